Source: an optimization exercise on an open RTL-to-GDS flow (aim: small area and a short achievable clock period). Production flows keep margins and buffers that such runs may drop. RTL that was checked went through simulation tests only; none was proved equivalent to the original. The runs stand in the order in which they began. Some may have run side by side, so a run need not build on the results above it, and the first need not be the original design. Not every run is shown, and edits may drop behaviour that the tests do not exercise. No functional check of the RTL was part of runs 2 to 5 and 13. Power and IR drop assume default switching activity.

--- flow/run.sh ---
#!/bin/bash
# synth_recipe.tcl (not shown) runs the flow's synth.tcl, then flattens the netlist and writes it again
# the make line also repeats each setting of config.mk as NAME=value (left out here)
make -C /OpenROAD-flow-scripts/flow DESIGN_CONFIG=/design/flow/config.mk WORK_HOME=/design/flow/orfs CLKGATE_MAP_FILE= SYNTH_SCRIPT=/design/flow/synth_recipe.tcl finish
--- flow/config.mk ---
export PLATFORM = sky130hd
export DESIGN_NAME = RegisterFile
export DESIGN_NICKNAME = RegisterFile
export VERILOG_FILES = /design/flow/design.v
export SDC_FILE = /design/flow/constraint.sdc
export NUM_CORES = 4
export LEC_CHECK = 0
export CAP_MARGIN = 20
export CORE_MARGIN = 2
export CORE_UTILIZATION = 40
export SLEW_MARGIN = 20
--- flow/constraint.sdc ---
create_clock -name core_clock -period 3.5 [get_ports {clk}]
set_input_delay 0.7000 -clock core_clock [delete_from_list [all_inputs] [get_ports {clk}]]
set_output_delay 0.7000 -clock core_clock [all_outputs]
set_load 0.01 [all_outputs]
--- flow/design.v ---
module RegisterFile(input wire clk,
                    input wire [7:0] A1,
                    input wire [7:0] A2,
                    input wire [7:0] A3,
                    input wire [7:0] WriteData,  
					input wire regWriteEnable,  
                    output wire [7:0] RD1,	 
                    output wire [7:0] RD2);	 
  reg[255:0] registers;  
  assign RD1 = registers[A1[4:0]*8 +: 8];
  assign RD2 = registers[A2[4:0]*8 +: 8];
  genvar i;
  generate
    for (i = 0; i < 32; i = i + 1) begin : reg_write
      always @(posedge clk) begin
        if(regWriteEnable && A3[4:0] == i) begin
          registers[i*8 +: 8] <= WriteData;
        end
      end
    end
  endgenerate
endmodule
==> results of run 1 <==
[stage by stage]
stage	hold WS, ns	power, mW	setup WS [ns]	TNS (ns)
5_1_grt	0.720	6.96	0.0108	0
2_1_floorplan	0.799	3.86	0.378	0
3_3_place_gp	1.76	4.14	-0.226	-2.93
3_5_place_dp	1.77	4.16	-0.222	-2.99
6_report	0.701	6.77	0.0392	0
4_1_cts	1.23	6.81	0.00173	0
[layer usage]
metal	GRT usage	routed length, um
met1	0.262	11500
met2	0.350	16000
met3	0.0332	2180
met4	0.0847	1270
met5	0	0
[power by group through the flow]
stage	clock (mW)	combinational, mW	sequential (mW)
after floorplan	0	0.375	3.49
after global placement	0	0.654	3.49
after detailed placement	0	0.669	3.49
after CTS	2.68	0.699	3.43
after global routing	2.80	0.732	3.43
final	2.64	0.698	3.43
[cell families (layout without fill, tap and decap cells)]
family / after synthesis / count (layout) / share of synthesized area
buffers and inverters: 41 / 169 / 0.0182
flip-flops: 256 / 256 / 0.647
multiplexers: 176 / 176 / 0.318
AND/OR/NAND/NOR: 48 / 48 / 0.0170
[synthesized netlist by cell type]
cell type	number	area, um2
edfxtp_1	256	7690
mux4_2	160	3600
nor2_1	33	124
mux2_2	16	180
buf_1	13	48.8
buf_4	12	90.1
clkbuf_1	12	45.0
nand2_1	4	15.0
nand3_1	4	20.0
nor2b_1	3	18.8
buf_2	2	10.0
buf_6	2	22.5
nand2b_1	2	12.5
nand4_1	1	6.26
or2_2	1	6.26
[worst paths after layout]
path | from | to | slack (ns) | depth (start not counted)
worst max-delay path | A2[0] | RD2[0] | 0.04 | 7
worst min-delay path | WriteData[3] | registers[3] | 0.70 | 1
[layout by cell type (no fill, tap or decap), drive strengths merged]
cell,n
nand2,4
clkdlybuf4s50,14
nor2b,3
dlygate4sd2,14
nand3,4
clkinvlp,2
clkdlybuf4s15,2
or2,1
clkbuf,32
buf,95
nor2,33
nand4,1
mux4,160
clkinv,8
edfxtp,256
nand2b,2
mux2,16
bufinv,2
[final cells by class]
| class | instances | area [um2] | area share |
|---|---|---|---|
| well taps | 390 | 488 | 0.0340 |
| multi-input cells | 224 | 3990 | 0.278 |
| clock inverters | 12 | 110 | 0.00766 |
| clock buffers | 32 | 694 | 0.0483 |
| flip-flops and latches | 256 | 7690 | 0.535 |
| repair buffers | 125 | 1400 | 0.0972 |
[worst max-delay path, cell delays in order]
cell and delay [ns]:
buf_12 0.13, buf_12 0.15, buf_12 0.12, mux4_2 0.50, mux4_2 0.55, mux2_4 0.30, dlygate4sd2_1 0.30
[timing repair]
action,in CTS,in global routing
gates cloned,5,0
setup buffers,8,10
endpoints found under the hold margin,0,0
pin swaps,0,0
resized for setup,36,1
endpoints found under the setup margin,16,4
hold buffers,0,0
==> flow_summary_export.csv, run 1 <==
group,metric,value,unit
pwr,power.net_switching,1.44,mW
clock_tree,cts_tree,"built",
placement,routabilityCongestion,0.812,
logic_synthesis,yosysUniqueCellTypes,15,
routing,vias_per_cell,6.08,
sta,rsz0062_at_grt,"false",
global_route,track_usage,0.205,
die,die_area,31100,um2
flow_run,drv_cap,0,
placement,port_buffers,40,
pwr,p_leak,4.61,nW
final_layout,antenna_cells,0,
clock_tree,cts-root-buf,"clkbuf_16",
pwr,pwr-share-seq,0.507,
die,core_area,29500,um2
min_path,hold_class,"input pin to flop",
global_route,grt_pass1_vias,6577,
setup_path,required,2.80,ns
logic_synthesis,yosys_warnings,1,
routing,post_drt_wl_per_cell,29.8,um
global_route,grt_first_pass_wirelength,45.0,mm
clock_tree,clkTransAtPathRegs,0.06,ns
pwr,power_frac_comb,0.103,
logic_synthesis,synth_area,11900,um2
outcome,status,"finished clean",
setup_path,crit_type,"input pin to output pin",
routing,antenna_left,0,
routing,drt-initial-drc-count,659,
final_layout,fill_cells,2377,
sta,tightest_slew,1.02,ns
die,fp-row-count,63,
placement,placed_cell_area,13300,um2
die,initial_core_util,0.403,
setup_path,cp.arrival,2.76,ns
clock_tree,ctsHtreeMaxLevel,1,
sta,max-slew-margin-rel,0.321,
global_route,grt_overflow,0,
pwr,power.internal,5.33,mW
clock_tree,cts_made_buffers,26,
sta,finalMaxSlewViolations,0,
global_route,grt_max_degree,33,
routing,drc,0,
setup_path,start_kind,"input pin",
pwr,power_density,471,nW/um2
sta,period_needed,3.46,ns
sta,max_freq,0.289,GHz
die,io_pins,50,
final_layout,syn_to_final_growth,20.9,%
routing,wl,31.0,mm
logic_synthesis,ys_seq_area_frac,0.647,
logic_synthesis,syn_inst,521,
final_layout,fin_area,14400,um2
final_layout,finish.utilization,0.487,
setup_path,cp-end-kind,"output pin",
sta,setup_viol,0,
final_layout,largest_reg_flops,256,
die,fp.dieW,176,um
logic_synthesis,syn-num-nets,555,
clock_tree,cts_buffer_depth,3,
global_route,antenna_found_initial,0,
final_layout,layout.cells.non_filler,1039,
pwr,ir_worst_vdd,0.226,mV
die,die_y,176,um
logic_synthesis,ys_ff_latch,256,
final_layout,layout.nets,667,
pwr,swShare,0.213,
routing,vias,6319,
setup_path,critPathMaxFanout,7,
clock_tree,cts_num_sinks,256,
final_layout,drive_gt1_frac,0.476,
placement,hpwl,19.6,mm
routing,first_pass_iters,5,
sta,fin_crit_sh,0.989,
pwr,clkPwrFrac,0.390,
final_layout,top_regs,"registers x256",
final_layout,largest_register,"registers",
logic_synthesis,synth_area_per_cell,22.8,um2
sta,hold_viol_final,0,
placement,place_inst,972,
==> inputs of run 2 (changes only) <==
==> flow/design.v (replaced) <==
module RegisterFile(input wire clk,
                    input wire [7:0] A1,
                    input wire [7:0] A2,
                    input wire [7:0] A3,
                    input wire [7:0] WriteData,
                    input wire regWriteEnable,
                    output wire [7:0] RD1,
                    output wire [7:0] RD2);
  reg  [255:0] registers;  
  wire [255:0] next;
  wire [31:0] wen, nwen, sel1, sel2;
  rf_wdec  u_wdec (.a(A3[4:0]), .we(regWriteEnable), .en(wen), .nen(nwen));
  rf_rdec  u_rdec1(.a(A1[4:0]), .sel(sel1));
  rf_rdec  u_rdec2(.a(A2[4:0]), .sel(sel2));
  genvar i, b;
  generate
    for (i = 0; i < 32; i = i + 1) begin : row
      for (b = 0; b < 8; b = b + 1) begin : bt
        rf_hold u_hold(.q(registers[i*8 + b]), .en(wen[i]), .nen(nwen[i]),
                       .wd(WriteData[b]), .d(next[i*8 + b]));
      end
    end
  endgenerate
  always @(posedge clk)
    registers <= next;
  generate
    for (b = 0; b < 8; b = b + 1) begin : rd
      wire [31:0] col;
      for (i = 0; i < 32; i = i + 1) begin : c
        assign col[i] = registers[i*8 + b];
      end
      rf_rmux u_rmux1(.d(col), .sel(sel1), .y(RD1[b]));
      rf_rmux u_rmux2(.d(col), .sel(sel2), .y(RD2[b]));
    end
  endgenerate
endmodule
module rf_hold(input wire q, input wire en, input wire nen, input wire wd, output wire d);
  assign d = (q & nen) | (wd & en);
endmodule
module rf_wdec(input wire [4:0] a, input wire we, output wire [31:0] en, output wire [31:0] nen);
  genvar i;
  generate
    for (i = 0; i < 32; i = i + 1) begin : d
      assign en[i]  = we & (a == i);
      assign nen[i] = ~(we & (a == i));
    end
  endgenerate
endmodule
module rf_rdec(input wire [4:0] a, output wire [31:0] sel);
  genvar i;
  generate
    for (i = 0; i < 32; i = i + 1) begin : d
      assign sel[i] = (a == i);
    end
  endgenerate
endmodule
module rf_aoi222(input wire a0, input wire s0, input wire a1, input wire s1,
                 input wire a2, input wire s2, output wire y);
  assign y = ~((a0 & s0) | (a1 & s1) | (a2 & s2));
endmodule
module rf_aoi22(input wire a0, input wire s0, input wire a1, input wire s1, output wire y);
  assign y = ~((a0 & s0) | (a1 & s1));
endmodule
module rf_nand4(input wire a, input wire b, input wire c, input wire d, output wire y);
  assign y = ~(a & b & c & d);
endmodule
module rf_nand3(input wire a, input wire b, input wire c, output wire y);
  assign y = ~(a & b & c);
endmodule
module rf_or3(input wire a, input wire b, input wire c, output wire y);
  assign y = a | b | c;
endmodule
module rf_rmux(input wire [31:0] d, input wire [31:0] sel, output wire y);
  wire [10:0] p;
  wire [2:0]  q;
  genvar k;
  generate
    for (k = 0; k < 10; k = k + 1) begin : g
      rf_aoi222 u(.a0(d[3*k]), .s0(sel[3*k]), .a1(d[3*k+1]), .s1(sel[3*k+1]),
                  .a2(d[3*k+2]), .s2(sel[3*k+2]), .y(p[k]));
    end
  endgenerate
  rf_aoi22 u_last(.a0(d[30]), .s0(sel[30]), .a1(d[31]), .s1(sel[31]), .y(p[10]));
  rf_nand4 u_n0(.a(p[0]), .b(p[1]), .c(p[2]), .d(p[3]), .y(q[0]));
  rf_nand4 u_n1(.a(p[4]), .b(p[5]), .c(p[6]), .d(p[7]), .y(q[1]));
  rf_nand3 u_n2(.a(p[8]), .b(p[9]), .c(p[10]), .y(q[2]));
  rf_or3   u_o (.a(q[0]), .b(q[1]), .c(q[2]), .y(y));
endmodule
--- a/flow/config.mk
+++ b/flow/config.mk
@@ -10,2 +10,3 @@
 export CORE_UTILIZATION = 40
 export SLEW_MARGIN = 20
+export SYNTH_HIERARCHICAL = 1
==> run 2 against run 1 <==
Against the previous run: now fails the layout checks on setup timing; sequential cell count is the same; core utilization grew 2.6 points; first-iteration DRC count grew to 4.0 times the previous value; combinational power grew 65%; non-clock buffer count grew 20; synthesized cell count grew 81%; critical endpoint is now RD1[4].
==> flow_summary_export.csv, run 2 <==
group,metric,value,unit
outcome,status,"finished with violations",
outcome,so.violations,"setup timing",
logic_synthesis,ys_ff_latch,256,
final_layout,top_regs,"registers x256",
die,io_pins,50,
final_layout,layout.nets,1137,
final_layout,drive_gt1_frac,0.228,
die,die_area,27500,um2
logic_synthesis,synth_edf_count,0,
global_route,grt_first_pass_wirelength,61.3,mm
clock_tree,cts_num_sinks,256,
sta,fin_crit_sh,1.01,
setup_path,crit_type,"input pin to output pin",
clock_tree,clkTransAtPathRegs,0.06,ns
sta,period_needed,3.53,ns
die,initial_core_util,0.405,
clock_tree,ctsHoldBuffers,0,
die,die_y,166,um
clock_tree,ctsHtreeMaxLevel,1,
global_route,track_usage,0.283,
logic_synthesis,synthXorXnorAreaFrac,0,
die,fp.dieW,166,um
final_layout,largest_register,"registers",
routing,wl,41.0,mm
final_layout,final_cell_mix,"256 x a22o_1, 256 x dfxtp_1, 160 x a222oi_1",
placement,hpwl,28.6,mm
sta,finalWorstSetupSlack,-0.0337,ns
logic_synthesis,yosys_warnings,7,
global_route,grt_pass1_vias,9527,
logic_synthesis,synthArstFlopShare,0,
sta,hold_viol_final,0,
logic_synthesis,muxShareOfSynthArea,0,
logic_synthesis,synth_area_leaders,"dfxtp_1 49%, a22o_1 21%, a222oi_1 15%, nor2_1 3.5%, nand4_1 2.0%",
routing,post_drt_wl_per_cell,28.1,um
routing,drt-initial-drc-count,2667,
sta,finalMaxSlewViolations,0,
placement,routabilityCongestion,0.922,
sta,max-slew-margin-rel,0.497,
pwr,p_leak,5.00,nW
clock_tree,clk_latency,0.54,ns
sta,setup_viol,3,
logic_synthesis,synth_compound_area_frac,0.386,
clock_tree,cts-root-buf,"clkbuf_16",
logic_synthesis,yosysUniqueCellTypes,24,
sta,holdWs,0.514,ns
min_path,hold_class,"flop to flop",
global_route,grt_max_degree,33,
final_layout,syn_to_final_growth,26.8,%
logic_synthesis,synth_ff_type,"dfxtp_1",
sta,skew,0,ns
setup_path,cp-end-kind,"output pin",
pwr,power_density,644,nW/um2
routing,antenna_left,0,
routing,vias_per_cell,7.22,
logic_synthesis,synthTopCellsByCount,"256 x a22o_1, 256 x dfxtp_1, 160 x a222oi_1",
logic_synthesis,synth_top_area_frac,0.489,
die,fp-row-count,59,
logic_synthesis,synth_adder_area_share,0,
routing,drc,0,
clock_tree,cts_made_buffers,28,
global_route,antenna_found_initial,0,
final_layout,fill_cells,2335,
die,core_area,25900,um2
pwr,p_total,8.57,mW
pwr,ir_worst_vdd,0.530,mV
logic_synthesis,yosys.area_share.simple,0.120,
logic_synthesis,synth_area,10500,um2
logic_synthesis,synth_area_per_cell,11.1,um2
logic_synthesis,yosys.area.top_type,"dfxtp_1",
setup_path,required,2.80,ns
logic_synthesis,syn-num-nets,978,
clock_tree,cts_tree,"built",
final_layout,layout.cells.non_filler,1460,
routing,vias,10537,
flow_run,drv_cap,0,
sta,tightest_slew,0.752,ns
routing,first_pass_iters,11,
final_layout,largest_reg_flops,256,
sta,max_freq,0.283,GHz
setup_path,critPathMaxFanout,8,
logic_synthesis,synth_top_family_by_area,"compound AO/OA/AOI/OAI gates",
placement,port_buffers,40,
setup_path,start_kind,"input pin",
logic_synthesis,ys_seq_area_frac,0.489,
setup_path,cp.arrival,2.83,ns
global_route,grt_overflow,0,
placement,place_inst,1396,
clock_tree,cts_buffer_depth,3,
logic_synthesis,syn_inst,944,
sta,setup_tns,-0.0452,ns
final_layout,antenna_cells,0,
run 2: cell count changes in the layout (fill, tap and decap cells not counted), moves of 31 or more:
cell	previous run	this run
edfxtp_1	256	0
nand4_1	1	33
dfxtp_1	0	256
buf_4	56	98
nor2_2	0	38
mux4_2	160	0
a22o_1	0	256
nand2_1	4	35
a222oi_1	0	160
run 2: Yosys stat by module, one instance, submodules excluded, excerpt:
module | cells inside | flops+latches | times used
rf_aoi22 | 1 | 0 | 16
rf_wdec | 98 | 0 | 1
rf_aoi222 | 1 | 0 | 160
rf_hold | 1 | 0 | 256
rf_or3 | 1 | 0 | 16
rf_nand4 | 1 | 0 | 32
RegisterFile | 256 | 256 | 1
rf_nand3 | 1 | 0 | 16
rf_rdec | 47 | 0 | 2
run 2: metal layers:
metal | vias up | share of wire | global-route usage
li1 | 4528 | - | -
met1 | 5128 | 0.43 | 0.415
met2 | 775 | 0.42 | 0.413
met3 | 106 | 0.10 | 0.0448
met4 | 0 | 0.044 | 0.115
met5 | - | 0 | 0
run 2: path summary, 6_finish.rpt:
kind                       start        endpoint  slack [ns]  cells after the start
setup / recovery           A1[0]          RD1[4]       -0.03                      8
hold / removal    registers[121]  registers[121]        0.51                      1
setup reg to reg  registers[244]  registers[244]        2.78                      1
hold reg to reg   registers[121]  registers[121]        0.51                      1
run 2: power breakdown:
group	switching [mW]	internal (mW)	total (mW)
sequential	0.526	3.50	4.03
clock	1.22	2.17	3.39
combinational	0.474	0.674	1.15
run 2: area by class of cell:
| cell class | instances | area [um2] | share of cell area |
|---|---|---|---|
| Multi-Input combinational cell | 672 | 5480 | 0.412 |
| Sequential cell | 256 | 5120 | 0.386 |
| Timing Repair Buffer | 145 | 1190 | 0.0892 |
| Clock buffer | 39 | 833 | 0.0627 |
| Tap cell | 335 | 419 | 0.0315 |
| Clock inverter | 13 | 248 | 0.0186 |
run 2: worst max-delay path, cell delays in order:
cell	delay [ns]
buf_4	0.14
or3b_4	0.27
buf_4	0.14
nor2_2	0.09
a222oi_1	0.49
nand4_1	0.26
or3_1	0.45
dlygate4sd2_1	0.30
run 2: repair_timing:
action | CTS | global route
gates resized for setup | 121 | 26
pin swaps | 60 | 33
setup buffers | 7 | 5
endpoints found under the setup margin | 16 | 14
run 2: cell families after synthesis:
| family | count (synthesis) |
|---|---|
| and+or+nand+nor | 240 |
| DFF | 256 |
| buffers and inverters | 16 |
| AOI/OAI and AO/OA | 432 |
run 2: through the flow:
| step | area [um2] | worst slack (ns) | util |
|---|---|---|---|
| after floorplan | 10500 | 0.809 | - |
| after global placement | 12000 | -0.703 | 0.463 |
| after detailed placement | 12000 | -0.789 | 0.463 |
| after CTS | 13300 | 0.0262 | 0.513 |
| after global routing | 13300 | -0.00594 | 0.513 |
| final | 13300 | -0.0337 | 0.513 |
==> inputs of run 3 (changes only) <==
--- a/flow/design.v
+++ b/flow/design.v
@@ -39,19 +39,52 @@
 endmodule
 module rf_wdec(input wire [4:0] a, input wire we, output wire [31:0] en, output wire [31:0] nen);
+  wire [4:0] an;
+  wire [3:0] pl;   
+  wire [7:0] ph;   
   genvar i;
   generate
+    for (i = 0; i < 5; i = i + 1) begin : n
+      rf_inv u(.a(a[i]), .y(an[i]));
+    end
+    for (i = 0; i < 4; i = i + 1) begin : l
+      rf_nand3 u(.a(we), .b(i[1] ? a[1] : an[1]), .c(i[0] ? a[0] : an[0]), .y(pl[i]));
+    end
+    for (i = 0; i < 8; i = i + 1) begin : h
+      rf_nand3 u(.a(i[2] ? a[4] : an[4]), .b(i[1] ? a[3] : an[3]), .c(i[0] ? a[2] : an[2]), .y(ph[i]));
+    end
     for (i = 0; i < 32; i = i + 1) begin : d
-      assign en[i]  = we & (a == i);
-      assign nen[i] = ~(we & (a == i));
+      rf_nor2 u(.a(pl[i % 4]), .b(ph[i / 4]), .y(en[i]));
+      rf_inv  v(.a(en[i]), .y(nen[i]));
     end
   endgenerate
 endmodule
 module rf_rdec(input wire [4:0] a, output wire [31:0] sel);
+  wire [4:0] an;
+  wire [3:0] pl;   
+  wire [7:0] ph;   
   genvar i;
   generate
+    for (i = 0; i < 5; i = i + 1) begin : n
+      rf_inv u(.a(a[i]), .y(an[i]));
+    end
+    for (i = 0; i < 4; i = i + 1) begin : l
+      rf_nand2 u(.a(i[1] ? a[1] : an[1]), .b(i[0] ? a[0] : an[0]), .y(pl[i]));
+    end
+    for (i = 0; i < 8; i = i + 1) begin : h
+      rf_nand3 u(.a(i[2] ? a[4] : an[4]), .b(i[1] ? a[3] : an[3]), .c(i[0] ? a[2] : an[2]), .y(ph[i]));
+    end
     for (i = 0; i < 32; i = i + 1) begin : d
-      assign sel[i] = (a == i);
+      rf_nor2 u(.a(pl[i % 4]), .b(ph[i / 4]), .y(sel[i]));
     end
   endgenerate
+endmodule
+module rf_inv(input wire a, output wire y);
+  assign y = ~a;
+endmodule
+module rf_nand2(input wire a, input wire b, output wire y);
+  assign y = ~(a & b);
+endmodule
+module rf_nor2(input wire a, input wire b, output wire y);
+  assign y = ~(a | b);
 endmodule
 module rf_aoi222(input wire a0, input wire s0, input wire a1, input wire s1,
--- a/flow/config.mk
+++ b/flow/config.mk
@@ -9,4 +9,5 @@
 export CORE_MARGIN = 2
 export CORE_UTILIZATION = 40
+export SETUP_SLACK_MARGIN = 1.2
 export SLEW_MARGIN = 20
 export SYNTH_HIERARCHICAL = 1
==> run 3 against run 2 <==
Against the previous run: now clean on timing, DRC and antenna; combinational power up 12%; design area up 3.8%; register-to-register slack barely moved; power decreased by 2.7%; routed wire length decreased by 1.9%; die area fell by 2.1%; core utilization rose by 3.5 points; synthesized area decreased by 2.2%; sequential power about the same; worst hold slack improved by 0.0010 ns; first-iteration DRC count fell by 19%; critical path type unchanged.
==> flow_summary_export.csv, run 3 <==
group,metric,value,unit
outcome,status,"finished clean",
setup_path,reg2reg_from,"registers[253]",
die,io_pins,50,
clock_tree,ctsHtreeMaxLevel,1,
global_route,grt_overflow,0,
placement,hpwl,27.3,mm
final_layout,largest_register,"registers",
min_path,min_from,"registers[39]",
routing,vias,10257,
flow_run,drv_cap,0,
logic_synthesis,syn-num-nets,965,
clock_tree,cts-root-buf,"clkbuf_16",
pwr,p_total,8.34,mW
logic_synthesis,synth_edf_count,0,
global_route,antenna_found_initial,0,
global_route,track_usage,0.292,
final_layout,fill_cells,2171,
logic_synthesis,synth_area,10300,um2
clock_tree,cts_tree,"built",
die,die_area,26900,um2
logic_synthesis,syn_inst,931,
routing,antenna_left,0,
sta,max-slew-margin-rel,0.348,
die,die_y,164,um
clock_tree,cts_buffer_depth,3,
setup_path,worst_path_max_delay_cell,"a222oi_1",
setup_path,reg2reg_to,"registers[253]",
routing,wl,40.2,mm
logic_synthesis,synthArstFlopShare,0,
sta,skew,0,ns
sta,max_freq,0.303,GHz
setup_path,critPathMaxFanout,8,
min_path,hold_path_depth,1,
pwr,ir_worst_vdd,0.408,mV
setup_path,required,2.80,ns
setup_path,path_buf_inv,4,
sta,finalMaxSlewViolations,0,
global_route,grt_first_pass_wirelength,59.6,mm
final_layout,final_cell_mix,"256 x a22o_1, 256 x dfxtp_1, 160 x a222oi_1",
setup_path,critPathMaxStageDelay,0.47,ns
sta,rsz0062_at_grt,"true",
logic_synthesis,synth_top_area_frac,0.500,
routing,first_pass_iters,15,
setup_path,cp_top_family,"simple AND/OR/NAND/NOR gates",
final_layout,fin_area,13800,um2
sta,holdWs,0.515,ns
placement,placed_cell_area,12200,um2
min_path,hold_end,"registers[39]",
min_path,hold_class,"flop to flop",
pwr,p_leak,5.11,nW
routing,drc,0,
logic_synthesis,synth_area_per_cell,11.0,um2
die,core_area,25200,um2
logic_synthesis,yosys.area.top_type,"dfxtp_1",
final_layout,layout.nets,1161,
clock_tree,cts_num_sinks,256,
sta,tightest_slew,0.978,ns
sta,setup_viol,0,
logic_synthesis,yosys_warnings,7,
setup_path,start_kind,"input pin",
setup_path,ff2ff_path_depth,1,
setup_path,crit_type,"input pin to output pin",
logic_synthesis,yosysUniqueCellTypes,10,
die,initial_core_util,0.407,
sta,period_needed,3.30,ns
pwr,power_density,604,nW/um2
routing,vias_per_cell,6.94,
sta,setup_tns,0,ns
logic_synthesis,synthTopCellsByCount,"256 x a22o_1, 256 x dfxtp_1, 160 x a222oi_1",
setup_path,path_cells,"buf_8, buf_4, inv_6, nand3_4, nor2_4, a222oi_1, nand4_1, or3_4, buf_6",
placement,routabilityCongestion,0.958,
clock_tree,cts_made_buffers,28,
placement,port_buffers,40,
setup_path,r2r_slack,2.78,ns
sta,fin_crit_sh,0.942,
sta,hold_viol_final,0,
global_route,grt_max_degree,33,
final_layout,syn_to_final_growth,34.5,%
setup_path,cp.arrival,2.60,ns
global_route,grt_pass1_vias,9458,
final_layout,antenna_cells,0,
routing,post_drt_wl_per_cell,27.2,um
clock_tree,clkTransAtPathRegs,0.06,ns
die,fp.dieW,164,um
clock_tree,ctsHoldBuffers,0,
final_layout,top_regs,"registers x256",
logic_synthesis,ys_seq_area_frac,0.500,
logic_synthesis,synth_area_leaders,"dfxtp_1 50%, a22o_1 22%, a222oi_1 16%, nor2_1 3.5%, nand3_1 2.1%",
logic_synthesis,ys_ff_latch,256,
final_layout,drive_gt1_frac,0.283,
routing,drt-initial-drc-count,2147,
final_layout,largest_reg_flops,256,
setup_path,cp-end-kind,"output pin",
clock_tree,clk_latency,0.54,ns
die,fp-row-count,58,
logic_synthesis,synth_ff_type,"dfxtp_1",
run 3: cell count changes after synthesis, sizes merged, moves of 6 or more:
cell,change
clkbuf,-14
nand3b,-6
inv,+47
nand2,-27
or3b,-6
nand2b,-6
nand3,+26
run 3: kinds of logic after synthesis:
family,Yosys count,synth area share
AO/OA/AOI/OAI,432,0.394
AND/OR/NAND/NOR,196,0.0888
buffers and inverters,47,0.0172
flip-flops,256,0.500
run 3: worst max path at each step:
stage                     slack, ns  startpoint  endpoint  cells past startpoint
after detailed placement      -0.59       A2[0]    RD2[6]                     10
after floorplan                1.01       A1[1]    RD1[0]                      6
final                          0.20       A2[2]    RD2[0]                      9
after global routing           0.21       A2[2]    RD2[0]                      9
after global placement        -0.61       A1[1]    RD1[5]                      9
after CTS                      0.28       A1[0]    RD1[7]                     10
run 3: area by class of cell:
type                            count  area [um2]  area share
Clock buffer                       34         764      0.0554
Clock inverter                     16         175      0.0127
Inverter                           47         196      0.0142
Multi-Input combinational cell    628        5620       0.407
Sequential cell                   256        5120       0.371
Tap cell                          330         413      0.0299
Timing Repair Buffer              166        1510       0.109
run 3: report_power, final:
part / switching [mW] / internal, mW
registers: 0.550 / 3.50
clock network: 1.27 / 1.72
logic: 0.527 / 0.765
run 3: repair_timing:
item                                    in CTS  in global routing
hold endpoints to repair                     0                  0
buffers inserted                             5                  7
endpoints found under the setup margin      16                 24
resized for setup                          254                 24
pin swaps                                   95                 34
run 3: metrics by stage:
| step | setup WS, ns | instances | utilization |
|---|---|---|---|
| finish | 0.203 | 1477 | 0.548 |
| global route | 0.209 | 1477 | 0.548 |
| CTS | 0.282 | 1470 | 0.542 |
| detailed placement | -0.586 | 1415 | 0.483 |
| global placement | -0.610 | 1415 | 0.483 |
| floorplan | 1.01 | 931 | - |
run 3: modules after synthesis, one instance, submodules excluded, a selection:
module	flops+latches	cell area [um2]	cells	times used
rf_nand2	0	3.75	1	8
RegisterFile	256	5120	256	1
rf_aoi22	0	12.5	1	16
rf_hold	0	8.76	1	256
rf_or3	0	6.26	1	16
rf_nand3	0	5.00	1	44
run 3: routing by layer:
metal	routed length (um)	track usage	up-vias
li1	-	-	4511
met1	17300	0.420	4997
met2	17200	0.441	642
met3	3890	0.0376	107
met4	1750	0.116	0
met5	0	0	-
==> inputs of run 4 (changes only) <==
--- a/flow/design.v
+++ b/flow/design.v
@@ -88,34 +88,23 @@
   assign y = ~(a | b);
 endmodule
-module rf_aoi222(input wire a0, input wire s0, input wire a1, input wire s1,
-                 input wire a2, input wire s2, output wire y);
-  assign y = ~((a0 & s0) | (a1 & s1) | (a2 & s2));
-endmodule
-module rf_aoi22(input wire a0, input wire s0, input wire a1, input wire s1, output wire y);
-  assign y = ~((a0 & s0) | (a1 & s1));
-endmodule
-module rf_nand4(input wire a, input wire b, input wire c, input wire d, output wire y);
-  assign y = ~(a & b & c & d);
+module rf_rmux(input wire [31:0] d, input wire [31:0] sel, output wire y);
+  wire [15:0] p;   
+  wire [3:0]  q;   
+  wire [1:0]  r;   
+  genvar k;
+  generate
+    for (k = 0; k < 16; k = k + 1) begin : g
+      assign p[k] = ~((d[2*k] & sel[2*k]) | (d[2*k+1] & sel[2*k+1]));
+    end
+    for (k = 0; k < 4; k = k + 1) begin : h
+      assign q[k] = ~(&p[4*k +: 4]);
+    end
+    for (k = 0; k < 2; k = k + 1) begin : m
+      assign r[k] = ~(q[2*k] | q[2*k+1]);
+    end
+  endgenerate
+  assign y = ~(r[0] & r[1]);
 endmodule
 module rf_nand3(input wire a, input wire b, input wire c, output wire y);
   assign y = ~(a & b & c);
 endmodule
-module rf_or3(input wire a, input wire b, input wire c, output wire y);
-  assign y = a | b | c;
-endmodule
-module rf_rmux(input wire [31:0] d, input wire [31:0] sel, output wire y);
-  wire [10:0] p;
-  wire [2:0]  q;
-  genvar k;
-  generate
-    for (k = 0; k < 10; k = k + 1) begin : g
-      rf_aoi222 u(.a0(d[3*k]), .s0(sel[3*k]), .a1(d[3*k+1]), .s1(sel[3*k+1]),
-                  .a2(d[3*k+2]), .s2(sel[3*k+2]), .y(p[k]));
-    end
-  endgenerate
-  rf_aoi22 u_last(.a0(d[30]), .s0(sel[30]), .a1(d[31]), .s1(sel[31]), .y(p[10]));
-  rf_nand4 u_n0(.a(p[0]), .b(p[1]), .c(p[2]), .d(p[3]), .y(q[0]));
-  rf_nand4 u_n1(.a(p[4]), .b(p[5]), .c(p[6]), .d(p[7]), .y(q[1]));
-  rf_nand3 u_n2(.a(p[8]), .b(p[9]), .c(p[10]), .y(q[2]));
-  rf_or3   u_o (.a(q[0]), .b(q[1]), .c(q[2]), .y(y));
-endmodule
--- a/flow/config.mk
+++ b/flow/config.mk
@@ -9,4 +9,5 @@
 export CORE_MARGIN = 2
 export CORE_UTILIZATION = 40
+export CTS_BUF_LIST = sky130_fd_sc_hd__clkbuf_4 sky130_fd_sc_hd__clkbuf_8
 export SETUP_SLACK_MARGIN = 1.2
 export SLEW_MARGIN = 20
==> run 4 against run 3 <==
Against the previous run: largest cell class unchanged; sequential cell count is the same; design area grew 8.9%; routed wire length grew 9.2%; synthesized cell count grew 10%; via count grew 4.7%; worst hold slack lost 0.0015 ns; sequential share of layout area shrank 3.0 points; highest routed layer unchanged; clock-buffer cell count grew 34.
==> flow_summary_export.csv, run 4 <==
group,metric,value,unit
outcome,status,"finished clean",
global_route,grt_pass1_vias,10262,
pwr,power_frac_comb,0.160,
final_layout,fill_cells,2211,
global_route,grt_overflow,0,
die,fp.dieW,167,um
pwr,p_total,8.23,mW
global_route,grt_first_pass_wirelength,64.9,mm
logic_synthesis,syn_inst,1027,
sta,tightest_slew,0.612,ns
routing,antenna_left,0,
final_layout,layout.nets,1294,
logic_synthesis,ys_ff_latch,256,
logic_synthesis,yosysUniqueCellTypes,10,
global_route,track_usage,0.304,
logic_synthesis,yosys.area.top_type,"dfxtp_1",
die,die_area,27800,um2
final_layout,drive_gt1_frac,0.371,
setup_path,cp-end-kind,"output pin",
routing,drc,0,
logic_synthesis,synth_area,10600,um2
clock_tree,cts_buffer_depth,3,
clock_tree,cts_tree,"built",
sta,skew,0,ns
logic_synthesis,synth_ff_type,"dfxtp_1",
min_path,hold_class,"flop to flop",
sta,setup_viol,0,
setup_path,cp_top_family,"simple AND/OR/NAND/NOR gates",
setup_path,path_buf_inv,3,
die,io_pins,50,
routing,drt-initial-drc-count,1137,
logic_synthesis,synthArstFlopShare,0,
pwr,p_leak,5.42,nW
clock_tree,cts_num_sinks,256,
placement,port_buffers,40,
sta,finalMaxSlewViolations,0,
placement,routabilityCongestion,0.967,
logic_synthesis,synthTopCellsByCount,"256 x a22o_1, 256 x dfxtp_1, 240 x a22oi_1",
logic_synthesis,syn-num-nets,1061,
pwr,pwr-share-seq,0.503,
flow_run,drv_cap,0,
final_layout,largest_reg_flops,256,
routing,first_pass_iters,6,
logic_synthesis,synth_area_leaders,"dfxtp_1 48%, a22o_1 21%, a22oi_1 17%, nand4_1 3.8%, nor2_1 3.4%",
sta,hold_viol_final,0,
logic_synthesis,synth_compound_area_frac,0.401,
routing,wl,43.9,mm
setup_path,worst_path_max_delay_cell,"or4_4",
routing,post_drt_wl_per_cell,27.0,um
final_layout,finish.utilization,0.577,
sta,rsz0062_at_grt,"true",
logic_synthesis,synth_top_area_frac,0.484,
logic_synthesis,synth_top_family_by_area,"compound AO/OA/AOI/OAI gates",
setup_path,crit_top_cell,"buf_6",
logic_synthesis,synth_adder_area_share,0,
sta,period_needed,3.17,ns
logic_synthesis,yosys_warnings,7,
clock_tree,ctsHoldBuffers,0,
pwr,ir_worst_vdd,0.561,mV
routing,vias_per_cell,6.61,
global_route,grt_max_degree,33,
clock_tree,clkTransAtPathRegs,0.06,ns
setup_path,path_cells,"buf_8, buf_6, nand3_4, nor2_2, a22oi_1, nand4_1, or4_4, buf_6",
pwr,power_density,548,nW/um2
sta,setup_tns,0,ns
die,core_area,26100,um2
pwr,swShare,0.290,
placement,hpwl,30.5,mm
final_layout,syn_to_final_growth,41.8,%
final_layout,final_cell_mix,"256 x a22o_1, 256 x dfxtp_1, 138 x a22oi_1",
logic_synthesis,synth_edf_count,0,
setup_path,critPathMaxStageDelay,0.57,ns
sta,max-slew-margin-rel,0.592,
logic_synthesis,ys_seq_area_frac,0.484,
logic_synthesis,synthXorXnorAreaFrac,0,
die,initial_core_util,0.407,
logic_synthesis,yosys.area_share.simple,0.0992,
logic_synthesis,synth_area_per_cell,10.3,um2
setup_path,cp.arrival,2.47,ns
clock_tree,clk_latency,0.56,ns
clock_tree,cts-root-buf,"clkbuf_8",
setup_path,critPathMaxFanout,8,
setup_path,crit_type,"input pin to output pin",
pwr,clkPwrFrac,0.337,
final_layout,largest_register,"registers",
global_route,antenna_found_initial,2,
clock_tree,ctsHtreeMaxLevel,2,
logic_synthesis,muxShareOfSynthArea,0,
pwr,power.net_switching,2.39,mW
clock_tree,cts_made_buffers,43,
setup_path,required,2.80,ns
die,fp-row-count,59,
pwr,power.internal,5.84,mW
sta,fin_crit_sh,0.906,
final_layout,top_regs,"registers x256",
sta,max_freq,0.315,GHz
routing,vias,10742,
die,die_y,167,um
setup_path,start_kind,"input pin",
[run 4: repair_timing]
| action | in CTS | in global routing |
|---|---|---|
| pin swaps | 116 | 49 |
| setup buffers | 9 | 6 |
| resized for setup | 374 | 43 |
| setup endpoints to repair | 16 | 24 |
| gates cloned | 0 | 0 |
[run 4: final timing paths]
kind / startpoint / endpoint / slack (ns) / depth (start not counted)
worst min register to register: registers[138] / registers[138] / 0.51 / 1
worst min-delay path: registers[138] / registers[138] / 0.51 / 1
worst max-delay path: A1[2] / RD1[3] / 0.33 / 8
worst max register to register: registers[100] / registers[100] / 2.77 / 1
[run 4: stage by stage]
stage / instance area, um2 / hold WS (ns) / setup WS [ns] / cells
final: 15000 / 0.514 / 0.327 / 1624
after floorplan: 10800 / 0.479 / 1.01 / 1027
after detailed placement: 12700 / 0.497 / -0.568 / 1535
after global placement: 12700 / 0.490 / -0.555 / 1535
after CTS: 14800 / 0.514 / 0.391 / 1617
after global routing: 15000 / 0.532 / 0.295 / 1624
[run 4: final cells by class]
class,count,area (um2),area share
inverter,47,201,0.0134
antenna,1,2.50,0.000167
sequential,256,5120,0.341
clock buffer,68,867,0.0577
tap,335,419,0.0279
multi-input combinational,724,6530,0.435
clock inverter,5,33.8,0.00225
timing repair buffer,188,1840,0.123
[run 4: per-module statistics from Yosys (local to each module, per instance), a selection]
| module | flip-flops and latches | cell area [um2] |
|---|---|---|
| rf_nand3 | 0 | 5.00 |
| rf_nand2 | 0 | 3.75 |
| rf_nor2 | 0 | 3.75 |
| rf_rmux | 0 | 158 |
| RegisterFile | 256 | 5120 |
| rf_hold | 0 | 8.76 |
| rf_inv | 0 | 3.75 |
[run 4: power by group through the flow]
stage / combinational, mW / clock (mW) / sequential (mW)
global route: 1.40 / 2.94 / 4.19
floorplan: 0.760 / 0 / 3.90
detailed placement: 1.18 / 0 / 4.09
global placement: 1.15 / 0 / 4.08
CTS: 1.28 / 2.80 / 4.10
finish: 1.32 / 2.77 / 4.14
[run 4: cell families after synthesis]
kind of cell	after synthesis
buffers and inverters	47
DFF	256
and+or+nand+nor	212
AOI/OAI and AO/OA	512
[run 4: per-layer routing]
layer | share of wire | GRT usage | vias up
met1 | 0.41 | 0.394 | 5217
met5 | 0 | 0 | -
met3 | 0.092 | 0.0770 | 165
met4 | 0.054 | 0.165 | 0
li1 | - | - | 4776
met2 | 0.44 | 0.466 | 584
==> inputs of run 5 (changes only) <==
--- a/flow/config.mk
+++ b/flow/config.mk
@@ -9,5 +9,4 @@
 export CORE_MARGIN = 2
 export CORE_UTILIZATION = 40
-export CTS_BUF_LIST = sky130_fd_sc_hd__clkbuf_4 sky130_fd_sc_hd__clkbuf_8
 export SETUP_SLACK_MARGIN = 1.2
 export SLEW_MARGIN = 20
==> run 5 against run 4 <==
Against the previous run: still clean; clock skew stayed put; design area decreased by 0.20%; clock-buffer cell count down 28; critical path depth grew 2; critical path type unchanged; critical endpoint is now RD1[1]; largest cell class unchanged; highest routed layer unchanged.
==> flow_summary_export.csv, run 5 <==
group,metric,value,unit
sta,period_needed,3.17,ns
global_route,grt_pass1_vias,10159,
sta,hold_viol_final,0,
logic_synthesis,yosys_warnings,7,
sta,tightest_slew,0.595,ns
routing,post_drt_wl_per_cell,27.4,um
placement,hpwl,30.5,mm
final_layout,antenna_cells,0,
setup_path,reg2reg_from,"registers[100]",
logic_synthesis,yosys.area.top_type,"dfxtp_1",
die,io_pins,50,
pwr,p_leak,5.36,nW
sta,setup_viol,0,
clock_tree,cts_tree,"built",
final_layout,syn_to_final_growth,41.5,%
setup_path,path_cells,"buf_8, buf_6, nand3_4, nor2_4, buf_6, buf_4, a22oi_2, nand4_1, or4_4, buf_6",
logic_synthesis,synthTopCellsByCount,"256 x a22o_1, 256 x dfxtp_1, 240 x a22oi_1",
final_layout,top_regs,"registers x256",
die,fp.dieW,167,um
final_layout,final_cell_mix,"256 x a22o_1, 256 x dfxtp_1, 134 x a22oi_1",
setup_path,path_buf_inv,5,
logic_synthesis,syn_inst,1027,
clock_tree,cts_num_sinks,256,
sta,max_freq,0.315,GHz
setup_path,worst_path_max_delay_cell,"or4_4",
sta,rsz0062_at_grt,"true",
global_route,grt_overflow,0,
logic_synthesis,synthArstFlopShare,0,
setup_path,r2r_slack,2.77,ns
routing,drc,0,
flow_run,drv_cap,0,
sta,finalWorstSetupSlack,0.330,ns
logic_synthesis,synth_area_per_cell,10.3,um2
final_layout,largest_register,"registers",
setup_path,crit_top_cell,"buf_6",
placement,dpl_worst_slack,-0.568,ns
setup_path,critPathMaxFanout,6,
final_layout,drive_gt1_frac,0.358,
global_route,grt_first_pass_wirelength,64.9,mm
routing,antenna_left,0,
logic_synthesis,yosysUniqueCellTypes,10,
setup_path,cp_top_family,"simple AND/OR/NAND/NOR gates",
sta,setup_tns,0,ns
routing,first_pass_iters,6,
clock_tree,cts_buffer_depth,3,
setup_path,crit_type,"input pin to output pin",
pwr,ir_worst_vdd,0.425,mV
pwr,power_density,555,nW/um2
setup_path,crit_end,"RD1[1]",
logic_synthesis,syn-num-nets,1061,
clock_tree,cts-root-buf,"clkbuf_16",
min_path,hold_class,"flop to flop",
logic_synthesis,synth_edf_count,0,
clock_tree,clkTransAtPathRegs,0.06,ns
sta,fin_crit_sh,0.906,
final_layout,layout.nets,1280,
routing,vias,10740,
final_layout,fill_cells,2234,
global_route,track_usage,0.302,
logic_synthesis,ys_ff_latch,256,
clock_tree,ctsHtreeMaxLevel,1,
final_layout,largest_reg_flops,256,
global_route,grt_max_degree,33,
setup_path,start_kind,"input pin",
setup_path,required,2.80,ns
die,die_area,27800,um2
sta,finalMaxSlewViolations,0,
setup_path,startpoint,"A1[2]",
die,fp-row-count,59,
logic_synthesis,ys_seq_area_frac,0.484,
placement,port_buffers,40,
logic_synthesis,synth_area,10600,um2
pwr,p_total,8.32,mW
setup_path,cp-end-kind,"output pin",
logic_synthesis,synth_ff_type,"dfxtp_1",
clock_tree,ctsHoldBuffers,0,
final_layout,layout.cells.non_filler,1601,
global_route,antenna_found_initial,0,
die,die_y,167,um
logic_synthesis,synth_area_leaders,"dfxtp_1 48%, a22o_1 21%, a22oi_1 17%, nand4_1 3.8%, nor2_1 3.4%",
setup_path,critPathMaxStageDelay,0.55,ns
die,initial_core_util,0.407,
clock_tree,clk_latency,0.54,ns
sta,skew,0,ns
routing,vias_per_cell,6.71,
routing,drt-initial-drc-count,1134,
clock_tree,cts_made_buffers,26,
die,core_area,26100,um2
setup_path,ff2ff_path_depth,1,
routing,wl,43.8,mm
sta,max-slew-margin-rel,0.603,
logic_synthesis,synth_top_area_frac,0.484,
final_layout,finish.utilization,0.575,
setup_path,cp.arrival,2.47,ns
outcome,status,"finished clean",
setup_path,worst-path-stages,10,
placement,place_inst,1535,
placement,routabilityCongestion,0.967,
setup_path,reg2reg_to,"registers[100]",
[run 5: stage by stage]
stage               hold WS, ns  cell area (um2)
global placement          0.490            12700
CTS                       0.515            14800
floorplan                 0.479            10800
detailed placement        0.497            12700
global route              0.534            15000
finish                    0.516            15000
[run 5: routing by layer]
layer / up-vias / GRT usage / wire length, um
li1: 4752 / - / -
met1: 5258 / 0.403 / 18200
met2: 578 / 0.474 / 19500
met3: 152 / 0.0587 / 3720
met4: 0 / 0.143 / 2370
met5: - / 0 / 0
[run 5: what timing repair did]
item / 4_1_cts / 5_1_grt
pin swaps: 118 / 51
buffers inserted: 12 / 6
resized for setup: 373 / 39
endpoints found under the setup margin: 16 / 24
[run 5: how the worst min path moves through the flow]
| stage | slack (ns) | from | endpoint | depth (start not counted) |
|---|---|---|---|---|
| floorplan | 0.48 | registers[104] | registers[104] | 1 |
| global route | 0.53 | registers[68] | registers[68] | 1 |
| CTS | 0.52 | registers[192] | registers[192] | 1 |
| global placement | 0.49 | registers[159] | registers[159] | 1 |
| finish | 0.52 | registers[159] | registers[159] | 1 |
| detailed placement | 0.50 | registers[172] | registers[172] | 1 |
[run 5: final cells by class]
class | instances | area [um2] | share of cell area
multi-input combinational | 724 | 6550 | 0.437
sequential | 256 | 5120 | 0.342
timing repair buffer | 191 | 1830 | 0.122
clock buffer | 40 | 774 | 0.0517
tap | 335 | 419 | 0.0280
inverter | 47 | 194 | 0.0129
clock inverter | 8 | 104 | 0.00693
[run 5: logic make-up (layout without fill, tap and decap cells)]
| family | count (synthesis) | after routing | synth area share |
|---|---|---|---|
| AO/OA/AOI/OAI | 512 | 512 | 0.401 |
| AND/OR/NAND/NOR | 212 | 212 | 0.0992 |
| flip-flops | 256 | 256 | 0.484 |
| buffers and inverters | 47 | 286 | 0.0166 |
[run 5: modules after synthesis (local to each module, per instance), a selection]
module / area [um2] / copies in the design / cells
rf_nor2: 3.75 / 96 / 1
rf_nand2: 3.75 / 8 / 1
rf_nand3: 5.00 / 28 / 1
RegisterFile: 5120 / 1 / 256
rf_hold: 8.76 / 256 / 1
rf_inv: 3.75 / 47 / 1
rf_rmux: 158 / 16 / 21
[run 5: power breakdown]
| part | internal, mW | switching [mW] | total, mW | leakage (nW) |
|---|---|---|---|---|
| sequential | 3.50 | 0.642 | 4.14 | 2.13 |
| combinational | 0.776 | 0.544 | 1.32 | 2.82 |
| clock | 1.67 | 1.19 | 2.86 | 0.415 |
==> inputs of run 6 (changes only) <==
--- a/flow/design.v
+++ b/flow/design.v
@@ -88,21 +88,27 @@
   assign y = ~(a | b);
 endmodule
-module rf_rmux(input wire [31:0] d, input wire [31:0] sel, output wire y);
-  wire [15:0] p;   
-  wire [3:0]  q;   
-  wire [1:0]  r;   
+module rf_grp8(input wire [7:0] d, input wire [7:0] sel, output wire y);
+  wire [3:0] p;   
   genvar k;
   generate
-    for (k = 0; k < 16; k = k + 1) begin : g
+    for (k = 0; k < 4; k = k + 1) begin : g
       assign p[k] = ~((d[2*k] & sel[2*k]) | (d[2*k+1] & sel[2*k+1]));
     end
+  endgenerate
+  assign y = ~(&p);
+endmodule
+module rf_rmux(input wire [31:0] d, input wire [31:0] sel, output wire y);
+  wire [3:0] q;   
+  wire [1:0] r;   
+  genvar k;
+  generate
     for (k = 0; k < 4; k = k + 1) begin : h
-      assign q[k] = ~(&p[4*k +: 4]);
+      rf_grp8 u(.d(d[8*k +: 8]), .sel(sel[8*k +: 8]), .y(q[k]));
     end
     for (k = 0; k < 2; k = k + 1) begin : m
-      assign r[k] = ~(q[2*k] | q[2*k+1]);
+      rf_nor2 u(.a(q[2*k]), .b(q[2*k+1]), .y(r[k]));
     end
   endgenerate
-  assign y = ~(r[0] & r[1]);
+  rf_nand2 u_o(.a(r[0]), .b(r[1]), .y(y));
 endmodule
 module rf_nand3(input wire a, input wire b, input wire c, output wire y);
--- a/flow/config.mk
+++ b/flow/config.mk
@@ -9,5 +9,5 @@
 export CORE_MARGIN = 2
 export CORE_UTILIZATION = 40
-export SETUP_SLACK_MARGIN = 1.2
+export GPL_TIMING_DRIVEN = 0
 export SLEW_MARGIN = 20
 export SYNTH_HIERARCHICAL = 1
==> run 6 against run 5 <==
Against the previous run: the layout now fails its checks (setup timing); highest routed layer unchanged; clock-buffer cell count down 8; core utilization down 5.9 points; sequential share of layout area up 4.0 points; synthesized area down 0.19%; die area down 0.19%; sequential cell count unchanged; sequential power down 2%; combinational power down 8%; critical path depth down 2; global-route usage down 1.7 points; largest power group unchanged; fmax down 9.7%; critical endpoint is now RD1[5].
==> flow_summary_export.csv, run 6 <==
group,metric,value,unit
final_layout,final_cell_mix,"256 x a22o_1, 256 x dfxtp_1, 246 x a22oi_1",
setup_path,start_kind,"input pin",
global_route,antenna_found_initial,0,
final_layout,seq_area,5120,um2
logic_synthesis,ys_ff_latch,256,
sta,max-slew-margin-rel,0.461,
setup_path,cp-end-kind,"output pin",
routing,wl,41.1,mm
routing,post_drt_wl_per_cell,27.5,um
setup_path,path_buf_inv,2,
die,core_area,26000,um2
routing,top_layer_used,"met4",
final_layout,largest_register,"registers",
clock_tree,cts-root-buf,"clkbuf_16",
logic_synthesis,synth_area_per_cell,9.99,um2
clock_tree,ctsHtreeMaxLevel,1,
routing,routedLengthMet1,17.7,mm
flow_run,drv_cap,0,
sta,tightest_slew,0.806,ns
global_route,grt_overflow,0,
clock_tree,cts_buffer_depth,3,
logic_synthesis,yosysUniqueCellTypes,8,
logic_synthesis,synthArstFlopShare,0,
min_path,hold_class,"flop to flop",
global_route,grt_pass1_vias,9699,
clock_tree,clk_latency,0.55,ns
die,initial_core_util,0.407,
setup_path,required,2.80,ns
sta,fin_crit_sh,1.00,
die,fp-row-count,59,
die,die_y,167,um
logic_synthesis,synth_area,10600,um2
routing,vias,10358,
logic_synthesis,yosys_warnings,7,
final_layout,top_regs,"registers x256",
die,io_pins,50,
setup_path,crit_type,"input pin to output pin",
logic_synthesis,synth_edf_count,0,
routing,first_pass_iters,6,
setup_path,cp.arrival,2.81,ns
pwr,p_leak,4.67,nW
sta,rsz0062_at_grt,"true",
routing,drc,0,
logic_synthesis,syn_inst,1059,
final_layout,largest_reg_flops,256,
routing,wl_met2,17.7,mm
setup_path,path_cells,"clkdlybuf4s15_2, nand2_4, nor2_4, a22oi_1, nand4_1, nor2_2, nand2_1, clkdlybuf4s50_1",
final_layout,layout.nets,1174,
logic_synthesis,synth_top_area_frac,0.485,
final_layout,fill_cells,2382,
final_layout,drive_gt1_frac,0.173,
global_route,grt_first_pass_wirelength,61.2,mm
placement,routabilityCongestion,0.956,
routing,met3_length,4.19,mm
final_layout,multi_input_area,6130,um2
sta,hold_viol_final,0,
outcome,status,"finished with violations",
logic_synthesis,synth_ff_type,"dfxtp_1",
pwr,power_density,625,nW/um2
logic_synthesis,ys_seq_area_frac,0.485,
routing,drt-initial-drc-count,1356,
final_layout,finish.utilization,0.516,
final_layout,syn_to_final_growth,26.9,%
sta,finalMaxSlewViolations,0,
logic_synthesis,yosys.area.top_type,"dfxtp_1",
logic_synthesis,synthTopCellsByCount,"256 x a22o_1, 256 x a22oi_1, 256 x dfxtp_1",
clock_tree,ctsHoldBuffers,0,
final_layout,antenna_cells,0,
placement,port_buffers,40,
setup_path,cp_top_family,"simple AND/OR/NAND/NOR gates",
setup_path,critPathMaxFanout,8,
global_route,track_usage,0.285,
routing,antenna_left,0,
setup_path,critPathMaxStageDelay,0.49,ns
clock_tree,cts_num_sinks,256,
pwr,ir_worst_vdd,0.548,mV
logic_synthesis,synth_area_leaders,"dfxtp_1 48%, a22o_1 21%, a22oi_1 18%, nor2_1 4.5%, nand4_1 3.8%",
pwr,p_total,8.39,mW
placement,hpwl,28.8,mm
die,fp.dieW,167,um
sta,max_freq,0.285,GHz
outcome,so.violations,"setup timing",
clock_tree,clkTransAtPathRegs,0.06,ns
die,die_area,27800,um2
sta,period_needed,3.51,ns
clock_tree,cts_tree,"built",
sta,setup_viol,2,
clock_tree,cts_made_buffers,26,
sta,skew,0,ns
setup_path,worst_path_max_delay_cell,"clkdlybuf4s50_1",
routing,vias_per_cell,6.93,
sta,finalWorstSetupSlack,-0.0119,ns
logic_synthesis,syn-num-nets,1093,
global_route,grt_max_degree,26,
run 6: final cells by class:
| cell class | count | share of cell area |
|---|---|---|
| inverters | 47 | 0.0143 |
| clock inverters | 15 | 0.0173 |
| repair buffers | 53 | 0.0437 |
| well taps | 335 | 0.0312 |
| flip-flops and latches | 256 | 0.382 |
| clock buffers | 32 | 0.0547 |
| multi-input cells | 756 | 0.457 |
run 6: cell families after synthesis:
group | synth area share
flip-flops | 0.485
AO/OA/AOI/OAI | 0.394
AND/OR/NAND/NOR | 0.105
buffers and inverters | 0.0167
run 6: routing by layer:
metal  vias to the layer above  GRT usage
li1                       4526          -
met1                      5073      0.408
met2                       651      0.432
met3                       108     0.0537
met4                         0     0.0952
met5                         -          0
run 6: report_power, final:
part           switching, mW  internal, mW
clock                   1.19          1.93
sequential             0.549          3.50
combinational          0.555         0.664
run 6: timing repair:
| item | 4_1_cts | 5_1_grt |
|---|---|---|
| setup endpoints to repair | 16 | 16 |
| buffers inserted | 0 | 5 |
| resized for setup | 210 | 56 |
| pin swaps | 3 | 17 |
run 6: final timing paths:
check | cells after the start | endpoint | startpoint | slack (ns)
worst max-delay path | 8 | RD1[5] | A1[0] | -0.01
worst min-delay path | 1 | registers[236] | registers[236] | 0.52
worst max register to register | 1 | registers[27] | registers[27] | 2.80
worst min register to register | 1 | registers[236] | registers[236] | 0.52
run 6: Yosys stat by module (local to each module, per instance), a selection:
module	times used	cells
RegisterFile	1	256
rf_grp8	64	5
rf_inv	47	1
rf_nand2	24	1
rf_nand3	28	1
rf_nor2	128	1
run 6: stage by stage:
step           TNS, ns  worst slack (ns)  hold WS (ns)  cell area [um2]  std cells
3_5_place_dp     -7.74            -0.587         0.498            11500       1442
6_report       -0.0195           -0.0119         0.515            13400       1494
2_1_floorplan        0              1.18         0.479            10600       1059
3_3_place_gp     -7.42            -0.505         0.492            11400       1434
4_1_cts              0           0.00307         0.514            13200       1489
5_1_grt        -0.0486           -0.0347         0.528            13400       1494
==> inputs of run 7 (changes only) <==
--- a/flow/config.mk
+++ b/flow/config.mk
@@ -10,4 +10,5 @@
 export CORE_UTILIZATION = 40
 export GPL_TIMING_DRIVEN = 0
+export SETUP_SLACK_MARGIN = 0.8
 export SLEW_MARGIN = 20
 export SYNTH_HIERARCHICAL = 1
==> run 7 against run 6 <==
Against the previous run: clock skew unchanged; setup slack gained 0.54 ns; synthesized cell count stayed put; sequential share of layout area shrank 1.7 points; die area is the same; routed wire length increased by 1.1%; now clean on timing, DRC and antenna; combinational power about the same; sequential cell count did not move; critical path type unchanged; global-route usage up 0.40 points; synthesized area unchanged; fmax grew 18%; cell count grew 1.0%.
==> flow_summary_export.csv, run 7 <==
group,metric,value,unit
outcome,status,"finished clean",
pwr,pwr-share-seq,0.484,
logic_synthesis,synth_area,10600,um2
min_path,hold_class,"flop to flop",
logic_synthesis,synth_top_area_frac,0.485,
final_layout,largest_register,"registers",
pwr,p_total,8.46,mW
final_layout,top_regs,"registers x256",
logic_synthesis,synth_area_per_cell,9.99,um2
logic_synthesis,synth_area_leaders,"dfxtp_1 48%, a22o_1 21%, a22oi_1 18%, nor2_1 4.5%, nand4_1 3.8%",
setup_path,critPathMaxFanout,8,
die,die_y,167,um
min_path,min_from,"registers[137]",
sta,period_needed,2.97,ns
die,die_area,27800,um2
routing,first_pass_iters,6,
sta,setup_viol,0,
pwr,p_leak,4.81,nW
pwr,clkPwrFrac,0.368,
die,core_area,26000,um2
logic_synthesis,synth_compound_area_frac,0.394,
final_layout,drive_gt1_frac,0.273,
clock_tree,ctsHtreeMaxLevel,1,
logic_synthesis,synth_ff_type,"dfxtp_1",
routing,drc,0,
setup_path,reg2reg_to,"registers[130]",
setup_path,start_kind,"input pin",
sta,tightest_slew,0.963,ns
logic_synthesis,muxShareOfSynthArea,0,
logic_synthesis,synthArstFlopShare,0,
pwr,power.internal,6.09,mW
die,fp-row-count,59,
setup_path,cp-end-kind,"output pin",
clock_tree,cts_num_sinks,256,
clock_tree,clk_latency,0.55,ns
clock_tree,cts_tree,"built",
flow_run,drv_cap,0,
clock_tree,cts-root-buf,"clkbuf_16",
logic_synthesis,yosysUniqueCellTypes,8,
clock_tree,cts_made_buffers,26,
clock_tree,cts_buffer_depth,3,
routing,vias,10322,
global_route,track_usage,0.289,
sta,rsz0062_at_grt,"true",
logic_synthesis,ys_seq_area_frac,0.485,
logic_synthesis,synth_edf_count,0,
setup_path,startpoint,"A1[1]",
placement,routabilityCongestion,0.956,
final_layout,layout.nets,1189,
logic_synthesis,yosys_warnings,7,
die,initial_core_util,0.407,
die,io_pins,50,
logic_synthesis,syn_inst,1059,
sta,max-slew-margin-rel,0.356,
global_route,grt_max_degree,26,
sta,skew,0,ns
clock_tree,ctsHoldBuffers,0,
sta,max_freq,0.336,GHz
setup_path,crit_type,"input pin to output pin",
pwr,power_frac_comb,0.147,
logic_synthesis,synthXorXnorAreaFrac,0,
clock_tree,clkTransAtPathRegs,0.06,ns
final_layout,antenna_cells,0,
global_route,antenna_found_initial,0,
logic_synthesis,synth_adder_area_share,0,
logic_synthesis,yosys.area_share.simple,0.105,
sta,hold_viol_final,0,
final_layout,multi_input_area,6580,um2
global_route,grt_first_pass_wirelength,62.4,mm
placement,port_buffers,40,
pwr,power_density,603,nW/um2
die,fp.dieW,167,um
logic_synthesis,synthTopCellsByCount,"256 x a22o_1, 256 x a22oi_1, 256 x dfxtp_1",
setup_path,crit_end,"RD1[2]",
sta,fin_crit_sh,0.849,
routing,antenna_left,0,
min_path,hold_path_depth,1,
routing,vias_per_cell,6.84,
pwr,swShare,0.280,
final_layout,seq_area,5120,um2
final_layout,final_cell_mix,"256 x a22o_1, 256 x dfxtp_1, 177 x a22oi_1",
placement,hpwl,28.8,mm
sta,finalMaxSlewViolations,0,
setup_path,r2r_slack,2.79,ns
final_layout,largest_reg_flops,256,
logic_synthesis,ys_ff_latch,256,
final_layout,fill_cells,2313,
final_layout,syn_to_final_growth,32.6,%
setup_path,ff2ff_path_depth,1,
setup_path,required,2.80,ns
placement,placed_cell_area,11500,um2
global_route,grt_pass1_vias,9876,
logic_synthesis,yosys.area.top_type,"dfxtp_1",
routing,wl,41.6,mm
logic_synthesis,syn-num-nets,1093,
logic_synthesis,synth_top_family_by_area,"compound AO/OA/AOI/OAI gates",
pwr,ir_worst_vdd,0.549,mV
routing,post_drt_wl_per_cell,27.5,um
global_route,grt_overflow,0,
setup_path,cp.arrival,2.27,ns
setup_path,reg2reg_from,"registers[130]",
pwr,power.net_switching,2.37,mW
final_layout,fin_area,14000,um2
routing,drt-initial-drc-count,1294,
-- run 7: power groups by stage --
stage,sequential [mW],combinational [mW],clock (mW)
after floorplan,3.88,0.713,0
after global placement,4.06,1.05,0
after detailed placement,4.07,1.10,0
after CTS,4.05,1.18,3.15
after global routing,4.16,1.32,3.26
final,4.10,1.24,3.12
-- run 7: cells by family after synthesis --
group | Yosys count
AO/OA/AOI/OAI | 512
flip-flops | 256
AND/OR/NAND/NOR | 244
buffers and inverters | 47
-- run 7: Yosys stat by module (local to each module, per instance), a selection --
module | copies in the design | flip-flops and latches | cells | area [um2]
rf_hold | 256 | 0 | 1 | 8.76
rf_inv | 47 | 0 | 1 | 3.75
rf_nor2 | 128 | 0 | 1 | 3.75
rf_nand3 | 28 | 0 | 1 | 5.00
rf_nand2 | 24 | 0 | 1 | 3.75
rf_grp8 | 64 | 0 | 5 | 36.3
RegisterFile | 1 | 256 | 256 | 5120
-- run 7: layer usage --
| layer | global-route usage | up-vias | routed length [um] |
|---|---|---|---|
| li1 | - | 4573 | - |
| met1 | 0.412 | 4997 | 18000 |
| met2 | 0.436 | 616 | 17800 |
| met3 | 0.0558 | 136 | 3990 |
| met4 | 0.103 | 0 | 1750 |
| met5 | 0 | - | 0 |
-- run 7: critical path: stages --
cell,delay (ns)
buf_12,0.09
clkinvlp_4,0.17
nand2_8,0.24
nor2_4,0.10
a22oi_2,0.20
nand4_1,0.28
nor2_4,0.25
nand2_2,0.08
buf_2,0.15
-- run 7: metrics by stage --
step / setup slack (ns) / cells / hold WS [ns] / utilization / TNS (ns)
CTS: 0.622 / 1507 / 0.514 / 0.528 / 0
detailed placement: -0.587 / 1442 / 0.498 / 0.444 / -7.74
global route: 0.509 / 1509 / 0.531 / 0.540 / 0
floorplan: 1.18 / 1059 / 0.479 / - / 0
global placement: -0.505 / 1434 / 0.492 / 0.439 / -7.42
finish: 0.528 / 1509 / 0.519 / 0.540 / 0
-- run 7: timing repair --
action | CTS | global route
setup buffers | 18 | 2
gates resized for setup | 396 | 66
setup endpoints to repair | 16 | 102
hold endpoints to repair | 0 | 0
pin swaps | 78 | 55
-- run 7: how the worst min path moves through the flow --
stage	end	slack (ns)
final	registers[137]	0.52
after global routing	registers[137]	0.53
after CTS	registers[39]	0.51
after detailed placement	registers[197]	0.50
after global placement	registers[55]	0.49
after floorplan	registers[100]	0.48
-- run 7: final cells by class --
type | instances | share of cell area
repair buffers | 68 | 0.0516
multi-input cells | 756 | 0.469
inverters | 47 | 0.0147
flip-flops and latches | 256 | 0.365
clock inverters | 15 | 0.0166
clock buffers | 32 | 0.0524
well taps | 335 | 0.0299
==> inputs of run 8 (changes only) <==
==> flow/flow/run.sh (new file) <==
#!/bin/bash
# Standard layout, with plain buffers (not delay cells) on the ports.
set -euo pipefail
export BUFFER_PORTS_ARGS="-buffer_cell sky130_fd_sc_hd__buf_2"
bash standard.sh > flow_standard.log 2>&1
==> flow/standard.sh (new file) <==
#!/bin/bash
# synth_recipe.tcl (not shown) runs the flow's synth.tcl, then flattens the netlist and writes it again
# the make line also repeats each setting of config.mk as NAME=value (left out here)
make -C /OpenROAD-flow-scripts/flow DESIGN_CONFIG=/design/flow/config.mk WORK_HOME=/design/flow/orfs CLKGATE_MAP_FILE= SYNTH_SCRIPT=/design/flow/synth_recipe.tcl "${@:-finish}"
removed: flow/run.sh
==> run 8 against run 7 <==
Against the previous run: still clean; routed wire length down 1.3%; sequential power about the same; setup slack better by 0.0050 ns; cell count decreased by 0.66%; sequential cell count is the same; first-iteration DRC count is 6.2% lower; register-to-register slack worse by 0.02 ns; clock skew unchanged; synthesized cell count stayed put; power is 4.9% lower; clock power down 12%; critical path depth unchanged; critical path type unchanged.
==> flow_summary_export.csv, run 8 <==
group,metric,value,unit
setup_path,required,2.80,ns
routing,drc,0,
sta,max_freq,0.337,GHz
pwr,power_density,595,nW/um2
setup_path,crit_type,"input pin to output pin",
clock_tree,clkTransAtPathRegs,0.06,ns
pwr,p_total,8.05,mW
pwr,ir_worst_vdd,0.474,mV
clock_tree,cts_made_buffers,26,
min_path,hold_class,"flop to flop",
pwr,swShare,0.285,
final_layout,fill_cells,2381,
setup_path,ff2ff_path_depth,1,
clock_tree,cts_num_sinks,256,
setup_path,cp.arrival,2.27,ns
logic_synthesis,synth_top_area_frac,0.485,
sta,rsz0062_at_grt,"true",
final_layout,largest_reg_flops,256,
global_route,track_usage,0.282,
clock_tree,clk_latency,0.54,ns
final_layout,antenna_cells,0,
pwr,power.internal,5.76,mW
die,initial_core_util,0.407,
setup_path,cp_top_family,"simple AND/OR/NAND/NOR gates",
setup_path,reg2reg_to,"registers[134]",
setup_path,path_buf_inv,3,
final_layout,seq_area,5120,um2
placement,dpl_worst_slack,0.304,ns
placement,place_inst,1434,
die,die_area,27800,um2
final_layout,final_cell_mix,"256 x a22o_1, 256 x dfxtp_1, 187 x a22oi_1",
die,io_pins,50,
sta,period_needed,2.97,ns
setup_path,critPathMaxFanout,8,
sta,setup_tns,0,ns
logic_synthesis,syn_inst,1059,
setup_path,critPathMaxStageDelay,0.28,ns
final_layout,top_regs,"registers x256",
setup_path,r2r_slack,2.77,ns
routing,first_pass_iters,7,
routing,antenna_left,0,
clock_tree,cts_tree,"built",
setup_path,worst_path_max_delay_cell,"nor2_2",
die,fp-row-count,59,
setup_path,path_cells,"buf_12, clkinvlp_4, nand3_4, nor2_4, a22oi_2, nand4_1, nor2_2, nand2_1, buf_2",
placement,placed_cell_area,11200,um2
final_layout,multi_input_area,6440,um2
final_layout,fin_area,13500,um2
logic_synthesis,yosys_warnings,7,
die,fp.dieW,167,um
final_layout,layout.cells.non_filler,1499,
logic_synthesis,ys_ff_latch,256,
routing,vias,10297,
logic_synthesis,yosysUniqueCellTypes,8,
logic_synthesis,synth_edf_count,0,
global_route,grt_first_pass_wirelength,60.4,mm
sta,setup_viol,0,
pwr,power.net_switching,2.29,mW
pwr,clkPwrFrac,0.341,
global_route,grt_pass1_vias,9657,
global_route,grt_overflow,0,
global_route,grt_max_degree,33,
logic_synthesis,synthTopCellsByCount,"256 x a22o_1, 256 x a22oi_1, 256 x dfxtp_1",
pwr,p_leak,4.65,nW
setup_path,reg2reg_from,"registers[134]",
logic_synthesis,synth_area_leaders,"dfxtp_1 48%, a22o_1 21%, a22oi_1 18%, nor2_1 4.5%, nand4_1 3.8%",
placement,hpwl,27.1,mm
final_layout,layout.nets,1182,
sta,finalWorstSetupSlack,0.533,ns
placement,routabilityCongestion,0.968,
sta,holdWs,0.509,ns
die,core_area,26000,um2
logic_synthesis,yosys.area.top_type,"dfxtp_1",
sta,max-slew-margin-rel,0.313,
global_route,antenna_found_initial,0,
clock_tree,cts_buffer_depth,3,
clock_tree,ctsHtreeMaxLevel,1,
setup_path,start_kind,"input pin",
clock_tree,cts-root-buf,"clkbuf_16",
final_layout,largest_register,"registers",
flow_run,drv_cap,0,
routing,post_drt_wl_per_cell,27.4,um
placement,port_buffers,40,
logic_synthesis,synthArstFlopShare,0,
routing,drt-initial-drc-count,1214,
min_path,hold_end,"registers[138]",
clock_tree,ctsHoldBuffers,0,
die,die_y,167,um
routing,vias_per_cell,6.87,
logic_synthesis,synth_area_per_cell,9.99,um2
sta,fin_crit_sh,0.848,
setup_path,cp-end-kind,"output pin",
final_layout,drive_gt1_frac,0.246,
sta,hold_viol_final,0,
final_layout,syn_to_final_growth,27.9,%
logic_synthesis,ys_seq_area_frac,0.485,
min_path,hold_path_depth,1,
sta,tightest_slew,1.03,ns
logic_synthesis,synth_ff_type,"dfxtp_1",
final_layout,finish.utilization,0.521,
sta,finalMaxSlewViolations,0,
logic_synthesis,syn-num-nets,1093,
pwr,power_frac_comb,0.149,
min_path,min_from,"registers[138]",
logic_synthesis,synth_area,10600,um2
outcome,status,"finished clean",
routing,wl,41.0,mm
sta,skew,0,ns
pwr,pwr-share-seq,0.510,
## run 8: changes by cell type in the layout (fill, tap and decap cells not counted), moves of 6 or more
cell             before  now
a22oi_1             177  187
clkdlybuf4s50_1       6    0
nor2_2               24   18
buf_2                20   26
clkbuf_1              1    7
nor2_4               68   62
nor2_1               36   48
a22oi_2              79   69
## run 8: layout make-up
type	instances	share of cell area
multi-input cells	756	0.476
flip-flops and latches	256	0.379
clock buffers	41	0.0590
repair buffers	61	0.0372
well taps	335	0.0310
inverters	47	0.0150
clock inverters	3	0.00296
## run 8: timing repair
action	CTS	global route
resized for setup	253	60
hold endpoints to repair	0	0
setup endpoints to repair	16	16
pin swaps	47	68
setup buffers	15	6
## run 8: modules after synthesis (local to each module, per instance), a selection
| module | flip-flops and latches | times used |
|---|---|---|
| RegisterFile | 256 | 1 |
| rf_grp8 | 0 | 64 |
| rf_hold | 0 | 256 |
| rf_inv | 0 | 47 |
| rf_nand2 | 0 | 24 |
| rf_nand3 | 0 | 28 |
| rf_nor2 | 0 | 128 |
## run 8: layer usage
layer  wire, um  vias up  GRT usage
met3       3880      128     0.0613
met2      17800      601      0.428
met5          0        -          0
li1           -     4541          -
met4       1620        0     0.0967
met1      17700     5027      0.398
## run 8: power by group through the flow
stage	sequential [mW]	combinational, mW	clock, mW
after floorplan	3.88	0.713	0
after global placement	4.08	0.989	0
after detailed placement	4.08	1.02	0
after CTS	4.06	1.12	2.77
after global routing	4.16	1.28	2.89
final	4.11	1.20	2.74
## run 8: worst max-delay path by stage
| stage | from | to | slack [ns] | depth (start not counted) |
|---|---|---|---|---|
| after floorplan | A1[2] | RD1[0] | 1.18 | 7 |
| after global placement | A1[1] | RD1[6] | 0.31 | 9 |
| after detailed placement | A1[1] | RD1[7] | 0.30 | 9 |
| after CTS | A1[3] | RD1[7] | 0.61 | 9 |
| after global routing | A2[4] | RD2[3] | 0.53 | 9 |
| final | A2[4] | RD2[3] | 0.53 | 9 |
## run 8: cell families after synthesis
logic type	count (synthesis)	synth area share
AOI/OAI and AO/OA	512	0.394
DFF	256	0.485
and+or+nand+nor	244	0.105
buffers and inverters	47	0.0167
==> inputs of run 9 (changes only) <==
--- a/flow/config.mk
+++ b/flow/config.mk
@@ -10,5 +10,5 @@
 export CORE_UTILIZATION = 40
 export GPL_TIMING_DRIVEN = 0
-export SETUP_SLACK_MARGIN = 0.8
+export SETUP_SLACK_MARGIN = 1.1
 export SLEW_MARGIN = 20
 export SYNTH_HIERARCHICAL = 1
==> run 9 against run 8 <==
Against the previous run: still clean on timing, DRC and antenna; critical path depth stayed put; combinational power hardly changed; core utilization hardly changed; power is 0.12% higher; sequential cell count stayed put; sequential share of layout area hardly changed; setup slack better by 0.0070 ns; die area stayed put; synthesized area stayed put; global-route usage stayed put; via count stayed put; critical path type unchanged; largest cell class unchanged; highest routed layer unchanged.
==> flow_summary_export.csv, run 9 <==
group,metric,value,unit
outcome,status,"finished clean",
final_layout,syn_to_final_growth,28.0,%
setup_path,cp.arrival,2.26,ns
global_route,grt_overflow,0,
logic_synthesis,yosys.area.top_type,"dfxtp_1",
logic_synthesis,ys_seq_area_frac,0.485,
logic_synthesis,synth_ff_type,"dfxtp_1",
sta,hold_viol_final,0,
logic_synthesis,syn-num-nets,1093,
sta,setup_viol,0,
logic_synthesis,synthArstFlopShare,0,
setup_path,path_buf_inv,3,
global_route,antenna_found_initial,0,
placement,port_buffers,40,
clock_tree,ctsHtreeMaxLevel,1,
pwr,power_density,595,nW/um2
sta,max-slew-margin-rel,0.321,
logic_synthesis,synth_top_area_frac,0.485,
final_layout,largest_reg_flops,256,
sta,setup_tns,0,ns
routing,first_pass_iters,6,
final_layout,finish.utilization,0.521,
logic_synthesis,syn_inst,1059,
setup_path,crit_type,"input pin to output pin",
min_path,hold_path_depth,1,
clock_tree,ctsHoldBuffers,0,
final_layout,top_regs,"registers x256",
final_layout,largest_register,"registers",
sta,rsz0062_at_grt,"true",
sta,period_needed,2.96,ns
die,die_y,167,um
logic_synthesis,yosysUniqueCellTypes,8,
min_path,hold_class,"flop to flop",
logic_synthesis,synth_area_per_cell,9.99,um2
logic_synthesis,yosys_warnings,7,
clock_tree,clk_latency,0.54,ns
logic_synthesis,synth_adder_area_share,0,
clock_tree,cts_tree,"built",
die,core_area,26000,um2
logic_synthesis,synthTopCellsByCount,"256 x a22o_1, 256 x a22oi_1, 256 x dfxtp_1",
die,fp-row-count,59,
global_route,grt_max_degree,33,
placement,hpwl,27.1,mm
final_layout,layout.nets,1182,
logic_synthesis,synthXorXnorAreaFrac,0,
global_route,track_usage,0.282,
final_layout,fin_area,13500,um2
setup_path,worst-path-stages,9,
routing,post_drt_wl_per_cell,27.4,um
die,die_area,27800,um2
setup_path,path_cells,"buf_12, clkinvlp_4, nand3_4, nor2_4, a22oi_2, nand4_1, nor2_2, nand2_1, buf_2",
setup_path,cp-end-kind,"output pin",
logic_synthesis,yosys.area_share.simple,0.105,
flow_run,drv_cap,0,
sta,max_freq,0.338,GHz
placement,placed_cell_area,11200,um2
clock_tree,clkTransAtPathRegs,0.06,ns
final_layout,antenna_cells,0,
global_route,grt_first_pass_wirelength,60.4,mm
sta,fin_crit_sh,0.846,
logic_synthesis,synth_top_family_by_area,"compound AO/OA/AOI/OAI gates",
setup_path,required,2.80,ns
sta,holdWs,0.508,ns
sta,finalMaxSlewViolations,0,
clock_tree,cts_made_buffers,26,
routing,antenna_left,0,
setup_path,worst_path_max_delay_cell,"nor2_2",
clock_tree,cts_num_sinks,256,
setup_path,cp_top_family,"simple AND/OR/NAND/NOR gates",
die,io_pins,50,
pwr,p_leak,4.65,nW
final_layout,drive_gt1_frac,0.248,
routing,vias_per_cell,6.87,
logic_synthesis,synth_compound_area_frac,0.394,
setup_path,critPathMaxFanout,8,
logic_synthesis,synth_edf_count,0,
final_layout,final_cell_mix,"256 x a22o_1, 256 x dfxtp_1, 187 x a22oi_1",
global_route,grt_pass1_vias,9657,
die,fp.dieW,167,um
routing,drt-initial-drc-count,1200,
setup_path,start_kind,"input pin",
routing,wl,41.0,mm
sta,skew,0,ns
logic_synthesis,synth_area_leaders,"dfxtp_1 48%, a22o_1 21%, a22oi_1 18%, nor2_1 4.5%, nand4_1 3.8%",
setup_path,ff2ff_path_depth,1,
placement,routabilityCongestion,0.968,
logic_synthesis,synth_area,10600,um2
clock_tree,cts_buffer_depth,3,
logic_synthesis,muxShareOfSynthArea,0,
sta,tightest_slew,1.02,ns
routing,vias,10297,
clock_tree,cts-root-buf,"clkbuf_16",
logic_synthesis,ys_ff_latch,256,
setup_path,critPathMaxStageDelay,0.28,ns
routing,drc,0,
pwr,ir_worst_vdd,0.473,mV
die,initial_core_util,0.407,
-- run 9: cell counts after synthesis --
No cell type changed its count.
-- run 9: final cells by class --
| cell class | count | area [um2] |
|---|---|---|
| timing repair buffer | 61 | 503 |
| inverter | 47 | 203 |
| sequential | 256 | 5120 |
| clock inverter | 3 | 40.0 |
| clock buffer | 41 | 798 |
| tap | 335 | 419 |
| multi-input combinational | 756 | 6450 |
| fill | 2380 | 12500 |
-- run 9: routing by layer --
| layer | GRT usage | wire [um] | up-vias |
|---|---|---|---|
| li1 | - | - | 4537 |
| met1 | 0.398 | 18000 | 5051 |
| met2 | 0.428 | 17700 | 572 |
| met3 | 0.0613 | 3690 | 137 |
| met4 | 0.0967 | 1660 | 0 |
| met5 | 0 | 0 | - |
-- run 9: timing repair --
action / 4_1_cts / 5_1_grt
pin swaps: 47 / 68
setup endpoints to repair: 16 / 26
buffers inserted: 15 / 6
gates resized for setup: 253 / 63
-- run 9: cell families (layout without fill, tap and decap cells) --
kind of cell    count (synthesis)  after routing
buf+inv                        47            152
flops                         256            256
simple gates                  244            244
compound gates                512            512
-- run 9: final timing paths --
kind,slack (ns),startpoint,end
max reg2reg,2.77,registers[134],registers[134]
min reg2reg,0.51,registers[138],registers[138]
max,0.54,A2[4],RD2[3]
min,0.51,registers[138],registers[138]
-- run 9: Yosys stat by module, one instance, submodules excluded, a selection --
module        times used  cells
rf_nand2              24      1
rf_grp8               64      5
rf_hold              256      1
RegisterFile           1    256
rf_nand3              28      1
rf_inv                47      1
rf_nor2              128      1
-- run 9: metrics by stage --
stage | setup slack (ns) | std cells | power (mW)
after floorplan | 1.18 | 1059 | 4.60
after detailed placement | 0.304 | 1434 | 5.10
final | 0.540 | 1499 | 8.06
after CTS | 0.613 | 1493 | 7.96
after global routing | 0.532 | 1499 | 8.32
after global placement | 0.306 | 1434 | 5.07
-- run 9: power breakdown --
group | total [mW] | internal (mW) | switching (mW)
Sequential | 4.11 | 3.50 | 0.608
Clock | 2.75 | 1.62 | 1.13
Combinational | 1.20 | 0.638 | 0.559
==> inputs of run 10 (changes only) <==
==> flow/flow/run.sh (replaced) <==
#!/bin/bash
# Standard layout, with plain buffers (not delay cells) on the ports and a clock tree of
# small buffers without dummy loads.
set -euo pipefail
export BUFFER_PORTS_ARGS="-buffer_cell sky130_fd_sc_hd__buf_2"
export CTS_ARGS="-sink_clustering_enable -repair_clock_nets -dont_use_dummy_load -buf_list {sky130_fd_sc_hd__clkbuf_4 sky130_fd_sc_hd__clkbuf_8}"
bash standard.sh > flow_standard.log 2>&1
--- a/flow/config.mk
+++ b/flow/config.mk
@@ -10,5 +10,5 @@
 export CORE_UTILIZATION = 40
 export GPL_TIMING_DRIVEN = 0
-export SETUP_SLACK_MARGIN = 1.1
+export SETUP_SLACK_MARGIN = 0.8
 export SLEW_MARGIN = 20
 export SYNTH_HIERARCHICAL = 1
==> run 10 against run 9 <==
Against the previous run: sequential share of layout area increased by 2.1 points; design area decreased by 5.3%; combinational power decreased by 3%; fmax decreased by 4.1%; core utilization decreased by 2.8 points; routed wire length decreased by 0.43%; sequential cell count unchanged; clock power decreased by 23%; non-clock buffer count decreased by 7; worst hold slack improved by 0.0022 ns.
==> flow_summary_export.csv, run 10 <==
group,metric,value,unit
outcome,status,"finished clean",
logic_synthesis,synthTopCellsByCount,"256 x a22o_1, 256 x a22oi_1, 256 x dfxtp_1",
min_path,hold_path_depth,1,
clock_tree,cts_made_buffers,41,
final_layout,largest_register,"registers",
global_route,grt_pass1_vias,9753,
routing,vias_per_cell,6.90,
final_layout,largest_reg_flops,256,
setup_path,reg2reg_from,"registers[252]",
flow_run,drv_cap,0,
sta,setup_tns,0,ns
global_route,grt_overflow,0,
logic_synthesis,synth_area_per_cell,9.99,um2
logic_synthesis,yosys.area.top_type,"dfxtp_1",
placement,routabilityCongestion,0.968,
clock_tree,ctsHtreeMaxLevel,2,
routing,post_drt_wl_per_cell,27.4,um
sta,hold_viol_final,0,
final_layout,layout.cells.non_filler,1489,
logic_synthesis,synth_top_area_frac,0.485,
setup_path,r2r_slack,2.79,ns
setup_path,cp.arrival,2.39,ns
global_route,antenna_found_initial,0,
final_layout,drive_gt1_frac,0.219,
sta,rsz0062_at_grt,"true",
die,fp.dieW,167,um
final_layout,top_regs,"registers x256",
clock_tree,clk_latency,0.54,ns
clock_tree,cts_tree,"built",
setup_path,start_kind,"input pin",
setup_path,crit_type,"input pin to output pin",
die,die_area,27800,um2
setup_path,required,2.80,ns
placement,hpwl,27.1,mm
die,initial_core_util,0.407,
die,core_area,26000,um2
logic_synthesis,synth_area,10600,um2
min_path,hold_class,"flop to flop",
placement,place_inst,1434,
sta,skew,0,ns
die,fp-row-count,59,
routing,antenna_left,0,
final_layout,final_cell_mix,"256 x a22o_1, 256 x dfxtp_1, 211 x a22oi_1",
clock_tree,clkTransAtPathRegs,0.07,ns
routing,drt-initial-drc-count,1268,
setup_path,cp-end-kind,"output pin",
routing,wl,40.9,mm
logic_synthesis,synth_area_leaders,"dfxtp_1 48%, a22o_1 21%, a22oi_1 18%, nor2_1 4.5%, nand4_1 3.8%",
clock_tree,cts_buffer_depth,3,
sta,finalMaxSlewViolations,0,
setup_path,reg2reg_to,"registers[252]",
pwr,power_density,575,nW/um2
clock_tree,ctsHoldBuffers,0,
logic_synthesis,ys_ff_latch,256,
global_route,grt_max_degree,33,
clock_tree,cts-root-buf,"clkbuf_8",
sta,setup_viol,0,
setup_path,ff2ff_path_depth,1,
min_path,hold_end,"registers[138]",
routing,vias,10270,
final_layout,layout.nets,1190,
logic_synthesis,ys_seq_area_frac,0.485,
pwr,p_leak,4.48,nW
final_layout,antenna_cells,0,
die,die_y,167,um
logic_synthesis,synthArstFlopShare,0,
die,io_pins,50,
sta,fin_crit_sh,0.882,
placement,port_buffers,40,
pwr,ir_worst_vdd,0.364,mV
logic_synthesis,synth_ff_type,"dfxtp_1",
global_route,track_usage,0.281,
logic_synthesis,syn_inst,1059,
final_layout,syn_to_final_growth,21.2,%
setup_path,critPathMaxFanout,8,
min_path,min_from,"registers[138]",
sta,max_freq,0.324,GHz
logic_synthesis,yosysUniqueCellTypes,8,
clock_tree,cts_num_sinks,256,
logic_synthesis,yosys_warnings,7,
routing,first_pass_iters,6,
sta,max-slew-margin-rel,0.316,
sta,tightest_slew,1.03,ns
logic_synthesis,syn-num-nets,1093,
routing,drc,0,
global_route,grt_first_pass_wirelength,59.9,mm
logic_synthesis,synth_edf_count,0,
sta,period_needed,3.09,ns
## run 10: changes by cell type in the layout (fill, tap and decap cells not counted), moves of 9 or more
| cell | previous run | this run |
|---|---|---|
| nor2_4 | 62 | 39 |
| clkbuf_8 | 7 | 41 |
| a22oi_2 | 69 | 45 |
| nor2_2 | 21 | 41 |
| a22oi_1 | 187 | 211 |
| clkbuf_16 | 27 | 0 |
| buf_4 | 22 | 13 |
## run 10: layer usage
metal  global-route usage  part of all wire  vias up
li1                     -                 -     4541
met5                    0                 0        -
met4                0.106             0.037        0
met2                0.417              0.43      636
met3               0.0772              0.10      127
met1                0.389              0.44     4966
## run 10: how the worst max path moves through the flow
stage,from,end,slack (ns),depth (start not counted)
after detailed placement,A1[1],RD1[7],0.30,9
after global placement,A1[1],RD1[6],0.31,9
after CTS,A2[4],RD2[2],0.57,9
final,A2[1],RD2[1],0.41,9
after global routing,A2[2],RD2[6],0.43,9
after floorplan,A1[2],RD1[0],1.18,7
## run 10: cells by family (layout without fill, tap and decap cells)
| kind of cell | after synthesis | in the layout | synth area share |
|---|---|---|---|
| AO/OA/AOI/OAI | 512 | 512 | 0.394 |
| flip-flops | 256 | 256 | 0.485 |
| AND/OR/NAND/NOR | 244 | 244 | 0.105 |
| buffers and inverters | 47 | 142 | 0.0167 |
## run 10: modules after synthesis (local to each module, per instance), excerpt
module,copies in the design,cells inside
rf_nand3,28,1
rf_nand2,24,1
rf_hold,256,1
rf_grp8,64,5
RegisterFile,1,256
rf_inv,47,1
rf_nor2,128,1
## run 10: cell type report
| class | count | area [um2] |
|---|---|---|
| Fill cell | 2458 | 13200 |
| Timing Repair Buffer | 54 | 404 |
| Inverter | 47 | 188 |
| Clock buffer | 41 | 564 |
| Tap cell | 335 | 419 |
| Multi-Input combinational cell | 756 | 6110 |
| Sequential cell | 256 | 5120 |
## run 10: report_power, final
part	switching (mW)	internal [mW]	leakage, nW
combinational	0.537	0.619	2.06
clock	1.08	1.03	0.295
sequential	0.591	3.50	2.13
total	2.21	5.15	4.48
## run 10: stage by stage
step	setup WS [ns]	hold slack [ns]	cell area [um2]	util	power (mW)
5_1_grt	0.430	0.525	12800	0.493	7.63
6_report	0.412	0.511	12800	0.493	7.36
3_3_place_gp	0.306	0.493	11200	0.431	5.07
2_1_floorplan	1.18	0.479	10600	-	4.60
4_1_cts	0.565	0.516	12600	0.483	7.28
3_5_place_dp	0.304	0.500	11200	0.431	5.10
## run 10: worst max-delay path: stages
cell     delay (ns)
buf_2          0.17
inv_1          0.13
nand2_4        0.23
nor2_2         0.14
a22oi_1        0.26
nand4_1        0.20
nor2_2         0.25
nand2_1        0.14
buf_2          0.16
## run 10: what timing repair did
| action | 4_1_cts | 5_1_grt |
|---|---|---|
| endpoints found under the setup margin | 16 | 16 |
| resized for setup | 191 | 41 |
| pin swaps | 21 | 44 |
| setup buffers | 7 | 7 |
==> inputs of run 11 (changes only) <==
--- a/flow/config.mk
+++ b/flow/config.mk
@@ -8,5 +8,5 @@
 export CAP_MARGIN = 20
 export CORE_MARGIN = 2
-export CORE_UTILIZATION = 40
+export CORE_UTILIZATION = 55
 export GPL_TIMING_DRIVEN = 0
 export SETUP_SLACK_MARGIN = 0.8
==> run 11 against run 10 <==
Against the previous run: design area rose by 5.0%; sequential cell count did not move; via count rose by 2.3%; fmax rose by 2.8%; worst hold slack got worse by 0.0025 ns; power rose by 0.88%; core utilization rose by 22 points; largest cell class unchanged; largest power group unchanged; highest routed layer unchanged.
==> flow_summary_export.csv, run 11 <==
group,metric,value,unit
outcome,status,"finished clean",
final_layout,fin_area,13400,um2
setup_path,path_buf_inv,4,
placement,routabilityCongestion,1.02,
logic_synthesis,synth_ff_type,"dfxtp_1",
die,io_pins,50,
flow_run,drv_cap,0,
logic_synthesis,yosysUniqueCellTypes,8,
clock_tree,clkTransAtPathRegs,0.06,ns
placement,port_buffers,40,
final_layout,fill_cells,1424,
logic_synthesis,synth_top_area_frac,0.485,
global_route,grt_pass1_vias,9654,
logic_synthesis,ys_seq_area_frac,0.485,
logic_synthesis,syn-num-nets,1093,
setup_path,reg2reg_to,"registers[144]",
logic_synthesis,synth_area_leaders,"dfxtp_1 48%, a22o_1 21%, a22oi_1 18%, nor2_1 4.5%, nand4_1 3.8%",
sta,fin_crit_sh,0.858,
setup_path,cp.arrival,2.30,ns
die,die_area,20400,um2
setup_path,crit_top_cell,"buf_12",
pwr,power_density,552,nW/um2
routing,antenna_left,0,
placement,hpwl,25.9,mm
routing,wl,40.0,mm
placement,place_inst,1333,
clock_tree,cts_buffer_depth,3,
logic_synthesis,yosys.area.top_type,"dfxtp_1",
routing,post_drt_wl_per_cell,28.7,um
routing,drt-initial-drc-count,1591,
placement,placed_cell_area,11100,um2
clock_tree,ctsHoldBuffers,0,
logic_synthesis,ys_ff_latch,256,
final_layout,seq_area,5120,um2
setup_path,critPathMaxFanout,8,
setup_path,startpoint,"A1[0]",
die,core_area,18800,um2
setup_path,crit_type,"input pin to output pin",
setup_path,worst_path_max_delay_cell,"nand4_1",
final_layout,syn_to_final_growth,27.2,%
die,initial_core_util,0.564,
sta,setup_tns,0,ns
clock_tree,cts-root-buf,"clkbuf_8",
sta,finalMaxSlewViolations,0,
setup_path,start_kind,"input pin",
routing,first_pass_iters,7,
sta,period_needed,3.00,ns
setup_path,critPathMaxStageDelay,0.24,ns
pwr,ir_worst_vdd,0.366,mV
clock_tree,ctsHtreeMaxLevel,2,
setup_path,path_cells,"buf_12, clkinvlp_4, nand2_8, buf_12, nor2_4, a22oi_2, nand4_1, nor2_1, nand2_1, buf_2",
final_layout,antenna_cells,0,
sta,max-slew-margin-rel,0.348,
final_layout,largest_reg_flops,256,
global_route,grt_max_degree,33,
global_route,grt_overflow,0,
min_path,hold_class,"flop to flop",
setup_path,cp_top_family,"simple AND/OR/NAND/NOR gates",
logic_synthesis,synth_area_per_cell,9.99,um2
sta,hold_viol_final,0,
final_layout,largest_register,"registers",
sta,tightest_slew,0.977,ns
setup_path,cp-end-kind,"output pin",
clock_tree,cts_num_sinks,256,
routing,drc,0,
clock_tree,cts_made_buffers,41,
sta,holdWs,0.508,ns
final_layout,drive_gt1_frac,0.291,
logic_synthesis,synth_area,10600,um2
final_layout,layout.nets,1196,
final_layout,multi_input_area,6710,um2
final_layout,final_cell_mix,"256 x a22o_1, 256 x dfxtp_1, 145 x a22oi_1",
die,fp.dieW,143,um
setup_path,worst-path-stages,10,
logic_synthesis,syn_inst,1059,
global_route,track_usage,0.382,
clock_tree,cts_tree,"built",
setup_path,crit_end,"RD1[2]",
clock_tree,clk_latency,0.53,ns
global_route,antenna_found_initial,0,
sta,setup_viol,0,
final_layout,top_regs,"registers x256",
pwr,p_total,7.43,mW
sta,skew,0,ns
setup_path,ff2ff_path_depth,1,
setup_path,required,2.80,ns
logic_synthesis,synth_edf_count,0,
final_layout,layout.cells.non_filler,1394,
setup_path,r2r_slack,2.75,ns
global_route,grt_first_pass_wirelength,58.2,mm
sta,rsz0062_at_grt,"true",
sta,max_freq,0.333,GHz
setup_path,reg2reg_from,"registers[144]",
die,die_y,143,um
logic_synthesis,synthArstFlopShare,0,
pwr,p_leak,4.55,nW
routing,vias,10510,
logic_synthesis,yosys_warnings,7,
logic_synthesis,synthTopCellsByCount,"256 x a22o_1, 256 x a22oi_1, 256 x dfxtp_1",
routing,vias_per_cell,7.54,
die,fp-row-count,50,
==> run 11: area by class of cell <==
| cell class | count | area share |
|---|---|---|
| Clock buffer | 41 | 0.0420 |
| Inverter | 47 | 0.0157 |
| Tap cell | 234 | 0.0218 |
| Sequential cell | 256 | 0.381 |
| Timing Repair Buffer | 60 | 0.0406 |
| Multi-Input combinational cell | 756 | 0.499 |
==> run 11: power breakdown <==
group,switching (mW),leakage [nW],total [mW],internal [mW]
sequential,0.639,2.13,4.14,3.50
combinational,0.566,2.13,1.21,0.643
clock,1.04,0.295,2.08,1.03
==> run 11: modules after synthesis, one instance, submodules excluded, excerpt <==
module,flip-flops and latches,copies in the design,cells inside,area [um2]
rf_grp8,0,64,5,36.3
rf_nor2,0,128,1,3.75
rf_inv,0,47,1,3.75
rf_nand3,0,28,1,5.00
RegisterFile,256,1,256,5120
rf_hold,0,256,1,8.76
rf_nand2,0,24,1,3.75
==> run 11: cell families (layout without fill, tap and decap cells) <==
logic type      count (synthesis)  after routing  synth area share
flops                         256            256             0.485
simple gates                  244            244             0.105
buf+inv                        47            148            0.0167
compound gates                512            512             0.394
==> run 11: per-layer routing <==
layer,vias up,share of wire,GRT usage
met1,5029,0.41,0.534
met5,-,0,0.0100
met2,745,0.42,0.555
met4,0,0.045,0.150
met3,164,0.12,0.109
li1,4572,-,-
==> run 11: how the worst min path moves through the flow <==
stage,from,endpoint,cells after the start
floorplan,registers[100],registers[100],1
finish,registers[253],registers[253],1
global route,registers[153],registers[153],1
detailed placement,registers[253],registers[253],1
CTS,registers[253],registers[253],1
global placement,registers[253],registers[253],1
==> run 11: through the flow <==
stage,utilization,setup WS (ns)
floorplan,-,1.18
global placement,0.590,0.351
detailed placement,0.590,0.357
CTS,0.699,0.603
global route,0.717,0.535
finish,0.717,0.495
==> run 11: timing repair <==
action / CTS / global route
buffers inserted: 13 / 7
gates cloned: 0 / 0
endpoints found under the setup margin: 16 / 16
pin swaps: 72 / 68
gates resized for setup: 321 / 58
==> inputs of run 12 (changes only) <==
==> flow/flow/run.sh (replaced) <==
#!/bin/bash
# Standard layout, with plain buffers (not delay cells) on the ports and a clock tree of
# small buffers without dummy loads.
set -euo pipefail
export BUFFER_PORTS_ARGS="-buffer_cell sky130_fd_sc_hd__buf_2"
export CTS_ARGS="-sink_clustering_enable -repair_clock_nets -dont_use_dummy_load -buf_list {sky130_fd_sc_hd__clkbuf_4 sky130_fd_sc_hd__clkbuf_8} -sink_clustering_size 16 -sink_clustering_max_diameter 60"
bash standard.sh > flow_standard.log 2>&1
--- a/flow/config.mk
+++ b/flow/config.mk
@@ -8,5 +8,5 @@
 export CAP_MARGIN = 20
 export CORE_MARGIN = 2
-export CORE_UTILIZATION = 55
+export CORE_UTILIZATION = 40
 export GPL_TIMING_DRIVEN = 0
 export SETUP_SLACK_MARGIN = 0.8
==> run 12 against run 11 <==
Against the previous run: largest cell class unchanged; critical endpoint is now RD2[5]; fmax is 1.6% lower; non-clock buffer count decreased by 13; design area shrank 7.2%; die area rose by 36%; still clean on timing, DRC and antenna.
==> flow_summary_export.csv, run 12 <==
group,metric,value,unit
outcome,status,"finished clean",
logic_synthesis,synthTopCellsByCount,"256 x a22o_1, 256 x a22oi_1, 256 x dfxtp_1",
setup_path,critPathMaxFanout,8,
placement,hpwl,27.1,mm
sta,rsz0062_at_grt,"true",
placement,place_inst,1434,
global_route,grt_pass1_vias,9532,
logic_synthesis,synth_area_per_cell,9.99,um2
routing,antenna_left,0,
setup_path,crit_type,"input pin to output pin",
die,initial_core_util,0.407,
final_layout,multi_input_area,6130,um2
final_layout,antenna_cells,0,
clock_tree,cts_buffer_depth,3,
logic_synthesis,synth_edf_count,0,
setup_path,reg2reg_to,"registers[29]",
logic_synthesis,yosys_warnings,7,
sta,setup_tns,0,ns
sta,fin_crit_sh,0.872,
pwr,ir_worst_vdd,0.403,mV
final_layout,fill_cells,2491,
setup_path,ff2ff_path_depth,1,
die,fp.dieW,167,um
placement,port_buffers,40,
routing,first_pass_iters,6,
logic_synthesis,ys_seq_area_frac,0.485,
pwr,p_leak,4.30,nW
logic_synthesis,syn-num-nets,1093,
setup_path,reg2reg_from,"registers[29]",
final_layout,seq_area,5120,um2
setup_path,cp.arrival,2.35,ns
die,die_area,27800,um2
pwr,power_density,540,nW/um2
placement,routabilityCongestion,0.968,
global_route,antenna_found_initial,0,
sta,holdWs,0.518,ns
die,core_area,26000,um2
sta,tightest_slew,1.02,ns
sta,period_needed,3.05,ns
setup_path,worst_path_max_delay_cell,"nor2_2",
logic_synthesis,synth_area,10600,um2
clock_tree,ctsHtreeMaxLevel,1,
clock_tree,cts_num_sinks,256,
logic_synthesis,syn_inst,1059,
final_layout,drive_gt1_frac,0.200,
final_layout,layout.nets,1164,
setup_path,start_kind,"input pin",
setup_path,cp_top_family,"simple AND/OR/NAND/NOR gates",
final_layout,layout.cells.non_filler,1463,
clock_tree,clk_latency,0.57,ns
pwr,p_total,6.74,mW
die,die_y,167,um
sta,finalMaxSlewViolations,0,
logic_synthesis,yosys.area.top_type,"dfxtp_1",
setup_path,critPathMaxStageDelay,0.27,ns
final_layout,largest_register,"registers",
setup_path,required,2.80,ns
setup_path,path_cells,"buf_2, inv_1, nand2_4, nor2_2, a22oi_1, nand4_1, nor2_2, nand2_1, buf_2",
sta,hold_viol_final,0,
routing,wl,40.3,mm
final_layout,top_regs,"registers x256",
setup_path,cp-end-kind,"output pin",
logic_synthesis,synth_top_area_frac,0.485,
clock_tree,cts_made_buffers,22,
logic_synthesis,yosysUniqueCellTypes,8,
min_path,hold_path_depth,1,
setup_path,r2r_slack,2.79,ns
setup_path,path_buf_inv,3,
clock_tree,cts_tree,"built",
global_route,grt_overflow,0,
final_layout,finish.utilization,0.480,
logic_synthesis,ys_ff_latch,256,
final_layout,final_cell_mix,"256 x a22o_1, 256 x dfxtp_1, 213 x a22oi_1",
die,io_pins,50,
routing,drt-initial-drc-count,1405,
routing,post_drt_wl_per_cell,27.5,um
sta,max_freq,0.328,GHz
clock_tree,clkTransAtPathRegs,0.10,ns
routing,vias_per_cell,6.95,
sta,setup_viol,0,
final_layout,largest_reg_flops,256,
logic_synthesis,synth_ff_type,"dfxtp_1",
flow_run,drv_cap,0,
final_layout,syn_to_final_growth,18.0,%
sta,max-slew-margin-rel,0.321,
logic_synthesis,synthArstFlopShare,0,
clock_tree,cts-root-buf,"clkbuf_8",
routing,drc,0,
sta,skew,0,ns
routing,vias,10163,
min_path,hold_class,"flop to flop",
logic_synthesis,synth_area_leaders,"dfxtp_1 48%, a22o_1 21%, a22oi_1 18%, nor2_1 4.5%, nand4_1 3.8%",
die,fp-row-count,59,
global_route,grt_max_degree,33,
min_path,min_from,"registers[138]",
global_route,track_usage,0.276,
min_path,hold_end,"registers[138]",
global_route,grt_first_pass_wirelength,58.9,mm
run 12: cell type report:
cell class / instances / area share
Sequential cell: 256 / 0.411
Inverter: 47 / 0.0148
Clock buffer: 22 / 0.0243
Tap cell: 335 / 0.0336
Multi-Input combinational cell: 756 / 0.491
Timing Repair Buffer: 47 / 0.0259
run 12: through the flow:
step	instance area, um2	setup WS [ns]
after floorplan	10600	1.18
after global placement	11200	0.306
after detailed placement	11200	0.304
after CTS	12200	0.566
after global routing	12500	0.429
final	12500	0.448
run 12: cells by family after synthesis:
| group | count (synthesis) | share of synthesized area |
|---|---|---|
| and+or+nand+nor | 244 | 0.105 |
| buffers and inverters | 47 | 0.0167 |
| DFF | 256 | 0.485 |
| AOI/OAI and AO/OA | 512 | 0.394 |
run 12: modules after synthesis, one instance, submodules excluded, excerpt:
module / flops+latches / cell area [um2] / cells / copies in the design
RegisterFile: 256 / 5120 / 256 / 1
rf_inv: 0 / 3.75 / 1 / 47
rf_nor2: 0 / 3.75 / 1 / 128
rf_nand2: 0 / 3.75 / 1 / 24
rf_nand3: 0 / 5.00 / 1 / 28
rf_grp8: 0 / 36.3 / 5 / 64
rf_hold: 0 / 8.76 / 1 / 256
run 12: how the worst max path moves through the flow:
stage / startpoint / end / slack (ns) / cells after the start
2_1_floorplan: A1[2] / RD1[0] / 1.18 / 7
3_3_place_gp: A1[1] / RD1[6] / 0.31 / 9
3_5_place_dp: A1[1] / RD1[7] / 0.30 / 9
4_1_cts: A2[4] / RD2[2] / 0.57 / 9
5_1_grt: A2[0] / RD2[6] / 0.43 / 9
6_report: A2[1] / RD2[5] / 0.45 / 9
run 12: power breakdown:
part / internal, mW / total, mW / switching [mW]
registers: 3.49 / 4.08 / 0.589
clock network: 0.562 / 1.51 / 0.949
logic: 0.612 / 1.15 / 0.535
run 12: routing by layer:
layer,vias to the layer above,share of wire,track usage
li1,4497,-,-
met1,4962,0.44,0.387
met2,589,0.43,0.407
met3,115,0.10,0.0739
met4,0,0.038,0.105
met5,-,0,0
run 12: what timing repair did:
action	in CTS	in global routing
gates resized for setup	187	47
hold endpoints to repair	0	0
gates cloned	0	0
hold buffers	0	0
setup endpoints to repair	16	16
setup buffers	4	3
pin swaps	31	48
==> inputs of run 13 (changes only) <==
--- a/flow/design.v
+++ b/flow/design.v
@@ -9,8 +9,10 @@
   reg  [255:0] registers;  
   wire [255:0] next;
-  wire [31:0] wen, nwen, sel1, sel2;
+  wire [31:0] wen, nwen;
+  wire [7:0]  hi1, hi2;   
+  wire [3:0]  lo1, lo2;   
   rf_wdec  u_wdec (.a(A3[4:0]), .we(regWriteEnable), .en(wen), .nen(nwen));
-  rf_rdec  u_rdec1(.a(A1[4:0]), .sel(sel1));
-  rf_rdec  u_rdec2(.a(A2[4:0]), .sel(sel2));
+  rf_rdec  u_rdec1(.a(A1[4:0]), .hi(hi1), .lo(lo1));
+  rf_rdec  u_rdec2(.a(A2[4:0]), .hi(hi2), .lo(lo2));
   genvar i, b;
   generate
@@ -30,6 +32,6 @@
         assign col[i] = registers[i*8 + b];
       end
-      rf_rmux u_rmux1(.d(col), .sel(sel1), .y(RD1[b]));
-      rf_rmux u_rmux2(.d(col), .sel(sel2), .y(RD2[b]));
+      rf_rmux u_rmux1(.d(col), .hi(hi1), .lo(lo1), .y(RD1[b]));
+      rf_rmux u_rmux2(.d(col), .hi(hi2), .lo(lo2), .y(RD2[b]));
     end
   endgenerate
@@ -59,8 +61,6 @@
   endgenerate
 endmodule
-module rf_rdec(input wire [4:0] a, output wire [31:0] sel);
+module rf_rdec(input wire [4:0] a, output wire [7:0] hi, output wire [3:0] lo);
   wire [4:0] an;
-  wire [3:0] pl;   
-  wire [7:0] ph;   
   genvar i;
   generate
@@ -69,11 +69,8 @@
     end
     for (i = 0; i < 4; i = i + 1) begin : l
-      rf_nand2 u(.a(i[1] ? a[1] : an[1]), .b(i[0] ? a[0] : an[0]), .y(pl[i]));
+      rf_nor2 u(.a(i[1] ? an[1] : a[1]), .b(i[0] ? an[0] : a[0]), .y(lo[i]));
     end
     for (i = 0; i < 8; i = i + 1) begin : h
-      rf_nand3 u(.a(i[2] ? a[4] : an[4]), .b(i[1] ? a[3] : an[3]), .c(i[0] ? a[2] : an[2]), .y(ph[i]));
-    end
-    for (i = 0; i < 32; i = i + 1) begin : d
-      rf_nor2 u(.a(pl[i % 4]), .b(ph[i / 4]), .y(sel[i]));
+      rf_nor3 u(.a(i[2] ? an[4] : a[4]), .b(i[1] ? an[3] : a[3]), .c(i[0] ? an[2] : a[2]), .y(hi[i]));
     end
   endgenerate
@@ -98,17 +95,26 @@
   assign y = ~(&p);
 endmodule
-module rf_rmux(input wire [31:0] d, input wire [31:0] sel, output wire y);
-  wire [3:0] q;   
-  wire [1:0] r;   
-  genvar k;
+module rf_grp4(input wire [3:0] d, input wire [3:0] sel, output wire y);
+  wire [1:0] p;   
+  assign p[0] = ~((d[0] & sel[0]) | (d[1] & sel[1]));
+  assign p[1] = ~((d[2] & sel[2]) | (d[3] & sel[3]));
+  assign y = ~(&p);
+endmodule
+module rf_rmux(input wire [31:0] d, input wire [7:0] hi, input wire [3:0] lo, output wire y);
+  wire [3:0] g;
+  genvar j, k;
   generate
-    for (k = 0; k < 4; k = k + 1) begin : h
-      rf_grp8 u(.d(d[8*k +: 8]), .sel(sel[8*k +: 8]), .y(q[k]));
-    end
-    for (k = 0; k < 2; k = k + 1) begin : m
-      rf_nor2 u(.a(q[2*k]), .b(q[2*k+1]), .y(r[k]));
+    for (j = 0; j < 4; j = j + 1) begin : grp
+      wire [7:0] dj;
+      for (k = 0; k < 8; k = k + 1) begin : c
+        assign dj[k] = d[4*k + j];
+      end
+      rf_grp8 u(.d(dj), .sel(hi), .y(g[j]));
     end
   endgenerate
-  rf_nand2 u_o(.a(r[0]), .b(r[1]), .y(y));
+  rf_grp4 u_o(.d(g), .sel(lo), .y(y));
+endmodule
+module rf_nor3(input wire a, input wire b, input wire c, output wire y);
+  assign y = ~(a | b | c);
 endmodule
 module rf_nand3(input wire a, input wire b, input wire c, output wire y);
==> run 13 against run 12 <==
Against the previous run: sequential cell count did not move; sequential share of layout area shrank 4.4 points; global-route usage is 2.9 points higher; still clean on timing, DRC and antenna; power up 6.4%; worst hold slack improved by 0.0035 ns; clock power grew 3%; register-to-register slack got worse by 0.03 ns.
==> flow_summary_export.csv, run 13 <==
group,metric,value,unit
outcome,status,"finished clean",
routing,vias,10614,
setup_path,cp.arrival,2.38,ns
logic_synthesis,synthArstFlopShare,0,
die,core_area,26000,um2
logic_synthesis,synth_edf_count,0,
clock_tree,ctsHtreeMaxLevel,1,
pwr,p_leak,5.09,nW
pwr,p_total,7.17,mW
logic_synthesis,yosys_warnings,7,
final_layout,top_regs,"registers x256",
pwr,pwr-share-seq,0.563,
setup_path,cp-end-kind,"output pin",
pwr,swShare,0.313,
placement,port_buffers,40,
final_layout,final_cell_mix,"256 x a22o_1, 256 x dfxtp_1, 184 x a22oi_1",
pwr,ir_worst_vdd,0.254,mV
clock_tree,cts_num_sinks,256,
routing,antenna_left,0,
placement,hpwl,27.3,mm
logic_synthesis,synth_area,10500,um2
setup_path,r2r_slack,2.76,ns
global_route,grt_max_degree,33,
pwr,clkPwrFrac,0.216,
sta,setup_tns,0,ns
sta,holdWs,0.522,ns
logic_synthesis,synth.most_common_cell,"a22oi_1",
sta,rsz0062_at_grt,"true",
setup_path,reg2reg_to,"registers[211]",
clock_tree,clk_latency,0.56,ns
die,die_y,166,um
logic_synthesis,ys_seq_area_frac,0.486,
logic_synthesis,synth_ff_type,"dfxtp_1",
clock_tree,cts_tree,"built",
clock_tree,cts-root-buf,"clkbuf_8",
pwr,power.net_switching,2.25,mW
routing,post_drt_wl_per_cell,29.4,um
min_path,hold_path_depth,1,
die,fp.dieW,166,um
sta,setup_viol,0,
routing,drc,0,
sta,max_freq,0.324,GHz
final_layout,finish.utilization,0.539,
sta,period_needed,3.08,ns
routing,first_pass_iters,6,
min_path,hold_end,"registers[56]",
global_route,grt_pass1_vias,10014,
setup_path,cp_top_family,"buffers and inverters",
sta,max-slew-margin-rel,0.342,
setup_path,required,2.80,ns
logic_synthesis,synth_top_area_frac,0.486,
logic_synthesis,yosysUniqueCellTypes,9,
setup_path,reg2reg_from,"registers[211]",
final_layout,layout.nets,1225,
final_layout,drive_gt1_frac,0.272,
setup_path,path_buf_inv,6,
setup_path,critPathMaxFanout,6,
die,die_area,27700,um2
logic_synthesis,synth_area_leaders,"dfxtp_1 49%, a22o_1 21%, a22oi_1 21%, nand4_1 3.8%, inv_1 1.7%",
setup_path,worst_path_max_delay_cell,"a22oi_2",
sta,fin_crit_sh,0.881,
setup_path,critPathMaxStageDelay,0.31,ns
global_route,grt_overflow,0,
clock_tree,cts_made_buffers,22,
pwr,power_frac_comb,0.222,
global_route,track_usage,0.306,
logic_synthesis,synthTopCellsByCount,"288 x a22oi_1, 256 x a22o_1, 256 x dfxtp_1",
setup_path,ff2ff_path_depth,1,
logic_synthesis,synth_area_per_cell,10.6,um2
final_layout,syn_to_final_growth,32.9,%
setup_path,crit_top_cell,"buf_12",
sta,tightest_slew,0.984,ns
flow_run,drv_cap,0,
min_path,min_from,"registers[56]",
clock_tree,ctsHoldBuffers,0,
setup_path,start_kind,"input pin",
setup_path,crit_type,"input pin to output pin",
setup_path,path_cells,"buf_12, clkinvlp_4, buf_12, nor3_4, buf_6, buf_12, a22oi_1, nand4_1, a22oi_2, nand2_1, buf_2",
final_layout,largest_register,"registers",
logic_synthesis,syn-num-nets,1029,
global_route,grt_first_pass_wirelength,65.0,mm
placement,routabilityCongestion,0.910,
routing,drt-initial-drc-count,1533,
logic_synthesis,yosys.area.top_type,"dfxtp_1",
die,io_pins,50,
routing,vias_per_cell,6.96,
final_layout,largest_reg_flops,256,
global_route,antenna_found_initial,1,
sta,skew,0,ns
die,fp-row-count,59,
die,initial_core_util,0.405,
clock_tree,clkTransAtPathRegs,0.08,ns
logic_synthesis,syn_inst,995,
sta,finalMaxSlewViolations,0,
pwr,power_density,512,nW/um2
logic_synthesis,ys_ff_latch,256,
clock_tree,cts_buffer_depth,3,
sta,hold_viol_final,0,
routing,wl,44.8,mm
pwr,power.internal,4.93,mW
min_path,hold_class,"flop to flop",
run 13: changes by cell type after synthesis, sizes merged:
cell	previous run	this run
nor2	128	40
a22oi	256	288
nand3	28	12
nor3	0	16
nand2	24	16
run 13: through the flow:
step	worst slack, ns	instances	area (um2)
after floorplan	0.758	995	10600
after global placement	-0.805	1370	11300
after detailed placement	0.0104	1398	11700
after CTS	0.519	1513	13700
after global routing	0.432	1525	14000
final	0.417	1525	14000
run 13: power groups by stage:
stage	logic [mW]	clock network [mW]	registers (mW)
2_1_floorplan	0.886	0	3.88
3_3_place_gp	1.23	0	3.98
3_5_place_dp	1.29	0	4.00
4_1_cts	1.50	1.55	3.98
5_1_grt	1.67	1.67	4.10
6_report	1.59	1.55	4.04
run 13: repair_timing:
action                                  in CTS  in global routing
gates cloned                                 4                  2
endpoints found under the setup margin      16                 16
resized for setup                          151                 40
setup buffers                               89                  9
pin swaps                                   87                 64
run 13: how the worst max path moves through the flow:
stage / endpoint / cells past startpoint / start / slack (ns)
after floorplan: RD1[0] / 6 / A1[3] / 0.76
after global placement: RD2[0] / 8 / A2[4] / -0.81
after detailed placement: RD2[2] / 10 / A2[4] / 0.01
after CTS: RD1[3] / 11 / A1[4] / 0.52
after global routing: RD1[5] / 11 / A1[2] / 0.43
final: RD1[5] / 11 / A1[3] / 0.42
run 13: metal layers:
metal,vias to the layer above,part of all wire,wire (um),global-route usage
met1,5250,0.41,18200,0.411
met2,634,0.46,20500,0.493
li1,4596,-,-,-
met5,-,0,0,0
met3,134,0.089,4000,0.0541
met4,0,0.047,2130,0.115
run 13: layout make-up:
type | instances | area, um2
antenna | 1 | 2.50
clock buffer | 22 | 303
fill | 2265 | 12000
inverter | 47 | 199
multi-input combinational | 692 | 5860
sequential | 256 | 5120
tap | 335 | 419
timing repair buffer | 172 | 2090
run 13: cells by family after synthesis:
logic type | share of synthesized area
AO/OA/AOI/OAI | 0.418
buffers and inverters | 0.0167
flip-flops | 0.486
AND/OR/NAND/NOR | 0.0788
run 13: per-module statistics from Yosys (local to each module, per instance), excerpt:
module	area, um2	cells inside	flops+latches	copies in the design
rf_nor3	10.0	1	0	16
RegisterFile	5120	256	256	1
rf_inv	3.75	1	0	47
rf_grp8	36.3	5	0	64
rf_hold	8.76	1	0	256
rf_grp4	18.8	3	0	16
rf_nand3	5.00	1	0	12
rf_nor2	3.75	1	0	40
==> inputs of run 14 (changes only) <==
==> flow/design.v: back to that of run 6 <==
--- a/flow/config.mk
+++ b/flow/config.mk
@@ -10,5 +10,5 @@
 export CORE_UTILIZATION = 40
 export GPL_TIMING_DRIVEN = 0
-export SETUP_SLACK_MARGIN = 0.8
+export SETUP_SLACK_MARGIN = 0.6
 export SLEW_MARGIN = 20
 export SYNTH_HIERARCHICAL = 1
==> run 14 against run 13 <==
Against the previous run: still clean; setup slack better by 0.026 ns; design area down 11%; synthesized area up 0.38%; cell count down 3.8%; register-to-register slack better by 0.02 ns; power down 6.1%; sequential share of layout area up 4.5 points; largest power group unchanged; critical path type unchanged.
==> flow_summary_export.csv, run 14 <==
group,metric,value,unit
sta,rsz0062_at_grt,"true",
sta,max-slew-margin-rel,0.308,
sta,fin_crit_sh,0.873,
setup_path,reg2reg_to,"registers[250]",
logic_synthesis,syn_inst,1059,
clock_tree,cts_tree,"built",
global_route,grt_use_met2,0.406,
final_layout,final_cell_mix,"256 x a22o_1, 256 x dfxtp_1, 224 x a22oi_1",
sta,finalWorstSetupSlack,0.443,ns
placement,placed_cell_area,11200,um2
outcome,status,"finished clean",
final_layout,top_regs,"registers x256",
logic_synthesis,yosysUniqueCellTypes,8,
pwr,swShare,0.306,
die,fp.dieW,167,um
pwr,p_leak,4.34,nW
clock_tree,cts_num_sinks,256,
final_layout,syn_to_final_growth,18.0,%
pwr,pwr-share-seq,0.605,
die,fp-row-count,59,
sta,setup_viol,0,
logic_synthesis,synth_area,10600,um2
placement,hpwl,27.1,mm
die,die_area,27800,um2
clock_tree,clk_latency,0.57,ns
pwr,power.internal,4.67,mW
sta,skew,0,ns
logic_synthesis,synth_top_area_frac,0.485,
logic_synthesis,synthArstFlopShare,0,
clock_tree,cts_buffer_depth,3,
global_route,grt.met1_usage,0.386,
routing,wl,40.4,mm
logic_synthesis,syn-num-nets,1093,
logic_synthesis,synth_area_leaders,"dfxtp_1 48%, a22o_1 21%, a22oi_1 18%, nor2_1 4.5%, nand4_1 3.8%",
pwr,power_density,539,nW/um2
global_route,grt_max_degree,33,
final_layout,seq_area,5120,um2
die,io_pins,50,
final_layout,antenna_cells,0,
min_path,hold_class,"flop to flop",
setup_path,worst_path_max_delay_cell,"nor2_2",
clock_tree,ctsHoldBuffers,0,
sta,setup_tns,0,ns
routing,drc,0,
sta,hold_viol_final,0,
min_path,hold_end,"registers[138]",
setup_path,critPathMaxFanout,8,
final_layout,multi_input_area,6070,um2
setup_path,cp.arrival,2.36,ns
final_layout,fin_area,12500,um2
die,core_area,26000,um2
clock_tree,ctsHtreeMaxLevel,1,
clock_tree,cts-root-buf,"clkbuf_8",
final_layout,drive_gt1_frac,0.191,
die,initial_core_util,0.407,
setup_path,cp-end-kind,"output pin",
logic_synthesis,synth_ff_type,"dfxtp_1",
global_route,grt_pass1_vias,9500,
sta,period_needed,3.06,ns
setup_path,start_kind,"input pin",
logic_synthesis,ys_ff_latch,256,
sta,tightest_slew,1.04,ns
setup_path,reg2reg_from,"registers[250]",
pwr,power.net_switching,2.06,mW
flow_run,drv_cap,0,
final_layout,largest_register,"registers",
logic_synthesis,yosys.area.top_type,"dfxtp_1",
routing,post_drt_wl_per_cell,27.5,um
logic_synthesis,synth_edf_count,0,
routing,drt-initial-drc-count,1326,
routing,vias,10125,
setup_path,crit_type,"input pin to output pin",
clock_tree,cts_made_buffers,22,
final_layout,largest_reg_flops,256,
global_route,busiest_layer,"met2",
global_route,antenna_found_initial,0,
pwr,ir_worst_vdd,0.426,mV
logic_synthesis,synth_area_per_cell,9.99,um2
sta,holdWs,0.518,ns
routing,antenna_left,0,
sta,max_freq,0.327,GHz
setup_path,critPathMaxStageDelay,0.26,ns
setup_path,path_cells,"buf_2, inv_1, nand2_4, nor2_2, a22oi_1, nand4_1, nor2_2, nand2_1, buf_2",
pwr,clkPwrFrac,0.224,
routing,vias_per_cell,6.90,
clock_tree,clkTransAtPathRegs,0.10,ns
global_route,grt_first_pass_wirelength,59.0,mm
setup_path,ff2ff_path_depth,1,
setup_path,required,2.80,ns
sta,finalMaxSlewViolations,0,
global_route,grt_overflow,0,
logic_synthesis,yosys_warnings,7,
setup_path,r2r_slack,2.78,ns
pwr,p_total,6.73,mW
final_layout,layout.nets,1168,
routing,first_pass_iters,6,
final_layout,fill_cells,2496,
min_path,hold_path_depth,1,
die,die_y,167,um
placement,port_buffers,40,
placement,dpl_worst_slack,0.304,ns
logic_synthesis,synthTopCellsByCount,"256 x a22o_1, 256 x a22oi_1, 256 x dfxtp_1",
global_route,use_met3,0.0777,
min_path,min_from,"registers[138]",
global_route,track_usage,0.277,
placement,routabilityCongestion,0.968,
logic_synthesis,ys_seq_area_frac,0.485,
pwr,power_frac_comb,0.171,
==> run 14: cell types whose count changed after synthesis, sizes merged <==
cell / before / now
nor2: 40 / 128
a22oi: 288 / 256
nand3: 12 / 28
nor3: 16 / 0
nand2: 16 / 24
==> run 14: area by class of cell <==
| type | instances | area share |
|---|---|---|
| clock buffer | 22 | 0.0243 |
| sequential | 256 | 0.411 |
| inverter | 47 | 0.0148 |
| tap | 335 | 0.0336 |
| multi-input combinational | 756 | 0.486 |
| timing repair buffer | 51 | 0.0305 |
==> run 14: critical path, delay by kind of cell <==
family / cells / cell delay [ns]
AO/OA/AOI/OAI: 1 / 0.22
buffers and inverters: 3 / 0.46
AND/OR/NAND/NOR: 5 / 0.96
==> run 14: metrics by stage <==
step / util / instances
2_1_floorplan: - / 1059
3_3_place_gp: 0.431 / 1434
3_5_place_dp: 0.431 / 1434
4_1_cts: 0.466 / 1462
5_1_grt: 0.480 / 1467
6_report: 0.480 / 1467
==> run 14: power by group through the flow <==
stage / Clock [mW] / Combinational [mW] / Sequential (mW)
floorplan: 0 / 0.713 / 3.88
global placement: 0 / 0.989 / 4.08
detailed placement: 0 / 1.02 / 4.08
CTS: 1.54 / 1.07 / 4.04
global route: 1.63 / 1.23 / 4.13
finish: 1.51 / 1.15 / 4.07
==> run 14: per-layer routing <==
layer / part of all wire / up-vias
met2: 0.43 / 591
met1: 0.44 / 4939
li1: - / 4488
met5: 0 / -
met3: 0.094 / 107
met4: 0.037 / 0
==> run 14: logic make-up (layout without fill, tap and decap cells) <==
logic type | Yosys count | in the layout | share of synthesized area
AO/OA/AOI/OAI | 512 | 512 | 0.394
flip-flops | 256 | 256 | 0.485
buffers and inverters | 47 | 120 | 0.0167
AND/OR/NAND/NOR | 244 | 244 | 0.105
==> run 14: worst max-delay path by stage <==
stage	start	endpoint	slack, ns
6_report	A2[1]	RD2[1]	0.44
5_1_grt	A2[4]	RD2[5]	0.42
4_1_cts	A2[4]	RD2[2]	0.57
3_5_place_dp	A1[1]	RD1[7]	0.30
3_3_place_gp	A1[1]	RD1[6]	0.31
2_1_floorplan	A1[2]	RD1[0]	1.18
==> run 14: what timing repair did <==
item	4_1_cts	5_1_grt
endpoints found under the setup margin	16	16
gates resized for setup	152	70
setup buffers	6	5
pin swaps	20	35
==> run 14: Yosys stat by module, one instance, submodules excluded, a selection <==
module | cells | area [um2] | flip-flops and latches
rf_nand3 | 1 | 5.00 | 0
rf_hold | 1 | 8.76 | 0
rf_nand2 | 1 | 3.75 | 0
RegisterFile | 256 | 5120 | 256
rf_nor2 | 1 | 3.75 | 0
rf_grp8 | 5 | 36.3 | 0
rf_inv | 1 | 3.75 | 0
==> inputs of run 15 (changes only) <==
==> flow/flow/run.sh (replaced) <==
#!/bin/bash
# Standard layout, with plain buffers (not delay cells) on the ports and a clock tree of
# small buffers without dummy loads.
set -euo pipefail
export BUFFER_PORTS_ARGS="-buffer_cell sky130_fd_sc_hd__buf_2"
export CTS_ARGS="-sink_clustering_enable -repair_clock_nets -dont_use_dummy_load -buf_list {sky130_fd_sc_hd__clkbuf_8 sky130_fd_sc_hd__clkbuf_16} -sink_clustering_size 24 -sink_clustering_max_diameter 80"
bash standard.sh > flow_standard.log 2>&1
--- a/flow/config.mk
+++ b/flow/config.mk
@@ -10,5 +10,5 @@
 export CORE_UTILIZATION = 40
 export GPL_TIMING_DRIVEN = 0
-export SETUP_SLACK_MARGIN = 0.6
+export SETUP_SLACK_MARGIN = 0.8
 export SLEW_MARGIN = 20
 export SYNTH_HIERARCHICAL = 1
==> run 15 against run 14 <==
Against the previous run: combinational power about the same; synthesized area unchanged; sequential cell count did not move; register-to-register slack barely moved; power increased by 2.8%; sequential share of layout area down 0.086 points; die area unchanged; synthesized cell count unchanged; clock skew unchanged; design area rose by 0.21%; non-clock buffer count fell by 3; largest cell class unchanged.
==> flow_summary_export.csv, run 15 <==
group,metric,value,unit
sta,hold_viol_final,0,
pwr,power.net_switching,2.05,mW
logic_synthesis,yosys_warnings,7,
pwr,p_total,6.92,mW
pwr,p_leak,4.33,nW
setup_path,path_cells,"buf_2, inv_1, nand2_4, nor2_2, a22oi_1, nand4_1, nor2_2, nand2_1, buf_2",
sta,max_freq,0.325,GHz
global_route,grt_use_met2,0.413,
logic_synthesis,synth_ff_type,"dfxtp_1",
pwr,pwr-share-seq,0.589,
clock_tree,cts_tree,"built",
logic_synthesis,ys_ff_latch,256,
clock_tree,clk_latency,0.51,ns
routing,vias,10052,
logic_synthesis,syn-num-nets,1093,
global_route,grt.met1_usage,0.388,
clock_tree,cts_num_sinks,256,
global_route,track_usage,0.276,
final_layout,largest_reg_flops,256,
logic_synthesis,yosysUniqueCellTypes,8,
global_route,grt_overflow,0,
routing,antenna_left,0,
logic_synthesis,synth_area,10600,um2
sta,finalMaxSlewViolations,0,
sta,skew,0,ns
final_layout,antenna_cells,0,
placement,port_buffers,40,
sta,max-slew-margin-rel,0.314,
logic_synthesis,synthArstFlopShare,0,
clock_tree,ctsHoldBuffers,0,
sta,finalWorstSetupSlack,0.426,ns
min_path,hold_class,"flop to flop",
logic_synthesis,synth_edf_count,0,
setup_path,worst_path_max_delay_cell,"a22oi_1",
setup_path,required,2.80,ns
clock_tree,cts-root-buf,"clkbuf_16",
logic_synthesis,synth_area_per_cell,9.99,um2
global_route,antenna_found_initial,0,
setup_path,cp.arrival,2.37,ns
outcome,status,"finished clean",
final_layout,top_regs,"registers x256",
pwr,power_density,553,nW/um2
sta,period_needed,3.07,ns
die,fp.dieW,167,um
setup_path,path_buf_inv,3,
final_layout,layout.cells.non_filler,1457,
placement,routabilityCongestion,0.968,
setup_path,crit_type,"input pin to output pin",
placement,dpl_worst_slack,0.304,ns
routing,wl,40.1,mm
die,die_area,27800,um2
sta,fin_crit_sh,0.878,
die,die_y,167,um
setup_path,critPathMaxStageDelay,0.25,ns
logic_synthesis,ys_seq_area_frac,0.485,
final_layout,final_cell_mix,"256 x a22o_1, 256 x dfxtp_1, 217 x a22oi_1",
pwr,swShare,0.297,
setup_path,start_kind,"input pin",
pwr,clkPwrFrac,0.246,
setup_path,cp_top_family,"simple AND/OR/NAND/NOR gates",
pwr,power_frac_comb,0.164,
logic_synthesis,synth_top_area_frac,0.485,
final_layout,layout.nets,1158,
pwr,power.internal,4.87,mW
sta,setup_viol,0,
die,fp-row-count,59,
routing,drt-initial-drc-count,1338,
logic_synthesis,synthTopCellsByCount,"256 x a22o_1, 256 x a22oi_1, 256 x dfxtp_1",
logic_synthesis,syn_inst,1059,
die,io_pins,50,
routing,post_drt_wl_per_cell,27.6,um
setup_path,critPathMaxFanout,8,
routing,drc,0,
sta,rsz0062_at_grt,"true",
die,initial_core_util,0.407,
clock_tree,clkTransAtPathRegs,0.09,ns
global_route,busiest_layer,"met2",
global_route,grt_pass1_vias,9488,
global_route,use_met3,0.0677,
pwr,ir_worst_vdd,0.551,mV
logic_synthesis,yosys.area.top_type,"dfxtp_1",
flow_run,drv_cap,0,
sta,setup_tns,0,ns
placement,hpwl,27.1,mm
setup_path,cp-end-kind,"output pin",
final_layout,drive_gt1_frac,0.191,
clock_tree,cts_made_buffers,15,
clock_tree,cts_buffer_depth,3,
routing,vias_per_cell,6.90,
logic_synthesis,synth_area_leaders,"dfxtp_1 48%, a22o_1 21%, a22oi_1 18%, nor2_1 4.5%, nand4_1 3.8%",
routing,first_pass_iters,8,
clock_tree,ctsHtreeMaxLevel,1,
global_route,grt_max_degree,33,
global_route,grt_first_pass_wirelength,59.0,mm
placement,place_inst,1434,
final_layout,syn_to_final_growth,18.3,%
final_layout,largest_register,"registers",
die,core_area,26000,um2
sta,tightest_slew,1.03,ns
run 15: cell count changes in the layout (fill, tap and decap cells not counted), sizes merged:
| cell | previous run | this run |
|---|---|---|
| buf | 51 | 47 |
| clkbuf | 22 | 16 |
run 15: Yosys stat by module, one instance, submodules excluded, excerpt:
module	area [um2]	cells	copies in the design
rf_grp8	36.3	5	64
rf_nor2	3.75	1	128
rf_nand2	3.75	1	24
rf_nand3	5.00	1	28
RegisterFile	5120	256	1
rf_hold	8.76	1	256
rf_inv	3.75	1	47
run 15: final timing paths:
check                               startpoint  slack, ns  cells after the start              to
worst min register to register  registers[138]       0.52                      1  registers[138]
worst max register to register  registers[111]       2.79                      1  registers[111]
worst max-delay path                     A2[1]       0.43                      9          RD2[7]
worst min-delay path            registers[138]       0.52                      1  registers[138]
run 15: per-stage QoR:
stage / util / hold slack [ns] / area [um2]
finish: 0.481 / 0.517 / 12500
detailed placement: 0.431 / 0.500 / 11200
floorplan: - / 0.479 / 10600
global placement: 0.431 / 0.493 / 11200
global route: 0.481 / 0.527 / 12500
CTS: 0.474 / 0.520 / 12300
run 15: cell families after synthesis:
kind of cell | Yosys count | share of synthesized area
buffers and inverters | 47 | 0.0167
and+or+nand+nor | 244 | 0.105
DFF | 256 | 0.485
AOI/OAI and AO/OA | 512 | 0.394
run 15: cell type report:
type / instances / area, um2
timing repair buffer: 48 / 314
fill: 2478 / 13500
clock buffer: 15 / 375
sequential: 256 / 5120
inverter: 47 / 185
multi-input combinational: 756 / 6090
tap: 335 / 419
run 15: power by group through the flow:
stage	Clock [mW]	Combinational, mW	Sequential (mW)
after floorplan	0	0.713	3.88
after global placement	0	0.989	4.08
after detailed placement	0	1.02	4.08
after CTS	1.73	1.09	4.05
after global routing	1.82	1.22	4.13
final	1.70	1.14	4.08
run 15: repair_timing:
action	CTS	global route
setup endpoints to repair	16	16
buffers inserted	4	4
pin swaps	31	40
resized for setup	187	34
run 15: per-layer routing:
metal,share of wire,routed length (um),up-vias
met4,0.037,1490,0
met3,0.11,4240,109
met1,0.43,17200,4875
met5,0,0,-
met2,0.43,17200,586
li1,-,-,4482
==> inputs of run 16 (changes only) <==
--- a/flow/config.mk
+++ b/flow/config.mk
@@ -10,4 +10,5 @@
 export CORE_UTILIZATION = 40
 export GPL_TIMING_DRIVEN = 0
+export PLACE_DENSITY = 0.8
 export SETUP_SLACK_MARGIN = 0.8
 export SLEW_MARGIN = 20
==> run 16 against run 15 <==
Against the previous run: still clean; sequential share of layout area fell by 2.4 points; core utilization rose by 3.0 points; setup slack better by 0.037 ns; cell count grew 0.82%; sequential power increased by 1%; clock skew is the same; fmax increased by 1.2%; register-to-register slack worse by 0.03 ns; first-iteration DRC count is 27% higher; design area up 6.2%; via count is 6.3% higher; routed wire length up 0.96%; largest cell class unchanged.
==> flow_summary_export.csv, run 16 <==
group,metric,value,unit
final_layout,largest_reg_flops,256,
placement,port_buffers,40,
logic_synthesis,synthArstFlopShare,0,
clock_tree,cts-root-buf,"clkbuf_16",
routing,wl,40.5,mm
pwr,clkPwrFrac,0.242,
sta,skew,0,ns
pwr,pwr-share-seq,0.586,
logic_synthesis,ys_seq_area_frac,0.485,
sta,finalMaxSlewViolations,0,
flow_run,drv_cap,0,
setup_path,cp-end-kind,"output pin",
outcome,status,"finished clean",
pwr,power_density,530,nW/um2
final_layout,final_cell_mix,"256 x a22o_1, 256 x dfxtp_1, 152 x a22oi_1",
routing,top_layer_used,"met4",
setup_path,critPathMaxFanout,8,
min_path,hold_class,"flop to flop",
global_route,track_usage,0.275,
setup_path,required,2.80,ns
die,initial_core_util,0.407,
sta,setup_tns,0,ns
global_route,grt_first_pass_wirelength,60.1,mm
sta,fin_crit_sh,0.868,
routing,met3_length,5.27,mm
clock_tree,clkTransAtPathRegs,0.09,ns
setup_path,crit_type,"input pin to output pin",
placement,place_inst,1434,
routing,wl_met2,16.7,mm
final_layout,syn_to_final_growth,25.6,%
final_layout,fill_cells,2301,
clock_tree,ctsHtreeMaxLevel,1,
logic_synthesis,synth_area_per_cell,9.99,um2
clock_tree,cts_buffer_depth,3,
placement,routabilityCongestion,1.04,
pwr,p_total,7.04,mW
global_route,antenna_found_initial,0,
sta,setup_viol,0,
logic_synthesis,synth_area,10600,um2
clock_tree,clk_latency,0.50,ns
logic_synthesis,synthTopCellsByCount,"256 x a22o_1, 256 x a22oi_1, 256 x dfxtp_1",
setup_path,path_buf_inv,3,
sta,tightest_slew,1.01,ns
die,core_area,26000,um2
global_route,grt_overflow,0,
die,die_area,27800,um2
logic_synthesis,syn_inst,1059,
final_layout,layout.cells.non_filler,1469,
setup_path,path_cells,"buf_12, clkinvlp_4, nand2_8, nor2_4, a22oi_2, nand4_1, nor2_2, nand2_1, buf_2",
setup_path,critPathMaxStageDelay,0.26,ns
routing,drc,0,
routing,antenna_left,0,
global_route,grt_max_degree,33,
logic_synthesis,synth_top_area_frac,0.485,
final_layout,drive_gt1_frac,0.268,
routing,drt-initial-drc-count,1697,
routing,first_pass_iters,8,
placement,dpl_worst_slack,0.340,ns
logic_synthesis,yosysUniqueCellTypes,8,
pwr,power.net_switching,2.14,mW
global_route,grt_pass1_vias,10018,
sta,max-slew-margin-rel,0.329,
sta,hold_viol_final,0,
setup_path,cp.arrival,2.34,ns
logic_synthesis,synth_ff_type,"dfxtp_1",
final_layout,top_regs,"registers x256",
clock_tree,cts_made_buffers,15,
pwr,power_frac_comb,0.172,
setup_path,cp_top_family,"simple AND/OR/NAND/NOR gates",
setup_path,worst_path_max_delay_cell,"nand4_1",
die,fp-row-count,59,
sta,max_freq,0.329,GHz
placement,hpwl,26.3,mm
final_layout,finish.utilization,0.511,
final_layout,antenna_cells,0,
die,fp.dieW,167,um
routing,routedLengthMet1,16.1,mm
logic_synthesis,yosys.area.top_type,"dfxtp_1",
pwr,ir_worst_vdd,0.546,mV
clock_tree,cts_tree,"built",
die,io_pins,50,
routing,post_drt_wl_per_cell,27.6,um
final_layout,largest_register,"registers",
logic_synthesis,synth_area_leaders,"dfxtp_1 48%, a22o_1 21%, a22oi_1 18%, nor2_1 4.5%, nand4_1 3.8%",
clock_tree,cts_num_sinks,256,
logic_synthesis,synth_edf_count,0,
pwr,p_leak,4.42,nW
routing,vias_per_cell,7.27,
final_layout,layout.nets,1170,
logic_synthesis,syn-num-nets,1093,
logic_synthesis,yosys_warnings,7,
logic_synthesis,ys_ff_latch,256,
die,die_y,167,um
setup_path,start_kind,"input pin",
routing,vias,10684,
pwr,swShare,0.304,
sta,period_needed,3.04,ns
sta,finalWorstSetupSlack,0.463,ns
sta,rsz0062_at_grt,"true",
pwr,power.internal,4.89,mW
## run 16: cell counts after synthesis
Identical to the previous run, type by type.
## run 16: worst paths after layout
check,startpoint,depth (start not counted),slack [ns],endpoint
max,A2[1],9,0.46,RD2[2]
min,registers[29],1,0.52,registers[29]
max reg2reg,registers[233],1,2.76,registers[233]
min reg2reg,registers[29],1,0.52,registers[29]
## run 16: metal layers
layer  up-vias  GRT usage
met5         -          0
met4         0      0.128
met3       233     0.0765
met2       819      0.402
met1      5125      0.377
li1       4507          -
## run 16: per-module statistics from Yosys (local to each module, per instance), a selection
| module | cells inside | times used | flops+latches |
|---|---|---|---|
| RegisterFile | 256 | 1 | 256 |
| rf_hold | 1 | 256 | 0 |
| rf_grp8 | 5 | 64 | 0 |
| rf_inv | 1 | 47 | 0 |
| rf_nor2 | 1 | 128 | 0 |
| rf_nand2 | 1 | 24 | 0 |
| rf_nand3 | 1 | 28 | 0 |
## run 16: cell families (layout without fill, tap and decap cells)
family / Yosys count / after routing / synth area share
AO/OA/AOI/OAI: 512 / 512 / 0.394
flip-flops: 256 / 256 / 0.485
AND/OR/NAND/NOR: 244 / 244 / 0.105
buffers and inverters: 47 / 122 / 0.0167
## run 16: layout make-up
type / count / area (um2) / area share
Clock buffer: 15 / 375 / 0.0283
Tap cell: 335 / 419 / 0.0316
Timing Repair Buffer: 60 / 494 / 0.0372
Inverter: 47 / 210 / 0.0158
Multi-Input combinational cell: 756 / 6660 / 0.501
Sequential cell: 256 / 5120 / 0.386
## run 16: power groups by stage
stage	logic [mW]	clock network (mW)	registers (mW)
global placement	0.979	0	4.04
detailed placement	1.02	0	4.06
CTS	1.14	1.72	4.05
finish	1.21	1.71	4.12
global route	1.27	1.81	4.18
floorplan	0.713	0	3.88
## run 16: timing repair
action,in CTS,in global routing
buffers inserted,14,6
gates resized for setup,311,54
cloned,0,0
hold buffers,0,0
endpoints found under the setup margin,16,16
pin swaps,76,70
## run 16: stage by stage
stage / area [um2] / hold slack (ns)
global route: 13300 / 0.542
finish: 13300 / 0.524
detailed placement: 11200 / 0.499
CTS: 13000 / 0.522
floorplan: 10600 / 0.479
global placement: 11200 / 0.491

port drivers added, routing unchanged:
In the flow no input, the clock included, has a driving cell. The finished layouts below were timed again as built, in two steps. Step 1 (the two cells are an assumption about what drives the block):
set clk [get_ports {clk}]
set_driving_cell -lib_cell sky130_fd_sc_hd__clkbuf_16 $clk
set_driving_cell -lib_cell sky130_fd_sc_hd__buf_2 [delete_from_list [all_inputs] $clk]
Step 2 moves the port delays by t, midway between the first and last clock arrival at a register: inputs arrive t later, outputs are due t later. That takes back most of the time a late clock gives input paths. Three values: no drivers, after step 1, after step 2; two values: the first two.
| run | shift t [ns] | setup WS [ns] | hold WS [ns] | cell pins on the clock port's net |
|---|---|---|---|---|
| run 1 | 0.573 | 0.039 / -0.025 / -0.025 | 0.701 / 0.674 / 1.248 | 1 |
| run 2 | 0.593 | -0.034 / -0.057 / -0.057 | 0.514 / 0.514 / 0.514 | 1 |
| run 3 | 0.592 | 0.203 / 0.139 / 0.139 | 0.515 / 0.515 / 0.515 | 1 |
| run 4 | 0.601 | 0.327 / 0.283 / 0.283 | 0.514 / 0.514 / 0.514 | 1 |
| run 5 | 0.591 | 0.330 / 0.291 / 0.291 | 0.516 / 0.516 / 0.516 | 1 |
| run 6 | 0.589 | -0.012 / -0.036 / -0.036 | 0.515 / 0.515 / 0.515 | 1 |
| run 7 | 0.593 | 0.528 / 0.461 / 0.174 | 0.519 / 0.519 / 0.519 | 1 |
| run 8 | 0.586 | 0.533 / 0.470 / 0.470 | 0.509 / 0.509 / 0.509 | 1 |
| run 9 | 0.587 | 0.540 / 0.475 / 0.475 | 0.508 / 0.508 / 0.508 | 1 |
| run 10 | 0.584 | 0.412 / 0.387 / 0.387 | 0.511 / 0.511 / 0.511 | 1 |
| run 11 | 0.585 | 0.495 / 0.428 / 0.428 | 0.508 / 0.508 / 0.508 | 1 |
| run 12 | 0.588 | 0.448 / 0.423 / 0.423 | 0.518 / 0.518 / 0.518 | 1 |
| run 13 | 0.599 | 0.417 / 0.351 / 0.351 | 0.522 / 0.522 / 0.522 | 1 |
| run 14 | 0.590 | 0.443 / 0.418 / 0.418 | 0.518 / 0.518 / 0.518 | 1 |
| run 15 | 0.532 | 0.426 / 0.401 / 0.401 | 0.517 / 0.517 / 0.517 | 1 |
| run 16 | 0.544 | 0.463 / 0.350 / 0.350 | 0.524 / 0.524 / 0.524 | 1 |
Met with ideal ports but missed after step 2: setup timing in run 1. For run 7, which loses most, drivers alone change the setup slack by -0.067 ns; drivers and shift together by -0.354 ns.
